This is an optimization exercise on Yosys and OpenROAD, whose aim is small area, not a production implementation.
RTL that was checked went through simulation tests only; none was proved equivalent to the original.
Runs are listed by start time; runs that overlapped did not see each other's results, and the first one shown may already differ from the original design.
The series may have gaps, and a smaller design here may also do less where the tests do not look.
Only the layout flow was run in runs 2 to 7; the RTL was not checked for function there.

## design.v

```verilog
`timescale 1ns/1ps
module lms_filter #(
    parameter DW = 16,
    parameter M  = 32,
    parameter MU = 16'd32     
)(
    input wire clk,
    input wire rst_n,
    input wire signed [DW-1:0] pcm_in,
    input wire pcm_valid,
    input wire speech,
    output reg signed [DW-1:0] pcm_out,
    output reg pcm_out_valid
);
reg signed [DW-1:0] delay_line [0:M-1];
reg signed [DW-1:0] weights [0:M-1];
integer i;
integer i1;
reg signed [DW-1:0] s1_in;
reg s1_valid, s1_speech;
always @(posedge clk or negedge rst_n) begin
    if (!rst_n) begin
        s1_valid <= 0; s1_speech <= 0; s1_in <= 0;
        for (i1 = 0; i1 < M; i1 = i1 + 1) delay_line[i1] <= 0;
    end else begin
        s1_valid <= pcm_valid;
        s1_speech <= speech;
        s1_in <= pcm_in;
        if (pcm_valid) begin : shift_delay
            integer j;
            for (j = M-1; j > 0; j = j - 1)
                delay_line[j] <= delay_line[j-1];
            delay_line[0] <= pcm_in;
        end
    end
end
reg signed [31:0] y_acc;
reg signed [DW-1:0] s2_in;
reg s2_valid, s2_speech;
always @(posedge clk or negedge rst_n) begin
    if (!rst_n) begin
        y_acc <= 0; s2_valid <= 0; s2_speech <= 0; s2_in <= 0;
    end else begin
        s2_valid <= s1_valid;
        s2_speech <= s1_speech;
        s2_in <= s1_in;
        if (s1_valid) begin : dot_product
            integer k;
            reg signed [31:0] acc;
            acc = 0;
            for (k = 0; k < M; k = k + 1)
                acc = acc + (($signed(weights[k]) * $signed(delay_line[k])) >>> 15);
            y_acc <= acc;
        end
    end
end
wire signed [DW-1:0] y_out = (y_acc > 32767) ? 16'sd32767 :
                                (y_acc < -32768) ? -16'sd32768 : y_acc[15:0];
wire signed [DW-1:0] err_out = s2_in - y_out;
always @(posedge clk or negedge rst_n) begin
    if (!rst_n) begin
        pcm_out <= 0; pcm_out_valid <= 0;
        for (i = 0; i < M; i = i + 1) weights[i] <= 0;
    end else begin
        pcm_out_valid <= s2_valid;
        if (s2_valid) begin
            pcm_out <= err_out;
            if (!s2_speech) begin : weight_update
                integer m;
                reg signed [47:0] upd;
                for (m = 0; m < M; m = m + 1) begin
                    upd = ($signed({32'd0, MU}) * $signed(delay_line[m]) * $signed(err_out)) >>> 30;
                    weights[m] <= weights[m] + upd[DW-1:0];
                end
            end
        end
    end
end
endmodule
```

## run.sh

```bash
#!/bin/bash
# synth_recipe.tcl (not shown) runs the flow's synth.tcl, then flattens the netlist and writes it again
# the make line also repeats each setting of config.mk as NAME=value (left out here)
make -C /OpenROAD-flow-scripts/flow DESIGN_CONFIG=/design/flow/config.mk WORK_HOME=/design/flow/orfs CLKGATE_MAP_FILE= SYNTH_SCRIPT=/design/flow/synth_recipe.tcl finish
```

## config.mk

```make
export PLATFORM = sky130hd
export DESIGN_NAME = lms_filter
export DESIGN_NICKNAME = lms_filter
export VERILOG_FILES = /design/flow/design.v
export SDC_FILE = /design/flow/constraint.sdc
export NUM_CORES = 8
export LEC_CHECK = 0
export CAP_MARGIN = 20
export CORE_MARGIN = 2
export CORE_UTILIZATION = 45
export SLEW_MARGIN = 20
```

## constraint.sdc

```tcl
create_clock -name core_clock -period 14.0 [get_ports {clk}]
set_input_delay 2.8000 -clock core_clock [delete_from_list [all_inputs] [get_ports {clk}]]
set_output_delay 2.8000 -clock core_clock [all_outputs]
set_load 0.01 [all_outputs]
```

==> reports/results.tsv, run 1 <==
metric	value	unit
first-pass GRT wire length	2910	mm
largest net degree at the start of global routing	152	
core area	1470000	sq um
CP arrival	14430	ps
clock-pin slew on the worst setup and hold paths	60	ps
Max-Cap Viols	0	
EDFF count, synth	0	
All-Layer GR Usage	25.2	%
DRT Pass-1 Iters	7	
die height	1.22	mm
hpwl dp	1490	mm
area grow syn2layout	5.63	%
CP most frequent cell	fa_1	
post-synth top area share	52.1	%
TNS Setup	0	ps
synthesized cell area	664000	sq um
Worst Skew	120	ps
Hold WC Path Type	reg -> reg	
Met3 Routed Length	112	mm
WS Path Type	reg -> reg	
Post-Syn Area per Cell	9.39	sq um
Finished Layout Cells	89500	
Fin. Hold Viols	0	
Worst Tran Pin Value	1190	ps
number of buffers created by CTS	188	
Max Freq	0.0739	GHz
vias per std cell	5.08	
Post-Syn Nets	93600	
WL final	1800	mm
ANT nets after route	0	
Synth cell types	87	
CP Max Fanout	17	
startpoint types	flop	
Max stage delay on crit path	910	ps
Period minus WS final	13520	ps
number of setup violations in the final report	0	
number of top-level pins	37	
sequential share of the synthesized area	4.18	%
Final period util	96.6	%
Seq cells post-synth	1109	
most frequent cells in the layout	inv_1 (18400), fa_1 (17300), nand2_1 (9482)	
fin. max-slew vios	0	
RSZ-0062 raised after global routing	false	
drt drc	0	
Slowest-stage cell, CP	dfrtp_1	
port bufs	36	
Max Root-Sink Buffers	5	
status	complete, no violations	
vias in the first global route	500000	
layout cell share with drive strength beyond 1	5.16	%
slew margin rel.	19.7	%
H-tree depth	4	
CTS tree	built	
initial antenna violation count	95	
post-synth top area cell	fa_1	
commonest non-fill, non-tap cell in the layout	inv_1	
Starting DRT DRC Count	26300	
Overflow after GRT	0	
Total Nets Final	92700	
Rows	446	
Die X	1.22	mm
Die ar.	1480000	sq um
initial core utilization	45.1	%
Met1 Wirelength	766	mm
Worst Path Required	14900	ps
Setup crit end kind	flop	
Async S/R FF share, synth	100	%
vias post-DR	455000	
Root Driver	clkbuf_16	
post-synthesis cell count	70700	
clock latency on the worst-skew pair	1150	ps
synth top area cells	fa_1 (52%), ha_1 (11%), inv_1 (10%), and2_1 (5.5%), nand2_1 (5.4%)	
Max Used Layer	met5	
hold buffers post-CTS	0	
placed insts	89100	
wire length per cell	20.2	microns
fillcell total	140000	
CTS Sinks	1109	
Met2 Routed Length	854	mm
YS warnings	3	
Top FF cell, synth	dfrtp_1	
RD Place Congestion	0.936	
-- per-stage QoR --
stage	utilization [%]	hold WS [ps]	worst slack [ps]	area [sq um]
finish	47.6	343	476	701000
global route	47.6	351	0.155	701000
CTS	47.6	343	145	700000
detailed placement	47.1	335	127	694000
global placement	47.1	334	144	694000
floorplan	-	331	1450	664000
-- routing by layer --
layer | up-vias | track usage [%]
met5 | - | 0
met4 | 18 | 8.30
met3 | 2262 | 3.58
met2 | 11800 | 41.7
met1 | 239000 | 34.3
li1 | 202000 | -
-- Yosys cell counts, types with 501 or more instances --
| cell | n |
|---|---|
| inv_1 | 18400 |
| fa_1 | 17300 |
| nand2_1 | 9483 |
| and2_1 | 5882 |
| ha_1 | 5593 |
| clkbuf_1 | 3075 |
| xnor2_1 | 1318 |
| dfrtp_1 | 1109 |
| o21ai_0 | 895 |
| nor2_1 | 849 |
| a21oi_1 | 839 |
| nor2b_1 | 812 |
| nand2b_1 | 765 |
| mux2_2 | 520 |
| or2_2 | 501 |
-- final timing paths --
kind | from | end | slack (ps) | depth (start not counted)
max | delay_line[29][11]$_DFFE_PN0P_ | y_acc[23]$_DFFE_PN0P_ | 480 | 45
min | s1_in[2]$_DFF_PN0_ | s2_in[2]$_DFF_PN0_ | 340 | 0
max reg2reg | delay_line[29][11]$_DFFE_PN0P_ | y_acc[23]$_DFFE_PN0P_ | 480 | 45
min reg2reg | s1_in[2]$_DFF_PN0_ | s2_in[2]$_DFF_PN0_ | 340 | 0
max in group asynchronous | rst_n | weights[13][12]$_DFFE_PN0P_ | 9370 | 4
min in group asynchronous | rst_n | weights[2][3]$_DFFE_PN0P_ | 1690 | 1
-- state kept, by name, summed over array words and instances, names as in the netlist --
signal / cells
delay_line: 512
pcm_out: 16
pcm_out_valid: 1
s1_in: 16
s1_speech: 1
s1_valid: 1
s2_in: 16
s2_speech: 1
s2_valid: 1
weights: 512
y_acc: 32
-- cells by family after synthesis --
family	count (synthesis)	synth area share, %
AND/OR/NAND/NOR	19400	14.4
buffers and inverters	21600	12.2
multiplexers	566	0.952
flip-flops	1109	4.18
XOR/XNOR	1775	2.34
AO/OA/AOI/OAI	3401	3.30
adder cells (fa/ha/maj)	22900	62.6
-- repair_timing --
| item | CTS | global route |
|---|---|---|
| pin swaps | 0 | 4 |
| endpoints found under the setup margin | 1 | 23 |
| buffers inserted | 0 | 3 |
| hold endpoints to repair | 0 | 0 |
| resized for setup | 1 | 136 |
-- worst max-delay path: cells and delay by family (launching register included) --
family | cells | cell delay, ps
adders and majority gates | 16 | 7140
xor gates and xnor gates | 2 | 390
buffers and inverters | 11 | 1190
and+or+nand+nor | 5 | 1000
AOI/OAI and AO/OA | 11 | 2710
DFF | 1 | 910
-- area by class of cell --
class | instances | area, sq um | area share [%]
tap | 19500 | 24400 | 3.48
antenna | 53 | 133 | 0.0189
timing repair buffer | 2086 | 17600 | 2.52
multi-input combinational | 48000 | 555000 | 79.2
inverter | 18400 | 69200 | 9.87
sequential | 1109 | 27800 | 3.97
clock buffer | 230 | 5150 | 0.735
clock inverter | 101 | 1360 | 0.194
Power of run 1 is left out: the tool's default activity adds up to more than one toggle a clock period on the data nets, which glitch-free logic cannot reach.
==> run 2, diff against run 1 <==
==> design.v (replaced) <==
`timescale 1ns/1ps
module lms_filter #(
    parameter DW = 16,
    parameter M  = 32,
    parameter MU = 16'd32     
)(
    input wire clk,
    input wire rst_n,
    input wire signed [DW-1:0] pcm_in,
    input wire pcm_valid,
    input wire speech,
    output reg signed [DW-1:0] pcm_out,
    output reg pcm_out_valid
);
reg [DW-1:0] dr [0:M-1];    
reg [DW-1:0] wr [0:M-1];    
reg [4:0] ph;               
reg clr;                    
reg pend;                   
reg [DW-1:0] xb;            
reg spb, spf;               
reg s0, upd, dot;           
reg [DW-1:0] ex;            
reg [21:0] acc;             
wire [DW-1:0] dh = dr[M-1];
wire [DW-1:0] wh = wr[M-1];
wire [DW-1:0] mb = upd ? pcm_out : (wh & {DW{s0 | dot}});
wire [9:0]  zl = acc[9:0];                         
wire [11:0] zm = acc[21:10] | (wh[11:0] & {12{upd}});
wire [3:0]  zh = wh[15:12];
wire [40:0] r;
wire one0_0 = mb[0] ^ 1'b0;
wire two0_1 = (mb[1] & ~mb[0] & ~1'b0) | (~mb[1] & mb[0] & 1'b0);
wire pp0_0_2 = (one0_0 & ex[0]) ^ mb[1];
wire pp0_1_3 = ((one0_0 & ex[1]) | (two0_1 & ex[0])) ^ mb[1];
wire pp0_2_4 = ((one0_0 & ex[2]) | (two0_1 & ex[1])) ^ mb[1];
wire pp0_3_5 = ((one0_0 & ex[3]) | (two0_1 & ex[2])) ^ mb[1];
wire pp0_4_6 = ((one0_0 & ex[4]) | (two0_1 & ex[3])) ^ mb[1];
wire pp0_5_7 = ((one0_0 & ex[5]) | (two0_1 & ex[4])) ^ mb[1];
wire pp0_6_8 = ((one0_0 & ex[6]) | (two0_1 & ex[5])) ^ mb[1];
wire pp0_7_9 = ((one0_0 & ex[7]) | (two0_1 & ex[6])) ^ mb[1];
wire pp0_8_10 = ((one0_0 & ex[8]) | (two0_1 & ex[7])) ^ mb[1];
wire pp0_9_11 = ((one0_0 & ex[9]) | (two0_1 & ex[8])) ^ mb[1];
wire pp0_10_12 = ((one0_0 & ex[10]) | (two0_1 & ex[9])) ^ mb[1];
wire pp0_11_13 = ((one0_0 & ex[11]) | (two0_1 & ex[10])) ^ mb[1];
wire pp0_12_14 = ((one0_0 & ex[12]) | (two0_1 & ex[11])) ^ mb[1];
wire pp0_13_15 = ((one0_0 & ex[13]) | (two0_1 & ex[12])) ^ mb[1];
wire pp0_14_16 = ((one0_0 & ex[14]) | (two0_1 & ex[13])) ^ mb[1];
wire pp0_15_17 = ((one0_0 & ex[15]) | (two0_1 & ex[14])) ^ mb[1];
wire pp0_16_18 = ((one0_0 & ex[15]) | (two0_1 & ex[15])) ^ mb[1];
wire ppn0_19 = ~pp0_16_18;
wire one1_20 = mb[2] ^ mb[1];
wire two1_21 = (mb[3] & ~mb[2] & ~mb[1]) | (~mb[3] & mb[2] & mb[1]);
wire pp1_0_22 = (one1_20 & ex[0]) ^ mb[3];
wire pp1_1_23 = ((one1_20 & ex[1]) | (two1_21 & ex[0])) ^ mb[3];
wire pp1_2_24 = ((one1_20 & ex[2]) | (two1_21 & ex[1])) ^ mb[3];
wire pp1_3_25 = ((one1_20 & ex[3]) | (two1_21 & ex[2])) ^ mb[3];
wire pp1_4_26 = ((one1_20 & ex[4]) | (two1_21 & ex[3])) ^ mb[3];
wire pp1_5_27 = ((one1_20 & ex[5]) | (two1_21 & ex[4])) ^ mb[3];
wire pp1_6_28 = ((one1_20 & ex[6]) | (two1_21 & ex[5])) ^ mb[3];
wire pp1_7_29 = ((one1_20 & ex[7]) | (two1_21 & ex[6])) ^ mb[3];
wire pp1_8_30 = ((one1_20 & ex[8]) | (two1_21 & ex[7])) ^ mb[3];
wire pp1_9_31 = ((one1_20 & ex[9]) | (two1_21 & ex[8])) ^ mb[3];
wire pp1_10_32 = ((one1_20 & ex[10]) | (two1_21 & ex[9])) ^ mb[3];
wire pp1_11_33 = ((one1_20 & ex[11]) | (two1_21 & ex[10])) ^ mb[3];
wire pp1_12_34 = ((one1_20 & ex[12]) | (two1_21 & ex[11])) ^ mb[3];
wire pp1_13_35 = ((one1_20 & ex[13]) | (two1_21 & ex[12])) ^ mb[3];
wire pp1_14_36 = ((one1_20 & ex[14]) | (two1_21 & ex[13])) ^ mb[3];
wire pp1_15_37 = ((one1_20 & ex[15]) | (two1_21 & ex[14])) ^ mb[3];
wire pp1_16_38 = ((one1_20 & ex[15]) | (two1_21 & ex[15])) ^ mb[3];
wire ppn1_39 = ~pp1_16_38;
wire one2_40 = mb[4] ^ mb[3];
wire two2_41 = (mb[5] & ~mb[4] & ~mb[3]) | (~mb[5] & mb[4] & mb[3]);
wire pp2_0_42 = (one2_40 & ex[0]) ^ mb[5];
wire pp2_1_43 = ((one2_40 & ex[1]) | (two2_41 & ex[0])) ^ mb[5];
wire pp2_2_44 = ((one2_40 & ex[2]) | (two2_41 & ex[1])) ^ mb[5];
wire pp2_3_45 = ((one2_40 & ex[3]) | (two2_41 & ex[2])) ^ mb[5];
wire pp2_4_46 = ((one2_40 & ex[4]) | (two2_41 & ex[3])) ^ mb[5];
wire pp2_5_47 = ((one2_40 & ex[5]) | (two2_41 & ex[4])) ^ mb[5];
wire pp2_6_48 = ((one2_40 & ex[6]) | (two2_41 & ex[5])) ^ mb[5];
wire pp2_7_49 = ((one2_40 & ex[7]) | (two2_41 & ex[6])) ^ mb[5];
wire pp2_8_50 = ((one2_40 & ex[8]) | (two2_41 & ex[7])) ^ mb[5];
wire pp2_9_51 = ((one2_40 & ex[9]) | (two2_41 & ex[8])) ^ mb[5];
wire pp2_10_52 = ((one2_40 & ex[10]) | (two2_41 & ex[9])) ^ mb[5];
wire pp2_11_53 = ((one2_40 & ex[11]) | (two2_41 & ex[10])) ^ mb[5];
wire pp2_12_54 = ((one2_40 & ex[12]) | (two2_41 & ex[11])) ^ mb[5];
wire pp2_13_55 = ((one2_40 & ex[13]) | (two2_41 & ex[12])) ^ mb[5];
wire pp2_14_56 = ((one2_40 & ex[14]) | (two2_41 & ex[13])) ^ mb[5];
wire pp2_15_57 = ((one2_40 & ex[15]) | (two2_41 & ex[14])) ^ mb[5];
wire pp2_16_58 = ((one2_40 & ex[15]) | (two2_41 & ex[15])) ^ mb[5];
wire ppn2_59 = ~pp2_16_58;
wire one3_60 = mb[6] ^ mb[5];
wire two3_61 = (mb[7] & ~mb[6] & ~mb[5]) | (~mb[7] & mb[6] & mb[5]);
wire pp3_0_62 = (one3_60 & ex[0]) ^ mb[7];
wire pp3_1_63 = ((one3_60 & ex[1]) | (two3_61 & ex[0])) ^ mb[7];
wire pp3_2_64 = ((one3_60 & ex[2]) | (two3_61 & ex[1])) ^ mb[7];
wire pp3_3_65 = ((one3_60 & ex[3]) | (two3_61 & ex[2])) ^ mb[7];
wire pp3_4_66 = ((one3_60 & ex[4]) | (two3_61 & ex[3])) ^ mb[7];
wire pp3_5_67 = ((one3_60 & ex[5]) | (two3_61 & ex[4])) ^ mb[7];
wire pp3_6_68 = ((one3_60 & ex[6]) | (two3_61 & ex[5])) ^ mb[7];
wire pp3_7_69 = ((one3_60 & ex[7]) | (two3_61 & ex[6])) ^ mb[7];
wire pp3_8_70 = ((one3_60 & ex[8]) | (two3_61 & ex[7])) ^ mb[7];
wire pp3_9_71 = ((one3_60 & ex[9]) | (two3_61 & ex[8])) ^ mb[7];
wire pp3_10_72 = ((one3_60 & ex[10]) | (two3_61 & ex[9])) ^ mb[7];
wire pp3_11_73 = ((one3_60 & ex[11]) | (two3_61 & ex[10])) ^ mb[7];
wire pp3_12_74 = ((one3_60 & ex[12]) | (two3_61 & ex[11])) ^ mb[7];
wire pp3_13_75 = ((one3_60 & ex[13]) | (two3_61 & ex[12])) ^ mb[7];
wire pp3_14_76 = ((one3_60 & ex[14]) | (two3_61 & ex[13])) ^ mb[7];
wire pp3_15_77 = ((one3_60 & ex[15]) | (two3_61 & ex[14])) ^ mb[7];
wire pp3_16_78 = ((one3_60 & ex[15]) | (two3_61 & ex[15])) ^ mb[7];
wire ppn3_79 = ~pp3_16_78;
wire one4_80 = mb[8] ^ mb[7];
wire two4_81 = (mb[9] & ~mb[8] & ~mb[7]) | (~mb[9] & mb[8] & mb[7]);
wire pp4_0_82 = (one4_80 & ex[0]) ^ mb[9];
wire pp4_1_83 = ((one4_80 & ex[1]) | (two4_81 & ex[0])) ^ mb[9];
wire pp4_2_84 = ((one4_80 & ex[2]) | (two4_81 & ex[1])) ^ mb[9];
wire pp4_3_85 = ((one4_80 & ex[3]) | (two4_81 & ex[2])) ^ mb[9];
wire pp4_4_86 = ((one4_80 & ex[4]) | (two4_81 & ex[3])) ^ mb[9];
wire pp4_5_87 = ((one4_80 & ex[5]) | (two4_81 & ex[4])) ^ mb[9];
wire pp4_6_88 = ((one4_80 & ex[6]) | (two4_81 & ex[5])) ^ mb[9];
wire pp4_7_89 = ((one4_80 & ex[7]) | (two4_81 & ex[6])) ^ mb[9];
wire pp4_8_90 = ((one4_80 & ex[8]) | (two4_81 & ex[7])) ^ mb[9];
wire pp4_9_91 = ((one4_80 & ex[9]) | (two4_81 & ex[8])) ^ mb[9];
wire pp4_10_92 = ((one4_80 & ex[10]) | (two4_81 & ex[9])) ^ mb[9];
wire pp4_11_93 = ((one4_80 & ex[11]) | (two4_81 & ex[10])) ^ mb[9];
wire pp4_12_94 = ((one4_80 & ex[12]) | (two4_81 & ex[11])) ^ mb[9];
wire pp4_13_95 = ((one4_80 & ex[13]) | (two4_81 & ex[12])) ^ mb[9];
wire pp4_14_96 = ((one4_80 & ex[14]) | (two4_81 & ex[13])) ^ mb[9];
wire pp4_15_97 = ((one4_80 & ex[15]) | (two4_81 & ex[14])) ^ mb[9];
wire pp4_16_98 = ((one4_80 & ex[15]) | (two4_81 & ex[15])) ^ mb[9];
wire ppn4_99 = ~pp4_16_98;
wire one5_100 = mb[10] ^ mb[9];
wire two5_101 = (mb[11] & ~mb[10] & ~mb[9]) | (~mb[11] & mb[10] & mb[9]);
wire pp5_0_102 = (one5_100 & ex[0]) ^ mb[11];
wire pp5_1_103 = ((one5_100 & ex[1]) | (two5_101 & ex[0])) ^ mb[11];
wire pp5_2_104 = ((one5_100 & ex[2]) | (two5_101 & ex[1])) ^ mb[11];
wire pp5_3_105 = ((one5_100 & ex[3]) | (two5_101 & ex[2])) ^ mb[11];
wire pp5_4_106 = ((one5_100 & ex[4]) | (two5_101 & ex[3])) ^ mb[11];
wire pp5_5_107 = ((one5_100 & ex[5]) | (two5_101 & ex[4])) ^ mb[11];
wire pp5_6_108 = ((one5_100 & ex[6]) | (two5_101 & ex[5])) ^ mb[11];
wire pp5_7_109 = ((one5_100 & ex[7]) | (two5_101 & ex[6])) ^ mb[11];
wire pp5_8_110 = ((one5_100 & ex[8]) | (two5_101 & ex[7])) ^ mb[11];
wire pp5_9_111 = ((one5_100 & ex[9]) | (two5_101 & ex[8])) ^ mb[11];
wire pp5_10_112 = ((one5_100 & ex[10]) | (two5_101 & ex[9])) ^ mb[11];
wire pp5_11_113 = ((one5_100 & ex[11]) | (two5_101 & ex[10])) ^ mb[11];
wire pp5_12_114 = ((one5_100 & ex[12]) | (two5_101 & ex[11])) ^ mb[11];
wire pp5_13_115 = ((one5_100 & ex[13]) | (two5_101 & ex[12])) ^ mb[11];
wire pp5_14_116 = ((one5_100 & ex[14]) | (two5_101 & ex[13])) ^ mb[11];
wire pp5_15_117 = ((one5_100 & ex[15]) | (two5_101 & ex[14])) ^ mb[11];
wire pp5_16_118 = ((one5_100 & ex[15]) | (two5_101 & ex[15])) ^ mb[11];
wire ppn5_119 = ~pp5_16_118;
wire one6_120 = mb[12] ^ mb[11];
wire two6_121 = (mb[13] & ~mb[12] & ~mb[11]) | (~mb[13] & mb[12] & mb[11]);
wire pp6_0_122 = (one6_120 & ex[0]) ^ mb[13];
wire pp6_1_123 = ((one6_120 & ex[1]) | (two6_121 & ex[0])) ^ mb[13];
wire pp6_2_124 = ((one6_120 & ex[2]) | (two6_121 & ex[1])) ^ mb[13];
wire pp6_3_125 = ((one6_120 & ex[3]) | (two6_121 & ex[2])) ^ mb[13];
wire pp6_4_126 = ((one6_120 & ex[4]) | (two6_121 & ex[3])) ^ mb[13];
wire pp6_5_127 = ((one6_120 & ex[5]) | (two6_121 & ex[4])) ^ mb[13];
wire pp6_6_128 = ((one6_120 & ex[6]) | (two6_121 & ex[5])) ^ mb[13];
wire pp6_7_129 = ((one6_120 & ex[7]) | (two6_121 & ex[6])) ^ mb[13];
wire pp6_8_130 = ((one6_120 & ex[8]) | (two6_121 & ex[7])) ^ mb[13];
wire pp6_9_131 = ((one6_120 & ex[9]) | (two6_121 & ex[8])) ^ mb[13];
wire pp6_10_132 = ((one6_120 & ex[10]) | (two6_121 & ex[9])) ^ mb[13];
wire pp6_11_133 = ((one6_120 & ex[11]) | (two6_121 & ex[10])) ^ mb[13];
wire pp6_12_134 = ((one6_120 & ex[12]) | (two6_121 & ex[11])) ^ mb[13];
wire pp6_13_135 = ((one6_120 & ex[13]) | (two6_121 & ex[12])) ^ mb[13];
wire pp6_14_136 = ((one6_120 & ex[14]) | (two6_121 & ex[13])) ^ mb[13];
wire pp6_15_137 = ((one6_120 & ex[15]) | (two6_121 & ex[14])) ^ mb[13];
wire pp6_16_138 = ((one6_120 & ex[15]) | (two6_121 & ex[15])) ^ mb[13];
wire ppn6_139 = ~pp6_16_138;
wire one7_140 = mb[14] ^ mb[13];
wire two7_141 = (mb[15] & ~mb[14] & ~mb[13]) | (~mb[15] & mb[14] & mb[13]);
wire pp7_0_142 = (one7_140 & ex[0]) ^ mb[15];
wire pp7_1_143 = ((one7_140 & ex[1]) | (two7_141 & ex[0])) ^ mb[15];
wire pp7_2_144 = ((one7_140 & ex[2]) | (two7_141 & ex[1])) ^ mb[15];
wire pp7_3_145 = ((one7_140 & ex[3]) | (two7_141 & ex[2])) ^ mb[15];
wire pp7_4_146 = ((one7_140 & ex[4]) | (two7_141 & ex[3])) ^ mb[15];
wire pp7_5_147 = ((one7_140 & ex[5]) | (two7_141 & ex[4])) ^ mb[15];
wire pp7_6_148 = ((one7_140 & ex[6]) | (two7_141 & ex[5])) ^ mb[15];
wire pp7_7_149 = ((one7_140 & ex[7]) | (two7_141 & ex[6])) ^ mb[15];
wire pp7_8_150 = ((one7_140 & ex[8]) | (two7_141 & ex[7])) ^ mb[15];
wire pp7_9_151 = ((one7_140 & ex[9]) | (two7_141 & ex[8])) ^ mb[15];
wire pp7_10_152 = ((one7_140 & ex[10]) | (two7_141 & ex[9])) ^ mb[15];
wire pp7_11_153 = ((one7_140 & ex[11]) | (two7_141 & ex[10])) ^ mb[15];
wire pp7_12_154 = ((one7_140 & ex[12]) | (two7_141 & ex[11])) ^ mb[15];
wire pp7_13_155 = ((one7_140 & ex[13]) | (two7_141 & ex[12])) ^ mb[15];
wire pp7_14_156 = ((one7_140 & ex[14]) | (two7_141 & ex[13])) ^ mb[15];
wire pp7_15_157 = ((one7_140 & ex[15]) | (two7_141 & ex[14])) ^ mb[15];
wire pp7_16_158 = ((one7_140 & ex[15]) | (two7_141 & ex[15])) ^ mb[15];
wire ppn7_159 = ~pp7_16_158;
wire fs160 = mb[3] ^ pp0_2_4 ^ pp1_0_22;
wire fc161 = (mb[3] & pp0_2_4) | (pp1_0_22 & (mb[3] ^ pp0_2_4));
wire fs162 = pp0_3_5 ^ pp1_1_23 ^ fc161;
wire fc163 = (pp0_3_5 & pp1_1_23) | (fc161 & (pp0_3_5 ^ pp1_1_23));
wire fs164 = mb[5] ^ pp0_4_6 ^ pp1_2_24;
wire fc165 = (mb[5] & pp0_4_6) | (pp1_2_24 & (mb[5] ^ pp0_4_6));
wire fs166 = pp2_0_42 ^ fs164 ^ fc163;
wire fc167 = (pp2_0_42 & fs164) | (fc163 & (pp2_0_42 ^ fs164));
wire fs168 = pp0_5_7 ^ pp1_3_25 ^ pp2_1_43;
wire fc169 = (pp0_5_7 & pp1_3_25) | (pp2_1_43 & (pp0_5_7 ^ pp1_3_25));
wire fs170 = fc165 ^ fs168 ^ fc167;
wire fc171 = (fc165 & fs168) | (fc167 & (fc165 ^ fs168));
wire fs172 = mb[7] ^ pp0_6_8 ^ pp1_4_26;
wire fc173 = (mb[7] & pp0_6_8) | (pp1_4_26 & (mb[7] ^ pp0_6_8));
wire fs174 = pp2_2_44 ^ pp3_0_62 ^ fc169;
wire fc175 = (pp2_2_44 & pp3_0_62) | (fc169 & (pp2_2_44 ^ pp3_0_62));
wire fs176 = fs172 ^ fs174 ^ fc171;
wire fc177 = (fs172 & fs174) | (fc171 & (fs172 ^ fs174));
wire fs178 = pp0_7_9 ^ pp1_5_27 ^ pp2_3_45;
wire fc179 = (pp0_7_9 & pp1_5_27) | (pp2_3_45 & (pp0_7_9 ^ pp1_5_27));
wire fs180 = pp3_1_63 ^ fc173 ^ fs178;
wire fc181 = (pp3_1_63 & fc173) | (fs178 & (pp3_1_63 ^ fc173));
wire fs182 = fc175 ^ fs180 ^ fc177;
wire fc183 = (fc175 & fs180) | (fc177 & (fc175 ^ fs180));
wire fs184 = mb[9] ^ pp0_8_10 ^ pp1_6_28;
wire fc185 = (mb[9] & pp0_8_10) | (pp1_6_28 & (mb[9] ^ pp0_8_10));
wire fs186 = pp2_4_46 ^ pp3_2_64 ^ pp4_0_82;
wire fc187 = (pp2_4_46 & pp3_2_64) | (pp4_0_82 & (pp2_4_46 ^ pp3_2_64));
wire fs188 = fc179 ^ fs184 ^ fs186;
wire fc189 = (fc179 & fs184) | (fs186 & (fc179 ^ fs184));
wire fs190 = fc181 ^ fs188 ^ fc183;
wire fc191 = (fc181 & fs188) | (fc183 & (fc181 ^ fs188));
wire fs192 = pp0_9_11 ^ pp1_7_29 ^ pp2_5_47;
wire fc193 = (pp0_9_11 & pp1_7_29) | (pp2_5_47 & (pp0_9_11 ^ pp1_7_29));
wire fs194 = pp3_3_65 ^ pp4_1_83 ^ fc185;
wire fc195 = (pp3_3_65 & pp4_1_83) | (fc185 & (pp3_3_65 ^ pp4_1_83));
wire fs196 = fc187 ^ fs192 ^ fs194;
wire fc197 = (fc187 & fs192) | (fs194 & (fc187 ^ fs192));
wire fs198 = fc189 ^ fs196 ^ fc191;
wire fc199 = (fc189 & fs196) | (fc191 & (fc189 ^ fs196));
wire fs200 = mb[11] ^ pp0_10_12 ^ pp1_8_30;
wire fc201 = (mb[11] & pp0_10_12) | (pp1_8_30 & (mb[11] ^ pp0_10_12));
wire fs202 = pp2_6_48 ^ pp3_4_66 ^ pp4_2_84;
wire fc203 = (pp2_6_48 & pp3_4_66) | (pp4_2_84 & (pp2_6_48 ^ pp3_4_66));
wire fs204 = pp5_0_102 ^ fc193 ^ fs200;
wire fc205 = (pp5_0_102 & fc193) | (fs200 & (pp5_0_102 ^ fc193));
wire fs206 = fs202 ^ fc195 ^ fs204;
wire fc207 = (fs202 & fc195) | (fs204 & (fs202 ^ fc195));
wire fs208 = fc197 ^ fs206 ^ fc199;
wire fc209 = (fc197 & fs206) | (fc199 & (fc197 ^ fs206));
wire fs210 = pp0_11_13 ^ pp1_9_31 ^ pp2_7_49;
wire fc211 = (pp0_11_13 & pp1_9_31) | (pp2_7_49 & (pp0_11_13 ^ pp1_9_31));
wire fs212 = pp3_5_67 ^ pp4_3_85 ^ pp5_1_103;
wire fc213 = (pp3_5_67 & pp4_3_85) | (pp5_1_103 & (pp3_5_67 ^ pp4_3_85));
wire fs214 = fc201 ^ fc203 ^ fs210;
wire fc215 = (fc201 & fc203) | (fs210 & (fc201 ^ fc203));
wire fs216 = fs212 ^ fc205 ^ fs214;
wire fc217 = (fs212 & fc205) | (fs214 & (fs212 ^ fc205));
wire fs218 = fc207 ^ fs216 ^ fc209;
wire fc219 = (fc207 & fs216) | (fc209 & (fc207 ^ fs216));
wire fs220 = mb[13] ^ pp0_12_14 ^ pp1_10_32;
wire fc221 = (mb[13] & pp0_12_14) | (pp1_10_32 & (mb[13] ^ pp0_12_14));
wire fs222 = pp2_8_50 ^ pp3_6_68 ^ pp4_4_86;
wire fc223 = (pp2_8_50 & pp3_6_68) | (pp4_4_86 & (pp2_8_50 ^ pp3_6_68));
wire fs224 = pp5_2_104 ^ pp6_0_122 ^ fc211;
wire fc225 = (pp5_2_104 & pp6_0_122) | (fc211 & (pp5_2_104 ^ pp6_0_122));
wire fs226 = fc213 ^ fs220 ^ fs222;
wire fc227 = (fc213 & fs220) | (fs222 & (fc213 ^ fs220));
wire fs228 = fs224 ^ fc215 ^ fs226;
wire fc229 = (fs224 & fc215) | (fs226 & (fs224 ^ fc215));
wire fs230 = fc217 ^ fs228 ^ fc219;
wire fc231 = (fc217 & fs228) | (fc219 & (fc217 ^ fs228));
wire fs232 = pp0_13_15 ^ pp1_11_33 ^ pp2_9_51;
wire fc233 = (pp0_13_15 & pp1_11_33) | (pp2_9_51 & (pp0_13_15 ^ pp1_11_33));
wire fs234 = pp3_7_69 ^ pp4_5_87 ^ pp5_3_105;
wire fc235 = (pp3_7_69 & pp4_5_87) | (pp5_3_105 & (pp3_7_69 ^ pp4_5_87));
wire fs236 = pp6_1_123 ^ fc221 ^ fc223;
wire fc237 = (pp6_1_123 & fc221) | (fc223 & (pp6_1_123 ^ fc221));
wire fs238 = fs232 ^ fs234 ^ fc225;
wire fc239 = (fs232 & fs234) | (fc225 & (fs232 ^ fs234));
wire fs240 = fs236 ^ fc227 ^ fs238;
wire fc241 = (fs236 & fc227) | (fs238 & (fs236 ^ fc227));
wire fs242 = fc229 ^ fs240 ^ fc231;
wire fc243 = (fc229 & fs240) | (fc231 & (fc229 ^ fs240));
wire fs244 = mb[15] ^ pp0_14_16 ^ pp1_12_34;
wire fc245 = (mb[15] & pp0_14_16) | (pp1_12_34 & (mb[15] ^ pp0_14_16));
wire fs246 = pp2_10_52 ^ pp3_8_70 ^ pp4_6_88;
wire fc247 = (pp2_10_52 & pp3_8_70) | (pp4_6_88 & (pp2_10_52 ^ pp3_8_70));
wire fs248 = pp5_4_106 ^ pp6_2_124 ^ pp7_0_142;
wire fc249 = (pp5_4_106 & pp6_2_124) | (pp7_0_142 & (pp5_4_106 ^ pp6_2_124));
wire fs250 = fc233 ^ fc235 ^ fs244;
wire fc251 = (fc233 & fc235) | (fs244 & (fc233 ^ fc235));
wire fs252 = fs246 ^ fs248 ^ fc237;
wire fc253 = (fs246 & fs248) | (fc237 & (fs246 ^ fs248));
wire fs254 = fs250 ^ fc239 ^ fs252;
wire fc255 = (fs250 & fc239) | (fs252 & (fs250 ^ fc239));
wire fs256 = fc241 ^ fs254 ^ fc243;
wire fc257 = (fc241 & fs254) | (fc243 & (fc241 ^ fs254));
wire fs258 = zl[0] ^ pp0_15_17 ^ pp1_13_35;
wire fc259 = (zl[0] & pp0_15_17) | (pp1_13_35 & (zl[0] ^ pp0_15_17));
wire fs260 = pp2_11_53 ^ pp3_9_71 ^ pp4_7_89;
wire fc261 = (pp2_11_53 & pp3_9_71) | (pp4_7_89 & (pp2_11_53 ^ pp3_9_71));
wire fs262 = pp5_5_107 ^ pp6_3_125 ^ pp7_1_143;
wire fc263 = (pp5_5_107 & pp6_3_125) | (pp7_1_143 & (pp5_5_107 ^ pp6_3_125));
wire fs264 = fc245 ^ fc247 ^ fc249;
wire fc265 = (fc245 & fc247) | (fc249 & (fc245 ^ fc247));
wire fs266 = fs258 ^ fs260 ^ fs262;
wire fc267 = (fs258 & fs260) | (fs262 & (fs258 ^ fs260));
wire fs268 = fs264 ^ fc251 ^ fs266;
wire fc269 = (fs264 & fc251) | (fs266 & (fs264 ^ fc251));
wire fs270 = fc253 ^ fs268 ^ fc255;
wire fc271 = (fc253 & fs268) | (fc255 & (fc253 ^ fs268));
wire fs272 = 1'b1 ^ zl[1] ^ pp1_14_36;
wire fc273 = (1'b1 & zl[1]) | (pp1_14_36 & (1'b1 ^ zl[1]));
wire fs274 = pp2_12_54 ^ pp3_10_72 ^ pp4_8_90;
wire fc275 = (pp2_12_54 & pp3_10_72) | (pp4_8_90 & (pp2_12_54 ^ pp3_10_72));
wire fs276 = pp5_6_108 ^ pp6_4_126 ^ pp7_2_144;
wire fc277 = (pp5_6_108 & pp6_4_126) | (pp7_2_144 & (pp5_6_108 ^ pp6_4_126));
wire fs278 = ppn0_19 ^ fc259 ^ fc261;
wire fc279 = (ppn0_19 & fc259) | (fc261 & (ppn0_19 ^ fc259));
wire fs280 = fc263 ^ fs272 ^ fs274;
wire fc281 = (fc263 & fs272) | (fs274 & (fc263 ^ fs272));
wire fs282 = fs276 ^ fc265 ^ fs278;
wire fc283 = (fs276 & fc265) | (fs278 & (fs276 ^ fc265));
wire fs284 = fc267 ^ fs280 ^ fc269;
wire fc285 = (fc267 & fs280) | (fc269 & (fc267 ^ fs280));
wire fs286 = fs282 ^ fs284 ^ fc271;
wire fc287 = (fs282 & fs284) | (fc271 & (fs282 ^ fs284));
wire fs288 = 1'b1 ^ zl[2] ^ pp1_15_37;
wire fc289 = (1'b1 & zl[2]) | (pp1_15_37 & (1'b1 ^ zl[2]));
wire fs290 = pp2_13_55 ^ pp3_11_73 ^ pp4_9_91;
wire fc291 = (pp2_13_55 & pp3_11_73) | (pp4_9_91 & (pp2_13_55 ^ pp3_11_73));
wire fs292 = pp5_7_109 ^ pp6_5_127 ^ pp7_3_145;
wire fc293 = (pp5_7_109 & pp6_5_127) | (pp7_3_145 & (pp5_7_109 ^ pp6_5_127));
wire fs294 = fc273 ^ fc275 ^ fc277;
wire fc295 = (fc273 & fc275) | (fc277 & (fc273 ^ fc275));
wire fs296 = fs288 ^ fs290 ^ fs292;
wire fc297 = (fs288 & fs290) | (fs292 & (fs288 ^ fs290));
wire fs298 = fc279 ^ fs294 ^ fc281;
wire fc299 = (fc279 & fs294) | (fc281 & (fc279 ^ fs294));
wire fs300 = fs296 ^ fc283 ^ fs298;
wire fc301 = (fs296 & fc283) | (fs298 & (fs296 ^ fc283));
wire fs302 = fc285 ^ fs300 ^ fc287;
wire fc303 = (fc285 & fs300) | (fc287 & (fc285 ^ fs300));
wire fs304 = zl[3] ^ pp2_14_56 ^ pp3_12_74;
wire fc305 = (zl[3] & pp2_14_56) | (pp3_12_74 & (zl[3] ^ pp2_14_56));
wire fs306 = pp4_10_92 ^ pp5_8_110 ^ pp6_6_128;
wire fc307 = (pp4_10_92 & pp5_8_110) | (pp6_6_128 & (pp4_10_92 ^ pp5_8_110));
wire fs308 = pp7_4_146 ^ ppn1_39 ^ fc289;
wire fc309 = (pp7_4_146 & ppn1_39) | (fc289 & (pp7_4_146 ^ ppn1_39));
wire fs310 = fc291 ^ fc293 ^ fs304;
wire fc311 = (fc291 & fc293) | (fs304 & (fc291 ^ fc293));
wire fs312 = fs306 ^ fc295 ^ fs308;
wire fc313 = (fs306 & fc295) | (fs308 & (fs306 ^ fc295));
wire fs314 = fc297 ^ fs310 ^ fc299;
wire fc315 = (fc297 & fs310) | (fc299 & (fc297 ^ fs310));
wire fs316 = fs312 ^ fc301 ^ fs314;
wire fc317 = (fs312 & fc301) | (fs314 & (fs312 ^ fc301));
wire fs318 = 1'b1 ^ zl[4] ^ pp2_15_57;
wire fc319 = (1'b1 & zl[4]) | (pp2_15_57 & (1'b1 ^ zl[4]));
wire fs320 = pp3_13_75 ^ pp4_11_93 ^ pp5_9_111;
wire fc321 = (pp3_13_75 & pp4_11_93) | (pp5_9_111 & (pp3_13_75 ^ pp4_11_93));
wire fs322 = pp6_7_129 ^ pp7_5_147 ^ fc305;
wire fc323 = (pp6_7_129 & pp7_5_147) | (fc305 & (pp6_7_129 ^ pp7_5_147));
wire fs324 = fc307 ^ fs318 ^ fs320;
wire fc325 = (fc307 & fs318) | (fs320 & (fc307 ^ fs318));
wire fs326 = fc309 ^ fs322 ^ fc311;
wire fc327 = (fc309 & fs322) | (fc311 & (fc309 ^ fs322));
wire fs328 = fs324 ^ fc313 ^ fs326;
wire fc329 = (fs324 & fc313) | (fs326 & (fs324 ^ fc313));
wire fs330 = fc315 ^ fs328 ^ fc317;
wire fc331 = (fc315 & fs328) | (fc317 & (fc315 ^ fs328));
wire fs332 = zl[5] ^ pp3_14_76 ^ pp4_12_94;
wire fc333 = (zl[5] & pp3_14_76) | (pp4_12_94 & (zl[5] ^ pp3_14_76));
wire fs334 = pp5_10_112 ^ pp6_8_130 ^ pp7_6_148;
wire fc335 = (pp5_10_112 & pp6_8_130) | (pp7_6_148 & (pp5_10_112 ^ pp6_8_130));
wire fs336 = ppn2_59 ^ fc319 ^ fc321;
wire fc337 = (ppn2_59 & fc319) | (fc321 & (ppn2_59 ^ fc319));
wire fs338 = fs332 ^ fs334 ^ fc323;
wire fc339 = (fs332 & fs334) | (fc323 & (fs332 ^ fs334));
wire fs340 = fs336 ^ fc325 ^ fs338;
wire fc341 = (fs336 & fc325) | (fs338 & (fs336 ^ fc325));
wire fs342 = fc327 ^ fs340 ^ fc329;
wire fc343 = (fc327 & fs340) | (fc329 & (fc327 ^ fs340));
wire fs344 = 1'b1 ^ zl[6] ^ pp3_15_77;
wire fc345 = (1'b1 & zl[6]) | (pp3_15_77 & (1'b1 ^ zl[6]));
wire fs346 = pp4_13_95 ^ pp5_11_113 ^ pp6_9_131;
wire fc347 = (pp4_13_95 & pp5_11_113) | (pp6_9_131 & (pp4_13_95 ^ pp5_11_113));
wire fs348 = pp7_7_149 ^ fc333 ^ fc335;
wire fc349 = (pp7_7_149 & fc333) | (fc335 & (pp7_7_149 ^ fc333));
wire fs350 = fs344 ^ fs346 ^ fc337;
wire fc351 = (fs344 & fs346) | (fc337 & (fs344 ^ fs346));
wire fs352 = fs348 ^ fc339 ^ fs350;
wire fc353 = (fs348 & fc339) | (fs350 & (fs348 ^ fc339));
wire fs354 = fc341 ^ fs352 ^ fc343;
wire fc355 = (fc341 & fs352) | (fc343 & (fc341 ^ fs352));
wire fs356 = zl[7] ^ pp4_14_96 ^ pp5_12_114;
wire fc357 = (zl[7] & pp4_14_96) | (pp5_12_114 & (zl[7] ^ pp4_14_96));
wire fs358 = pp6_10_132 ^ pp7_8_150 ^ ppn3_79;
wire fc359 = (pp6_10_132 & pp7_8_150) | (ppn3_79 & (pp6_10_132 ^ pp7_8_150));
wire fs360 = fc345 ^ fc347 ^ fs356;
wire fc361 = (fc345 & fc347) | (fs356 & (fc345 ^ fc347));
wire fs362 = fs358 ^ fc349 ^ fs360;
wire fc363 = (fs358 & fc349) | (fs360 & (fs358 ^ fc349));
wire fs364 = fc351 ^ fs362 ^ fc353;
wire fc365 = (fc351 & fs362) | (fc353 & (fc351 ^ fs362));
wire fs366 = 1'b1 ^ zl[8] ^ pp4_15_97;
wire fc367 = (1'b1 & zl[8]) | (pp4_15_97 & (1'b1 ^ zl[8]));
wire fs368 = pp5_13_115 ^ pp6_11_133 ^ pp7_9_151;
wire fc369 = (pp5_13_115 & pp6_11_133) | (pp7_9_151 & (pp5_13_115 ^ pp6_11_133));
wire fs370 = fc357 ^ fs366 ^ fs368;
wire fc371 = (fc357 & fs366) | (fs368 & (fc357 ^ fs366));
wire fs372 = fc359 ^ fc361 ^ fs370;
wire fc373 = (fc359 & fc361) | (fs370 & (fc359 ^ fc361));
wire fs374 = fc363 ^ fs372 ^ fc365;
wire fc375 = (fc363 & fs372) | (fc365 & (fc363 ^ fs372));
wire fs376 = zl[9] ^ pp5_14_116 ^ pp6_12_134;
wire fc377 = (zl[9] & pp5_14_116) | (pp6_12_134 & (zl[9] ^ pp5_14_116));
wire fs378 = pp7_10_152 ^ ppn4_99 ^ fc367;
wire fc379 = (pp7_10_152 & ppn4_99) | (fc367 & (pp7_10_152 ^ ppn4_99));
wire fs380 = fc369 ^ fs376 ^ fs378;
wire fc381 = (fc369 & fs376) | (fs378 & (fc369 ^ fs376));
wire fs382 = fc371 ^ fc373 ^ fs380;
wire fc383 = (fc371 & fc373) | (fs380 & (fc371 ^ fc373));
wire fs384 = 1'b1 ^ zm[0] ^ pp5_15_117;
wire fc385 = (1'b1 & zm[0]) | (pp5_15_117 & (1'b1 ^ zm[0]));
wire fs386 = pp6_13_135 ^ pp7_11_153 ^ fc377;
wire fc387 = (pp6_13_135 & pp7_11_153) | (fc377 & (pp6_13_135 ^ pp7_11_153));
wire fs388 = fs384 ^ fc379 ^ fs386;
wire fc389 = (fs384 & fc379) | (fs386 & (fs384 ^ fc379));
wire fs390 = fc381 ^ fs388 ^ fc383;
wire fc391 = (fc381 & fs388) | (fc383 & (fc381 ^ fs388));
wire fs392 = zm[1] ^ pp6_14_136 ^ pp7_12_154;
wire fc393 = (zm[1] & pp6_14_136) | (pp7_12_154 & (zm[1] ^ pp6_14_136));
wire fs394 = ppn5_119 ^ fc385 ^ fs392;
wire fc395 = (ppn5_119 & fc385) | (fs392 & (ppn5_119 ^ fc385));
wire fs396 = fc387 ^ fs394 ^ fc389;
wire fc397 = (fc387 & fs394) | (fc389 & (fc387 ^ fs394));
wire fs398 = 1'b1 ^ zm[2] ^ pp6_15_137;
wire fc399 = (1'b1 & zm[2]) | (pp6_15_137 & (1'b1 ^ zm[2]));
wire fs400 = pp7_13_155 ^ fc393 ^ fs398;
wire fc401 = (pp7_13_155 & fc393) | (fs398 & (pp7_13_155 ^ fc393));
wire fs402 = fc395 ^ fs400 ^ fc397;
wire fc403 = (fc395 & fs400) | (fc397 & (fc395 ^ fs400));
wire fs404 = zm[3] ^ pp7_14_156 ^ ppn6_139;
wire fc405 = (zm[3] & pp7_14_156) | (ppn6_139 & (zm[3] ^ pp7_14_156));
wire fs406 = fc399 ^ fs404 ^ fc401;
wire fc407 = (fc399 & fs404) | (fc401 & (fc399 ^ fs404));
wire fs408 = 1'b1 ^ zm[4] ^ pp7_15_157;
wire fc409 = (1'b1 & zm[4]) | (pp7_15_157 & (1'b1 ^ zm[4]));
wire fs410 = fs408 ^ fc405 ^ fc407;
wire fc411 = (fs408 & fc405) | (fc407 & (fs408 ^ fc405));
wire fs412 = zm[5] ^ ppn7_159 ^ fc409;
wire fc413 = (zm[5] & ppn7_159) | (fc409 & (zm[5] ^ ppn7_159));
wire fs414 = 1'b1 ^ zm[6] ^ fc413;
wire fc415 = (1'b1 & zm[6]) | (fc413 & (1'b1 ^ zm[6]));
wire fs416 = 1'b1 ^ zm[7] ^ fc415;
wire fc417 = (1'b1 & zm[7]) | (fc415 & (1'b1 ^ zm[7]));
wire fs418 = 1'b1 ^ zm[8] ^ fc417;
wire fc419 = (1'b1 & zm[8]) | (fc417 & (1'b1 ^ zm[8]));
wire fs420 = 1'b1 ^ zm[9] ^ fc419;
wire fc421 = (1'b1 & zm[9]) | (fc419 & (1'b1 ^ zm[9]));
wire fs422 = 1'b1 ^ zm[10] ^ fc421;
wire fc423 = (1'b1 & zm[10]) | (fc421 & (1'b1 ^ zm[10]));
wire fs424 = 1'b1 ^ zm[11] ^ fc423;
wire fc425 = (1'b1 & zm[11]) | (fc423 & (1'b1 ^ zm[11]));
wire fs426 = 1'b1 ^ zh[0] ^ fc425;
wire fc427 = (1'b1 & zh[0]) | (fc425 & (1'b1 ^ zh[0]));
wire fs428 = 1'b1 ^ zh[1] ^ fc427;
wire fc429 = (1'b1 & zh[1]) | (fc427 & (1'b1 ^ zh[1]));
wire fs430 = 1'b1 ^ zh[2] ^ fc429;
wire fc431 = (1'b1 & zh[2]) | (fc429 & (1'b1 ^ zh[2]));
wire fs432 = 1'b1 ^ zh[3] ^ fc431;
wire fc433 = (1'b1 & zh[3]) | (fc431 & (1'b1 ^ zh[3]));
wire rs434 = mb[1] ^ pp0_0_2;
wire rc435 = mb[1] & pp0_0_2;
wire rs436 = pp0_1_3 ^ rc435;
wire rc437 = pp0_1_3 & rc435;
wire rs438 = fs160 ^ rc437;
wire rc439 = fs160 & rc437;
wire rs440 = fs162 ^ rc439;
wire rc441 = fs162 & rc439;
wire rs442 = fs166 ^ rc441;
wire rc443 = fs166 & rc441;
wire rs444 = fs170 ^ rc443;
wire rc445 = fs170 & rc443;
wire rs446 = fs176 ^ rc445;
wire rc447 = fs176 & rc445;
wire rs448 = fs182 ^ rc447;
wire rc449 = fs182 & rc447;
wire rs450 = fs190 ^ rc449;
wire rc451 = fs190 & rc449;
wire rs452 = fs198 ^ rc451;
wire rc453 = fs198 & rc451;
wire rs454 = fs208 ^ rc453;
wire rc455 = fs208 & rc453;
wire rs456 = fs218 ^ rc455;
wire rc457 = fs218 & rc455;
wire rs458 = fs230 ^ rc457;
wire rc459 = fs230 & rc457;
wire rs460 = fs242 ^ rc459;
wire rc461 = fs242 & rc459;
wire rs462 = fs256 ^ rc461;
wire rc463 = fs256 & rc461;
wire rs464 = fs270 ^ fc257 ^ rc463;
wire rc465 = (fs270 & fc257) | (rc463 & (fs270 ^ fc257));
wire rs466 = fs286 ^ rc465;
wire rc467 = fs286 & rc465;
wire rs468 = fs302 ^ rc467;
wire rc469 = fs302 & rc467;
wire rs470 = fs316 ^ fc303 ^ rc469;
wire rc471 = (fs316 & fc303) | (rc469 & (fs316 ^ fc303));
wire rs472 = fs330 ^ rc471;
wire rc473 = fs330 & rc471;
wire rs474 = fs342 ^ fc331 ^ rc473;
wire rc475 = (fs342 & fc331) | (rc473 & (fs342 ^ fc331));
wire rs476 = fs354 ^ rc475;
wire rc477 = fs354 & rc475;
wire rs478 = fs364 ^ fc355 ^ rc477;
wire rc479 = (fs364 & fc355) | (rc477 & (fs364 ^ fc355));
wire rs480 = fs374 ^ rc479;
wire rc481 = fs374 & rc479;
wire rs482 = fs382 ^ fc375 ^ rc481;
wire rc483 = (fs382 & fc375) | (rc481 & (fs382 ^ fc375));
wire rs484 = fs390 ^ rc483;
wire rc485 = fs390 & rc483;
wire rs486 = fs396 ^ fc391 ^ rc485;
wire rc487 = (fs396 & fc391) | (rc485 & (fs396 ^ fc391));
wire rs488 = fs402 ^ rc487;
wire rc489 = fs402 & rc487;
wire rs490 = fs406 ^ fc403 ^ rc489;
wire rc491 = (fs406 & fc403) | (rc489 & (fs406 ^ fc403));
wire rs492 = fs410 ^ rc491;
wire rc493 = fs410 & rc491;
wire rs494 = fs412 ^ fc411 ^ rc493;
wire rc495 = (fs412 & fc411) | (rc493 & (fs412 ^ fc411));
wire rs496 = fs414 ^ rc495;
wire rc497 = fs414 & rc495;
wire rs498 = fs416 ^ rc497;
wire rc499 = fs416 & rc497;
wire rs500 = fs418 ^ rc499;
wire rc501 = fs418 & rc499;
wire rs502 = fs420 ^ rc501;
wire rc503 = fs420 & rc501;
wire rs504 = fs422 ^ rc503;
wire rc505 = fs422 & rc503;
wire rs506 = fs424 ^ rc505;
wire rc507 = fs424 & rc505;
wire rs508 = fs426 ^ rc507;
wire rc509 = fs426 & rc507;
wire rs510 = fs428 ^ rc509;
wire rc511 = fs428 & rc509;
wire rs512 = fs430 ^ rc511;
wire rc513 = fs430 & rc511;
wire rs514 = fs432 ^ rc513;
wire rc515 = fs432 & rc513;
assign r = {rs514, rs512, rs510, rs508, rs506, rs504, rs502, rs500, rs498, rs496, rs494, rs492, rs490, rs488, rs486, rs484, rs482, rs480, rs478, rs476, rs474, rs472, rs470, rs468, rs466, rs464, rs462, rs460, rs458, rs456, rs454, rs452, rs450, rs448, rs446, rs444, rs442, rs440, rs438, rs436, rs434};
wire [21:0] asum = r[36:15];
wire ovp = ~asum[21] & (|asum[20:15]);
wire ovn = asum[21] & ~(&asum[20:15]);
wire [16:0] sc;             
wire [15:0] eraw;
wire [16:0] ic;             
wire [15:0] einc;
assign sc[0] = 1'b1;
assign ic[0] = 1'b1;
genvar g;
generate for (g = 0; g < 16; g = g + 1) begin : esub
    wire nb = ~asum[g];
    assign eraw[g] = ex[g] ^ nb ^ sc[g];
    assign sc[g+1] = (ex[g] & nb) | (sc[g] & (ex[g] ^ nb));
    assign einc[g] = ex[g] ^ ic[g];
    assign ic[g+1] = ex[g] & ic[g];
end endgenerate
wire [15:0] e = ovp ? (einc ^ 16'h8000) : ovn ? (ex ^ 16'h8000) : eraw;
wire [DW-1:0] din = (s0 | upd) ? ex : (dh & {DW{~clr}});
wire [DW-1:0] win = (upd & ~spf) ? r[40:25] : (wh & {DW{~clr}});
wire start = (ph == 5'd31) & pend & ~upd;
integer i;
always @(posedge clk) begin
    for (i = M-1; i > 0; i = i - 1) begin
        dr[i] <= dr[i-1];
        wr[i] <= wr[i-1];
    end
    dr[0] <= din;
    wr[0] <= win;
    ex <= (ph == 5'd31) ? xb : dh;
    if (pcm_valid) begin
        xb <= pcm_in;
        spb <= speech;
    end
    if (start) spf <= spb;
    if (s0) pcm_out <= e;
    acc <= r[36:15] & {22{~(s0 | upd | clr)}};
end
always @(posedge clk or negedge rst_n) begin
    if (!rst_n) begin
        ph <= 0; clr <= 1; pend <= 0;
        s0 <= 0; upd <= 0; dot <= 0;
        pcm_out_valid <= 0;
    end else begin
        ph <= ph + 5'd1;
        if (ph == 5'd31) clr <= 0;
        if (pcm_valid) pend <= 1;
        else if (start) pend <= 0;
        s0 <= start;
        upd <= s0 | (upd & (ph != 5'd0));
        dot <= (upd & (ph == 5'd0)) | (dot & (ph != 5'd31));
        pcm_out_valid <= s0;
    end
end
endmodule
==> run 2 against run 1 <==
  * Still clean on timing, DRC and antenna
  * Sequential share of layout area is 56 points higher
  * Register-to-register slack worse by 110 ps
  * Die area is 95% lower
  * Synthesized cell count is 97% lower
  * Cell area is 95% lower
  * Critical path depth is 2 higher
  * Non-clock buffer count is 1976 lower
  * Utilization is 5.1 points higher
  * Critical path type unchanged
  * Critical endpoint is now pcm_out[9]$_DFFE_PP_
  * Largest cell class is now sequential cells
==> reports/results.tsv, run 2 <==
metric	value	unit
count leader, synth	dfxtp_1	
die height	272	microns
Top FF cell, synth	dfxtp_1	
DRT Pass-1 Iters	6	
Final period util	97.4	%
hpwl dp	41.9	mm
Root Driver	clkbuf_16	
Worst Path Required	14410	ps
WS Path Type	reg -> reg	
post-synthesis cell count	2401	
CP startpoint	s0$_DFF_PN0_	
fin. max-slew vios	0	
Synth top cells by count	dfxtp_1 (1062), fa_1 (140), nand3_1 (136)	
sequential share of the synthesized area	70.0	%
Die ar.	73700	sq um
Max Freq	0.0734	GHz
Antenna Cells	0	
most frequent cells in the layout	dfxtp_1 (1062), nand3_1 (136), fa_1 (130)	
Post-Syn Area per Cell	13.4	sq um
Worst Tran Pin Value	1030	ps
Max-Cap Viols	0	
number of top-level pins	37	
layout cell share with drive strength beyond 1	13.3	%
FF-to-FF Start	s0$_DFF_PN0_	
post-synth top area share	66.0	%
area grow syn2layout	16.4	%
Die X	272	microns
Crit Reg-Reg Endpoint	pcm_out[9]$_DFFE_PP_	
Synth cell types	63	
post-synth top area cell	dfxtp_1	
Met3 Routed Length	3.87	mm
first-pass GRT wire length	101	mm
CP most frequent cell	fa_1	
Fin. Hold Viols	0	
Worst R2R Setup Slack	370	ps
Worst Skew	53.7	ps
CP Max Fanout	14	
Max Used Layer	met4	
number of buffers created by CTS	100	
CTS tree	built	
vias in the first global route	17400	
wire length per cell	18.2	microns
number of setup violations in the final report	0	
synth top area cells	dfxtp_1 (66%), fa_1 (8.7%), edfxtp_1 (3.2%), a22oi_1 (2.2%), nand3_1 (2.1%)	
Max stage delay on crit path	440	ps
largest net degree at the start of global routing	40	
Rows	98	
dpl ws	-238	ps
PnR worst setup slack	371	ps
CP arrival	14040	ps
initial antenna violation count	0	
synthesized cell area	32200	sq um
H-tree depth	3	
Hold WC Path Type	reg -> reg	
commonest non-fill, non-tap cell in the layout	dfxtp_1	
drt drc	0	
Async S/R FF share, synth	0.994	%
vias per std cell	4.91	
YS warnings	3	
ANT nets after route	0	
slew margin rel.	30.8	%
Starting DRT DRC Count	1191	
initial core utilization	45.3	%
clock latency on the worst-skew pair	680	ps
hold buffers post-CTS	0	
EDFF count, synth	34	
Reg2Reg Depth	47	
core area	71100	sq um
Total Nets Final	2687	
Met1 Wirelength	29.9	mm
Setup crit end kind	flop	
WL final	63.9	mm
Post-Syn Nets	2613	
Largest regs	dr: 512 flops, wr: 512 flops, acc: 22 flops	
Period minus WS final	13630	ps
Util after Layout	52.7	%
TNS Setup	0	ps
Seq cells post-synth	1107	
vias post-DR	17300	
RD Place Congestion	0.865	
Met2 Routed Length	28.0	mm
All-Layer GR Usage	17.6	%
startpoint types	flop	
port bufs	36	
clock-pin slew on the worst setup and hold paths	70	ps
Max Root-Sink Buffers	3	
Slowest-stage cell, CP	fa_1	
status	complete, no violations	
Overflow after GRT	0	
CTS Sinks	1107	
Setup crit end	pcm_out[9]$_DFFE_PP_	
## run 2: changes by cell type in the layout (fill, tap and decap cells not counted), sizes merged, moves of 1062 or more
| cell | before | now |
|---|---|---|
| inv | 18441 | 117 |
| ha | 5593 | 52 |
| dfxtp | 0 | 1062 |
| dfrtp | 1109 | 10 |
| xnor2 | 1318 | 16 |
| and2 | 5882 | 12 |
| buf | 2052 | 74 |
| fa | 17272 | 140 |
| nand2 | 9483 | 129 |
## run 2: metrics by stage
step	std cells	hold WS, ps	instance area, sq um
CTS	3509	303	37400
global placement	3320	310	33700
floorplan	2401	310	32200
global route	3512	312	37500
detailed placement	3320	312	33700
finish	3512	306	37500
## run 2: metal layers
metal	up-vias	track usage [%]
met1	8448	25.1
met5	-	0
met4	0	6.69
met2	548	26.8
met3	137	3.41
li1	8126	-
## run 2: layout make-up
type / instances / area (sq um)
Timing Repair Buffer: 110 / 920
Clock inverter: 56 / 802
Tap cell: 950 / 1190
Multi-Input combinational cell: 1045 / 8720
Clock buffer: 133 / 2880
Fill cell: 6003 / 33600
Sequential cell: 1107 / 22600
Inverter: 111 / 417
## run 2: worst min path at each step
stage	from	cells past startpoint	slack, ps	end
6_report	dr[21][9]$_DFF_P_	0	310	dr[22][9]$_DFF_P_
5_1_grt	wr[29][11]$_DFF_P_	0	310	wr[30][11]$_DFF_P_
4_1_cts	dr[21][9]$_DFF_P_	0	300	dr[22][9]$_DFF_P_
3_5_place_dp	dr[11][1]$_DFF_P_	0	310	dr[12][1]$_DFF_P_
3_3_place_gp	dr[1][15]$_DFF_P_	0	310	dr[2][15]$_DFF_P_
2_1_floorplan	dr[9][0]$_DFF_P_	0	310	dr[10][0]$_DFF_P_
## run 2: timing repair
action                                  in CTS  in global routing
gates resized for setup                      3                 30
buffers inserted                             0                  3
pin swaps                                    0                 11
endpoints found under the setup margin      15                 19
## run 2: logic make-up (layout without fill, tap and decap cells)
| kind of cell | Yosys count | after routing | synth area share (%) |
|---|---|---|---|
| AO/OA/AOI/OAI | 282 | 282 | 6.39 |
| adder cells (fa/ha/maj) | 193 | 193 | 10.8 |
| AND/OR/NAND/NOR | 525 | 525 | 8.00 |
| buffers and inverters | 249 | 410 | 3.23 |
| XOR/XNOR | 18 | 18 | 0.688 |
| multiplexers | 27 | 27 | 0.901 |
| flip-flops | 1107 | 1107 | 70.0 |
## run 2: critical path: cells and delay by family, from the launching register on
family          cells  cell delay [ps]
fa+ha+maj          34            10750
compound gates      7             1390
simple gates        4              430
flops               1              430
buf+inv             2              350
Power of run 2 is not shown: the default activity estimate is doubtful for this run.
==> run 3, diff against run 2 <==
--- a/config.mk
+++ b/config.mk
@@ -7,5 +7,7 @@
 export LEC_CHECK = 0
 export CAP_MARGIN = 20
 export CORE_MARGIN = 2
-export CORE_UTILIZATION = 45
+export CORE_UTILIZATION = 70
+export CTS_BUF_LIST = sky130_fd_sc_hd__clkbuf_4
+export PLACE_DENSITY = 0.8
 export SLEW_MARGIN = 20
==> run 3 against run 2 <==
  * Setup slack better by 78 ps
  * Clock skew down 5.5 ps
  * Critical path type unchanged
  * Non-clock buffer count up 7
  * Synthesized area unchanged
  * Still clean
  * Final cell count down 3.5%
  * Via count up 10%
  * Cell area down 2.8%
  * Routed wire length up 17%
  * Utilization up 28 points
  * Global-route usage up 15 points
  * Highest routed layer unchanged
  * Maximum frequency up 0.57%
  * Critical endpoint is now pcm_out[12]$_DFFE_PP_
==> reports/results.tsv, run 3 <==
metric	value	unit
Worst Path Required	14850	ps
Max Freq	0.0738	GHz
Post-Syn Area per Cell	13.4	sq um
Max Root-Sink Buffers	3	
hpwl dp	46.1	mm
Max-Cap Viols	0	
Slowest-stage cell, CP	dfrtp_2	
startpoint types	flop	
Synth top cells by count	dfxtp_1 (1062), fa_1 (140), nand3_1 (136)	
initial antenna violation count	2	
number of top-level pins	37	
CTS Sinks	1107	
layout cell share with drive strength beyond 1	19.1	%
post-synth top area cell	dfxtp_1	
clock latency on the worst-skew pair	1110	ps
EDFF count, synth	34	
WL final	74.6	mm
fin area	36400	sq um
Starting DRT DRC Count	1921	
synthesized cell area	32200	sq um
area grow syn2layout	13.1	%
Max stage delay on crit path	450	ps
number of setup violations in the final report	0	
synth top area cells	dfxtp_1 (66%), fa_1 (8.7%), edfxtp_1 (3.2%), a22oi_1 (2.2%), nand3_1 (2.1%)	
Total Nets Final	2825	
Post-Syn Nets	2613	
slew margin rel.	22.0	%
clock-pin slew on the worst setup and hold paths	70	ps
die height	219	microns
number of buffers created by CTS	231	
ANT nets after route	0	
All-Layer GR Usage	32.8	%
RD Place Congestion	0.956	
status	complete, no violations	
Final period util	96.8	%
vias post-DR	19100	
vias per std cell	5.63	
first-pass GRT wire length	115	mm
Die ar.	47700	sq um
DP Area	33200	sq um
Synth cell types	63	
fin. max-slew vios	0	
drt drc	0	
Largest regs	dr: 512 flops, wr: 512 flops, acc: 22 flops	
CTS tree	built	
vias in the first global route	20300	
Root Driver	clkbuf_4	
hold buffers post-CTS	0	
count leader, synth	dfxtp_1	
Die X	219	microns
CP Max Fanout	11	
most frequent cells in the layout	dfxtp_1 (1062), clkbuf_4 (339), nand3_1 (135)	
post-synthesis cell count	2401	
DRT Pass-1 Iters	9	
post-synth top area share	66.0	%
Overflow after GRT	0	
YS warnings	3	
Hold WC Path Type	reg -> reg	
Period minus WS final	13550	ps
commonest non-fill, non-tap cell in the layout	dfxtp_1	
CP arrival	14400	ps
sequential share of the synthesized area	70.0	%
Async S/R FF share, synth	0.994	%
Top FF cell, synth	dfxtp_1	
Worst Tran Pin Value	1170	ps
H-tree depth	4	
largest net degree at the start of global routing	40	
core area	45400	sq um
Setup crit end kind	flop	
Fin. Hold Viols	0	
wire length per cell	22.0	microns
Rows	78	
port bufs	36	
Seq cells post-synth	1107	
WS Path Type	reg -> reg	
Worst Skew	48.2	ps
CP most frequent cell	ha_1	
initial core utilization	71.0	%
run 3: cell counts after synthesis:
Identical to the previous run, type by type.
run 3: path summary, 6_finish.rpt:
| check | startpoint | end | slack (ps) | cells past startpoint |
|---|---|---|---|---|
| hold reg to reg | dr[9][15]$_DFF_P_ | dr[10][15]$_DFF_P_ | 300 | 0 |
| max in group asynchronous | rst_n | s0$_DFF_PN0_ | 11320 | 1 |
| hold / removal | dr[9][15]$_DFF_P_ | dr[10][15]$_DFF_P_ | 300 | 0 |
| setup / recovery | upd$_DFF_PN0_ | pcm_out[12]$_DFFE_PP_ | 450 | 47 |
| setup reg to reg | upd$_DFF_PN0_ | pcm_out[12]$_DFFE_PP_ | 450 | 47 |
| min in group asynchronous | rst_n | ph[3]$_DFF_PN0_ | 2130 | 1 |
run 3: worst max-delay path, delay by kind of cell, from the launching register on:
family                   cells  cell delay, ps
AO/OA/AOI/OAI                4             810
adder cells (fa/ha/maj)     34           10780
flip-flops                   1             450
XOR/XNOR                     1             200
buffers and inverters        2             400
AND/OR/NAND/NOR              6             670
run 3: logic make-up after synthesis:
kind of cell	count (synthesis)	synth area share, %
AND/OR/NAND/NOR	525	8.00
flip-flops	1107	70.0
AO/OA/AOI/OAI	282	6.39
buffers and inverters	249	3.23
XOR/XNOR	18	0.688
multiplexers	27	0.901
adder cells (fa/ha/maj)	193	10.8
run 3: layout make-up:
| class | instances | area [sq um] |
|---|---|---|
| sequential | 1107 | 22600 |
| fill | 2373 | 8950 |
| multi-input combinational | 1045 | 8720 |
| clock buffer | 339 | 2540 |
| timing repair buffer | 117 | 987 |
| tap | 600 | 751 |
| clock inverter | 61 | 429 |
| inverter | 111 | 417 |
| antenna | 8 | 20.0 |
run 3: repair_timing:
item                                    CTS  global route
pin swaps                                 1            10
setup buffers                             1             8
endpoints found under the setup margin   16            19
resized for setup                         5            32
run 3: routing by layer:
metal	up-vias	global-route usage, %	share of wire [%]
met1	9217	41.6	40
met3	289	9.13	8.3
met4	0	17.4	4.9
li1	8539	-	-
met2	1014	51.6	47
met5	-	0	0
run 3: stage by stage:
stage	utilization, %	setup TNS [ps]	setup slack (ps)	std cells	hold slack (ps)
after global routing	80.3	-0.306	-0.306	3384	291
after floorplan	-	0	39.2	2401	310
after CTS	79.8	0	7.19	3372	295
after global placement	73.2	0	30.4	2971	309
after detailed placement	73.2	-3420	-285	2971	312
final	80.3	0	449	3388	304
Power of run 3 is not shown: the default activity estimate is doubtful for this run.
==> run 4, diff against run 3 <==
--- a/config.mk
+++ b/config.mk
@@ -8,6 +8,7 @@
 export CAP_MARGIN = 20
 export CORE_MARGIN = 2
 export CORE_UTILIZATION = 70
-export CTS_BUF_LIST = sky130_fd_sc_hd__clkbuf_4
+export CTS_BUF_LIST = sky130_fd_sc_hd__clkbuf_2 sky130_fd_sc_hd__clkbuf_4 sky130_fd_sc_hd__clkbuf_8
+export CTS_CLUSTER_SIZE = 20
 export PLACE_DENSITY = 0.8
 export SLEW_MARGIN = 20
==> run 4 against run 3 <==
  * Via count decreased by 2.8%
  * Global-route usage decreased by 0.44 points
  * Clock skew decreased by 3.7 ps
  * Worst hold slack improved by 9.1 ps
==> reports/results.tsv, run 4 <==
metric	value	unit
first-pass GRT wire length	114	mm
hold wc startpoint	dr[29][8]$_DFF_P_	
Hold WC Path Type	reg -> reg	
Worst R2R Setup Slack	340	ps
Starting DRT DRC Count	1820	
TNS Setup	0	ps
Root Driver	clkbuf_8	
Max Freq	0.0732	GHz
vias post-DR	18500	
FF-to-FF Start	s0$_DFF_PN0_	
fin area	36700	sq um
hold path depth	0	
status	complete, no violations	
Hold EP	dr[30][8]$_DFF_P_	
Antenna Cells	0	
Worst Skew	44.4	ps
Top FF cell, synth	dfxtp_1	
Die ar.	47700	sq um
CTS tree	built	
initial core utilization	71.0	%
EDFF count, synth	34	
Async S/R FF share, synth	0.994	%
CP arrival	14210	ps
Synth top cells by count	dfxtp_1 (1062), fa_1 (140), nand3_1 (136)	
core area	45400	sq um
Post-Syn Nets	2613	
most frequent cells in the layout	dfxtp_1 (1062), clkbuf_8 (188), nand3_1 (135)	
clock-pin slew on the worst setup and hold paths	60	ps
CTS Sinks	1107	
Max Root-Sink Buffers	3	
post-synth top area cell	dfxtp_1	
area grow syn2layout	13.9	%
ANT nets after route	0	
Reg2Reg Depth	48	
commonest non-fill, non-tap cell in the layout	dfxtp_1	
hold buffers post-CTS	0	
wire length per cell	22.7	microns
Synth cell types	63	
largest net degree at the start of global routing	40	
Overflow after GRT	0	
Worst Tran Pin Value	1140	ps
synthesized cell area	32200	sq um
number of top-level pins	37	
Final period util	97.5	%
Period minus WS final	13660	ps
post-synth top area share	66.0	%
WS Path Type	reg -> reg	
Max-Cap Viols	0	
number of buffers created by CTS	151	
count leader, synth	dfxtp_1	
layout cell share with drive strength beyond 1	16.5	%
DRT Pass-1 Iters	8	
CP Max Fanout	14	
number of setup violations in the final report	0	
slew margin rel.	23.7	%
H-tree depth	4	
Fin. Hold Viols	0	
drt drc	0	
YS warnings	3	
Largest regs	dr: 512 flops, wr: 512 flops, acc: 22 flops	
fin. max-slew vios	0	
Post-Syn Area per Cell	13.4	sq um
Crit Reg-Reg Endpoint	pcm_out[9]$_DFFE_PP_	
Slowest-stage cell, CP	fa_1	
Worst Path Required	14550	ps
startpoint types	flop	
Setup crit end kind	flop	
hpwl dp	46.1	mm
RD Place Congestion	0.956	
sequential share of the synthesized area	70.0	%
All-Layer GR Usage	32.4	%
WL final	73.8	mm
clock latency on the worst-skew pair	830	ps
Die X	219	microns
vias in the first global route	19400	
Max stage delay on crit path	490	ps
DP Area	33200	sq um
Seq cells post-synth	1107	
post-synthesis cell count	2401	
port bufs	36	
synth top area cells	dfxtp_1 (66%), fa_1 (8.7%), edfxtp_1 (3.2%), a22oi_1 (2.2%), nand3_1 (2.1%)	
Rows	78	
vias per std cell	5.70	
Total Nets Final	2743	
CP most frequent cell	ha_1	
initial antenna violation count	0	
die height	219	microns
run 4: final cells by class:
class	count	area [sq um]
timing repair buffer	115	980
fill	2265	8700
clock inverter	33	289
tap	600	751
inverter	111	417
multi-input combinational	1045	8720
clock buffer	239	2970
sequential	1107	22600
run 4: timing repair:
action	4_1_cts	5_1_grt
buffers inserted	1	6
setup endpoints to repair	16	19
resized for setup	5	30
pin swaps	1	9
run 4: metrics by stage:
stage               hold WS [ps]  util, %  cells  setup WS [ps]
floorplan                    310        -   2401           39.2
global placement             309     73.2   2971           30.4
detailed placement           312     73.2   2971           -285
CTS                          307     80.5   3244           8.47
global route                 313     80.8   3250          -8.77
finish                       313     80.8   3250            344
run 4: cell families (layout without fill, tap and decap cells):
logic type | count (synthesis) | count (layout) | synth area share [%]
AO/OA/AOI/OAI | 282 | 282 | 6.39
flip-flops | 1107 | 1107 | 70.0
multiplexers | 27 | 27 | 0.901
AND/OR/NAND/NOR | 525 | 525 | 8.00
adder cells (fa/ha/maj) | 193 | 193 | 10.8
buffers and inverters | 249 | 498 | 3.23
XOR/XNOR | 18 | 18 | 0.688
run 4: worst max-delay path: cells and delay by family (launching register included):
kind / cells / cell delay, ps
buffers and inverters: 3 / 510
AND/OR/NAND/NOR: 6 / 670
flip-flops: 1 / 460
AO/OA/AOI/OAI: 5 / 940
adder cells (fa/ha/maj): 34 / 10830
run 4: metal layers:
layer	GRT usage, %	part of all wire, %	up-vias
met3	8.07	8.2	254
li1	-	-	8261
met4	15.8	4.5	0
met5	0	0	-
met2	51.0	47	975
met1	42.2	40	9029
run 4: worst max path at each step:
stage | from | end | slack, ps | depth (start not counted)
after floorplan | s0$_DFF_PN0_ | pcm_out[13]$_DFFE_PP_ | 40 | 51
after global placement | upd$_DFF_PN0_ | pcm_out[1]$_DFFE_PP_ | 30 | 46
after detailed placement | upd$_DFF_PN0_ | pcm_out[1]$_DFFE_PP_ | -280 | 46
after CTS | s0$_DFF_PN0_ | wr[0][15]$_DFF_P_ | 8 | 50
after global routing | s0$_DFF_PN0_ | pcm_out[15]$_DFFE_PP_ | -9 | 44
final | s0$_DFF_PN0_ | pcm_out[9]$_DFFE_PP_ | 340 | 48
Power of run 4 is not shown: the default activity estimate is doubtful for this run.
==> run 5, diff against run 4 <==
--- a/config.mk
+++ b/config.mk
@@ -8,7 +8,8 @@
 export CAP_MARGIN = 20
 export CORE_MARGIN = 2
 export CORE_UTILIZATION = 70
-export CTS_BUF_LIST = sky130_fd_sc_hd__clkbuf_2 sky130_fd_sc_hd__clkbuf_4 sky130_fd_sc_hd__clkbuf_8
-export CTS_CLUSTER_SIZE = 20
+export CTS_BUF_LIST = sky130_fd_sc_hd__clkbuf_16
+export CTS_CLUSTER_DIAMETER = 60
+export CTS_CLUSTER_SIZE = 25
 export PLACE_DENSITY = 0.8
 export SLEW_MARGIN = 20
==> run 5 against run 4 <==
  * Non-clock buffer count unchanged
  * First-iteration DRC count increased by 18%
  * Clock skew fell by 1.2 ps
  * Setup slack improved by 120 ps
  * Flip-flop and latch count stayed put
  * Utilization decreased by 3.3 points
  * Register-to-register slack better by 120 ps
  * Die area unchanged
  * Worst hold slack better by 0.71 ps
  * Global-route usage down 0.53 points
  * Critical path type unchanged
  * Highest routed layer is now met5
==> reports/results.tsv, run 5 <==
metric	value	unit
Max Freq	0.0739	GHz
CP arrival	14060	ps
area grow syn2layout	9.24	%
Max stage delay on crit path	510	ps
area of the multi-input gates	8690	sq um
Worst Path Required	14520	ps
YS warnings	3	
sequential share of the synthesized area	70.0	%
clock-pin slew on the worst setup and hold paths	100	ps
WL final	73.4	mm
core area	45400	sq um
FF-to-FF Start	s0$_DFF_PN0_	
hold path depth	0	
Max-Cap Viols	0	
initial antenna violation count	1	
Period minus WS final	13540	ps
CTS Sinks	1107	
vias per std cell	5.86	
post-synth top area cell	dfxtp_1	
Starting DRT DRC Count	2144	
Finished Layout Cells	3066	
Setup crit end	wr[0][15]$_DFF_P_	
fin area	35200	sq um
Total Nets Final	2650	
Post-Syn Area per Cell	13.4	sq um
Seq cells post-synth	1107	
post-synthesis cell count	2401	
RSZ-0062 raised after global routing	false	
RD Place Congestion	0.956	
Largest regs	dr: 512 flops, wr: 512 flops, acc: 22 flops	
count leader, synth	dfxtp_1	
wire length per cell	24.0	microns
vias in the first global route	18700	
hpwl dp	46.1	mm
Worst Skew	43.2	ps
fin. max-slew vios	0	
number of setup violations in the final report	0	
Top FF cell, synth	dfxtp_1	
Rows	78	
Reg2Reg Depth	50	
Overflow after GRT	0	
Synth top cells by count	dfxtp_1 (1062), fa_1 (140), nand3_1 (136)	
dpl ws	-285	ps
commonest non-fill, non-tap cell in the layout	dfxtp_1	
largest net degree at the start of global routing	40	
EDFF count, synth	34	
die height	219	microns
number of top-level pins	37	
Crit Reg-Reg Endpoint	wr[0][15]$_DFF_P_	
H-tree depth	2	
number of buffers created by CTS	58	
Top delay family on crit path	adder cells	
fillcell total	2469	
Fin. Hold Viols	0	
Die ar.	47700	sq um
Worst R2R Setup Slack	460	ps
Root Driver	clkbuf_16	
WS Path Type	reg -> reg	
Slowest-stage cell, CP	fa_1	
synth top area cells	dfxtp_1 (66%), fa_1 (8.7%), edfxtp_1 (3.2%), a22oi_1 (2.2%), nand3_1 (2.1%)	
placed insts	2971	
ANT nets after route	0	
slew margin rel.	26.8	%
Worst Tran Pin Value	1090	ps
DRT Pass-1 Iters	7	
Bufs and invs on worst path	1	
layout cell share with drive strength beyond 1	9.66	%
Util after Layout	77.5	%
port bufs	36	
drt drc	0	
Async S/R FF share, synth	0.994	%
CP Max Fanout	5	
vias post-DR	18000	
clock latency on the worst-skew pair	650	ps
CP startpoint	s0$_DFF_PN0_	
status	complete, no violations	
Hold WC Path Type	reg -> reg	
CTS tree	built	
Reg area	22600	sq um
startpoint types	flop	
first-pass GRT wire length	113	mm
hold buffers post-CTS	0	
Die X	219	microns
Setup crit end kind	flop	
Synth cell types	63	
DP Area	33200	sq um
synthesized cell area	32200	sq um
post-synth top area share	66.0	%
Worst path depth	50	
Final period util	96.7	%
Max Root-Sink Buffers	3	
initial core utilization	71.0	%
Post-Syn Nets	2613	
PnR worst setup slack	459	ps
CP most frequent cell	ha_1	
All-Layer GR Usage	31.8	%
most frequent cells in the layout	dfxtp_1 (1062), nand3_1 (135), nand2_1 (128), fa_1 (128), inv_1 (117)	
-- run 5: timing repair --
action                     CTS  global route
resized for setup            8            18
setup buffers                3             4
setup endpoints to repair   17            18
pin swaps                    5             6
-- run 5: layout make-up --
type                    count  share of cell area, %
inverters                 111                   1.18
well taps                 600                   2.13
diodes                      1                0.00711
repair buffers            115                   2.72
flip-flops and latches   1107                   64.1
clock buffers              59                   4.20
clock inverters            28                  0.957
multi-input cells        1045                   24.7
-- run 5: worst min path at each step --
stage	from	endpoint	slack, ps
finish	wr[15][1]$_DFF_P_	wr[16][1]$_DFF_P_	310
global route	dr[3][0]$_DFF_P_	dr[4][0]$_DFF_P_	320
CTS	wr[15][1]$_DFF_P_	wr[16][1]$_DFF_P_	310
detailed placement	dr[18][10]$_DFF_P_	dr[19][10]$_DFF_P_	310
global placement	wr[11][12]$_DFF_P_	wr[12][12]$_DFF_P_	310
floorplan	dr[9][0]$_DFF_P_	dr[10][0]$_DFF_P_	310
-- run 5: through the flow --
stage	hold slack (ps)	setup TNS (ps)
2_1_floorplan	310	0
5_1_grt	317	0
3_5_place_dp	312	-3420
4_1_cts	310	0
3_3_place_gp	309	0
6_report	313	0
-- run 5: kinds of logic (layout without fill, tap and decap cells) --
group                    count (synthesis)  in the layout  share of synthesized area [%]
adder cells (fa/ha/maj)                193            193                           10.8
AO/OA/AOI/OAI                          282            282                           6.39
multiplexers                            27             27                          0.901
buffers and inverters                  249            313                           3.23
XOR/XNOR                                18             18                          0.688
AND/OR/NAND/NOR                        525            525                           8.00
flip-flops                            1107           1107                           70.0
other                                    0              1                              0
-- run 5: routing by layer --
| layer | global-route usage, % | vias up | part of all wire (%) |
|---|---|---|---|
| li1 | - | 7994 | - |
| met5 | 0 | - | 0.0095 |
| met2 | 51.3 | 966 | 47 |
| met1 | 42.2 | 8735 | 40 |
| met3 | 6.40 | 277 | 8.4 |
| met4 | 13.8 | 2 | 4.8 |
Power of run 5 is not shown: the default activity estimate is doubtful for this run.
==> run 6, diff against run 5 <==
--- a/config.mk
+++ b/config.mk
@@ -8,8 +8,8 @@
 export CAP_MARGIN = 20
 export CORE_MARGIN = 2
 export CORE_UTILIZATION = 70
-export CTS_BUF_LIST = sky130_fd_sc_hd__clkbuf_16
-export CTS_CLUSTER_DIAMETER = 60
-export CTS_CLUSTER_SIZE = 25
+export CTS_BUF_LIST = sky130_fd_sc_hd__clkbuf_8
+export CTS_CLUSTER_DIAMETER = 50
+export CTS_CLUSTER_SIZE = 20
 export PLACE_DENSITY = 0.8
 export SLEW_MARGIN = 20
==> run 6 against run 5 <==
  * Cell area shrank 1.0%
  * Flip-flop and latch count stayed put
  * Synthesized cell count unchanged
  * Setup slack got worse by 56 ps
  * Via count shrank 2.8%
  * Routed wire length down 8.8%
  * Worst hold slack lost 5.8 ps
  * Clock skew barely moved
  * First-iteration DRC count decreased by 19%
  * Critical endpoint is now pcm_out[9]$_DFFE_PP_
==> reports/results.tsv, run 6 <==
metric	value	unit
status	complete, no violations	
TNS Setup	0	ps
drt drc	0	
vias per std cell	5.66	
ANT nets after route	0	
CTS Sinks	1107	
area grow syn2layout	8.13	%
FF-to-FF Start	s0$_DFF_PN0_	
most frequent cells in the layout	dfxtp_1 (1062), nand3_1 (135), fa_1 (130)	
Max-Cap Viols	0	
first-pass GRT wire length	104	mm
initial antenna violation count	0	
hold wc startpoint	wr[0][11]$_DFF_P_	
slew margin rel.	27.3	%
initial core utilization	71.0	%
placed insts	2971	
CP Max Fanout	14	
Setup crit end kind	flop	
number of top-level pins	37	
Hold EP	wr[1][11]$_DFF_P_	
commonest non-fill, non-tap cell in the layout	dfxtp_1	
Reg2Reg Depth	48	
Util after Layout	76.8	%
port bufs	36	
Max Freq	0.0735	GHz
Slowest-stage cell, CP	dfrtp_2	
hpwl dp	46.1	mm
layout cell share with drive strength beyond 1	10.6	%
Top FF cell, synth	dfxtp_1	
startpoint types	flop	
Antenna Cells	0	
clock-pin slew on the worst setup and hold paths	110	ps
die height	219	microns
Starting DRT DRC Count	1733	
Post-Syn Nets	2613	
number of buffers created by CTS	74	
Largest regs	dr: 512 flops, wr: 512 flops, acc: 22 flops	
post-synthesis cell count	2401	
Final period util	97.1	%
vias post-DR	17500	
fin. max-slew vios	0	
vias in the first global route	17900	
Period minus WS final	13600	ps
Die ar.	47700	sq um
post-synth top area cell	dfxtp_1	
synth top area cells	dfxtp_1 (66%), fa_1 (8.7%), edfxtp_1 (3.2%), a22oi_1 (2.2%), nand3_1 (2.1%)	
Crit Reg-Reg Endpoint	pcm_out[9]$_DFFE_PP_	
Hold WC Path Type	reg -> reg	
Max stage delay on crit path	460	ps
hold path depth	0	
RD Place Congestion	0.956	
Seq cells post-synth	1107	
Die X	219	microns
Worst R2R Setup Slack	400	ps
Worst Path Required	14440	ps
WS Path Type	reg -> reg	
synthesized cell area	32200	sq um
Fin. Hold Viols	0	
wire length per cell	21.7	microns
Total Nets Final	2668	
Synth cell types	63	
Worst Skew	43.3	ps
YS warnings	3	
Worst Tran Pin Value	1090	ps
Rows	78	
core area	45400	sq um
Finished Layout Cells	3089	
All-Layer GR Usage	29.3	%
post-synth top area share	66.0	%
Async S/R FF share, synth	0.994	%
Root Driver	clkbuf_8	
CTS tree	built	
CP arrival	14040	ps
DRT Pass-1 Iters	6	
H-tree depth	3	
count leader, synth	dfxtp_1	
EDFF count, synth	34	
Max Root-Sink Buffers	3	
number of setup violations in the final report	0	
sequential share of the synthesized area	70.0	%
Post-Syn Area per Cell	13.4	sq um
fillcell total	2605	
Synth top cells by count	dfxtp_1 (1062), fa_1 (140), nand3_1 (136)	
largest net degree at the start of global routing	40	
Overflow after GRT	0	
CP most frequent cell	ha_1	
WL final	67.0	mm
clock latency on the worst-skew pair	700	ps
## run 6: cell counts after synthesis
No cell type changed its count.
## run 6: through the flow
step | hold slack [ps] | worst slack (ps) | area, sq um
after detailed placement | 312 | -285 | 33200
after CTS | 305 | 31.2 | 34600
after global placement | 309 | 30.4 | 33200
final | 308 | 403 | 34800
after floorplan | 310 | 39.2 | 32200
after global routing | 323 | -9.20 | 34800
## run 6: how the worst max path moves through the flow
stage	start	end	slack [ps]	depth (start not counted)
after floorplan	s0$_DFF_PN0_	pcm_out[13]$_DFFE_PP_	40	51
after global routing	s0$_DFF_PN0_	pcm_out[10]$_DFFE_PP_	-9	48
after CTS	s0$_DFF_PN0_	wr[0][15]$_DFF_P_	30	50
after detailed placement	upd$_DFF_PN0_	pcm_out[1]$_DFFE_PP_	-280	46
final	s0$_DFF_PN0_	pcm_out[9]$_DFFE_PP_	400	48
after global placement	upd$_DFF_PN0_	pcm_out[1]$_DFFE_PP_	30	46
## run 6: repair_timing
item	in CTS	in global routing
resized for setup	3	33
pin swaps	0	10
setup buffers	1	8
hold buffers	0	0
endpoints found under the hold margin	0	0
setup endpoints to repair	16	19
## run 6: cell families (layout without fill, tap and decap cells)
group	count (synthesis)	in the layout	share of synthesized area, %
XOR/XNOR	18	18	0.688
buffers and inverters	249	337	3.23
flip-flops	1107	1107	70.0
multiplexers	27	27	0.901
AO/OA/AOI/OAI	282	282	6.39
AND/OR/NAND/NOR	525	525	8.00
adder cells (fa/ha/maj)	193	193	10.8
## run 6: final cells by class
class                      instances  area, sq um  area share [%]
clock buffer                      76         1050            3.00
inverter                         111          417            1.20
multi-input combinational       1045         8720            25.0
sequential                      1107        22600            64.8
tap                              600          751            2.16
timing repair buffer             117          991            2.85
clock inverter                    33          345           0.991
## run 6: worst max-delay path: cells and delay by family (launching register included)
family	cells	cell delay, ps
buf+inv	3	510
flops	1	460
compound gates	4	740
fa+ha+maj	34	10830
simple gates	6	710
xor+xnor	1	140
## run 6: layer usage
layer	up-vias	track usage, %	part of all wire (%)	wire [microns]
li1	8032	-	-	-
met1	8417	39.7	41	27700
met2	805	45.7	46	30900
met3	215	6.03	7.9	5260
met4	0	13.7	4.6	3110
met5	-	0	0	0
Power of run 6 is not shown: the default activity estimate is doubtful for this run.
==> run 7, diff against run 6 <==
--- a/config.mk
+++ b/config.mk
@@ -5,11 +5,11 @@
 export SDC_FILE = /design/flow/constraint.sdc
 export NUM_CORES = 8
 export LEC_CHECK = 0
-export CAP_MARGIN = 20
+export CAP_MARGIN = 0
 export CORE_MARGIN = 2
 export CORE_UTILIZATION = 70
 export CTS_BUF_LIST = sky130_fd_sc_hd__clkbuf_8
 export CTS_CLUSTER_DIAMETER = 50
 export CTS_CLUSTER_SIZE = 20
 export PLACE_DENSITY = 0.8
-export SLEW_MARGIN = 20
+export SLEW_MARGIN = 0
==> run 7 against run 6 <==
  * Still clean
  * Setup slack improved by 41 ps
  * Synthesized cell count unchanged
  * Die area stayed put
  * Final cell count is essentially flat
  * Critical path type unchanged
  * Largest cell class unchanged
  * Highest routed layer unchanged
==> reports/results.tsv, run 7 <==
metric	value	unit
CP startpoint	s0$_DFF_PN0_	
YS warnings	3	
CTS tree	built	
H-tree depth	3	
Total Nets Final	2668	
CTS Sinks	1107	
Min Hold Slack	308	ps
Synth top cells by count	dfxtp_1 (1062), fa_1 (140), nand3_1 (136)	
drt drc	0	
Overflow after GRT	0	
CP Max Fanout	11	
Setup crit end kind	flop	
FF-to-FF Start	s0$_DFF_PN0_	
initial core utilization	71.0	%
vias per std cell	5.67	
Reg2Reg Depth	47	
Worst path depth	47	
EDFF count, synth	34	
clock-pin slew on the worst setup and hold paths	110	ps
Fin. Hold Viols	0	
Die X	219	microns
RD Place Congestion	0.956	
first-pass GRT wire length	104	mm
CP arrival	14010	ps
Post-Syn Area per Cell	13.4	sq um
vias in the first global route	17900	
commonest non-fill, non-tap cell in the layout	dfxtp_1	
Max stage delay on crit path	480	ps
Util after Layout	76.8	%
post-synthesis cell count	2401	
status	complete, no violations	
post-synth top area cell	dfxtp_1	
Max-Cap Viols	0	
Max Freq	0.0738	GHz
most frequent cells in the layout	dfxtp_1 (1062), nand3_1 (135), fa_1 (130)	
WL final	67.0	mm
ANT nets after route	0	
sequential share of the synthesized area	70.0	%
core area	45400	sq um
initial antenna violation count	0	
hold buffers post-CTS	0	
Worst R2R Setup Slack	440	ps
post-synth top area share	66.0	%
Top delay family on crit path	adder cells	
clock latency on the worst-skew pair	700	ps
Final period util	96.8	%
Worst Skew	42.5	ps
fin. max-slew vios	0	
CP most frequent cell	ha_1	
startpoint types	flop	
Seq cells post-synth	1107	
Post-Syn Nets	2613	
number of buffers created by CTS	74	
DRT Pass-1 Iters	6	
Max Root-Sink Buffers	3	
synth top area cells	dfxtp_1 (66%), fa_1 (8.7%), edfxtp_1 (3.2%), a22oi_1 (2.2%), nand3_1 (2.1%)	
number of setup violations in the final report	0	
layout cell share with drive strength beyond 1	10.6	%
synthesized cell area	32200	sq um
vias post-DR	17500	
Starting DRT DRC Count	1727	
Hold WC Path Type	reg -> reg	
wire length per cell	21.7	microns
die height	219	microns
Period minus WS final	13560	ps
TNS Setup	0	ps
Worst Tran Pin Value	1250	ps
area grow syn2layout	8.15	%
largest net degree at the start of global routing	40	
Top FF cell, synth	dfxtp_1	
Async S/R FF share, synth	0.994	%
port bufs	36	
Bufs and invs on worst path	2	
Worst Path Required	14460	ps
WS Path Type	reg -> reg	
number of top-level pins	37	
Rows	78	
Slowest-stage cell, CP	fa_1	
Root Driver	clkbuf_8	
Crit Reg-Reg Endpoint	pcm_out[12]$_DFFE_PP_	
hpwl dp	46.1	mm
Die ar.	47700	sq um
All-Layer GR Usage	29.3	%
slew margin rel.	16.5	%
Synth cell types	63	
Setup crit end	pcm_out[12]$_DFFE_PP_	
count leader, synth	dfxtp_1	
Largest regs	dr: 512 flops, wr: 512 flops, acc: 22 flops	
run 7: cell counts after synthesis:
Identical to the previous run, type by type.
run 7: cell type report:
cell class	instances	area [sq um]
flip-flops and latches	1107	22600
fillers	2605	10500
multi-input cells	1045	8710
clock buffers	76	1050
repair buffers	117	1000
well taps	600	751
inverters	111	417
clock inverters	33	345
diodes	1	2.50
run 7: metal layers:
metal / global-route usage [%] / up-vias / share of wire (%)
li1: - / 8040 / -
met1: 39.7 / 8430 / 41
met2: 45.7 / 838 / 46
met3: 6.03 / 224 / 8.2
met4: 13.7 / 0 / 4.6
met5: 0 / - / 0
run 7: cells by family (layout without fill, tap and decap cells):
family          Yosys count  in the layout  share of synthesized area (%)
buf+inv                 249            337                           3.23
compound gates          282            282                           6.39
flops                  1107           1107                           70.0
mux                      27             27                          0.901
other cells               0              1                              0
simple gates            525            525                           8.00
xor+xnor                 18             18                          0.688
fa+ha+maj               193            193                           10.8
run 7: timing repair:
action                     in CTS  in global routing
gates resized for setup         3                 36
gates cloned                    0                  0
setup endpoints to repair      16                 19
pin swaps                       0                 10
setup buffers                   1                  8
run 7: worst min-delay path by stage:
stage | start | endpoint | slack [ps] | depth (start not counted)
floorplan | dr[9][0]$_DFF_P_ | dr[10][0]$_DFF_P_ | 310 | 0
global placement | wr[11][12]$_DFF_P_ | wr[12][12]$_DFF_P_ | 310 | 0
detailed placement | dr[18][10]$_DFF_P_ | dr[19][10]$_DFF_P_ | 310 | 0
global route | dr[3][0]$_DFF_P_ | dr[4][0]$_DFF_P_ | 320 | 0
finish | wr[22][7]$_DFF_P_ | wr[23][7]$_DFF_P_ | 310 | 0
CTS | wr[19][10]$_DFF_P_ | wr[20][10]$_DFF_P_ | 300 | 0
run 7: metrics by stage:
stage	cells	worst slack, ps	instance area (sq um)
floorplan	2401	39.2	32200
global placement	2971	30.4	33200
detailed placement	2971	-285	33200
CTS	3081	31.2	34600
global route	3089	-64.0	34800
finish	3090	443	34800
Power of run 7 is not shown: the default activity estimate is doubtful for this run.

-- static timing again, ports no longer ideal --
No port has a modelled driver above. Below, the same layouts with a new extraction and two added sets of constraints. Step 1: set_driving_cell puts a clkbuf_16 on clk and a buf_2 on each other input, an assumption about the parent block. Step 2 also shifts input and output timing later by t, the mid clock arrival at the registers, as if the neighbouring blocks saw the same clock. Three values: no drivers, after step 1, after step 2; two values: the first two.
| run | shift t [ns] | slack for setup (ns) | hold WS [ns] | worst data-port slew with drivers (ns) |
|---|---|---|---|---|
| run 1 | 1.262 | 0.476 / 0.476 / 0.476 | 0.343 / 0.343 / 0.343 | 0.11 |
| run 2 | 0.716 | 0.371 / 0.371 / 0.371 | 0.306 / 0.306 / 0.306 | 0.05 |
| run 3 | 1.143 | 0.449 / 0.449 / 0.449 | 0.304 / 0.304 / 0.304 | 0.06 |
| run 4 | 0.861 | 0.344 / 0.344 / 0.344 | 0.313 / 0.313 / 0.313 | 0.06 |
| run 5 | 0.683 | 0.459 / 0.459 / 0.459 | 0.313 / 0.313 / 0.313 | 0.05 |
| run 6 | 0.728 | 0.403 / 0.403 / 0.403 | 0.308 / 0.308 / 0.308 | 0.05 |
| run 7 | 0.730 | 0.443 / 0.443 / 0.443 | 0.308 / 0.308 / 0.308 | 0.05 |
After both steps setup and hold are still met in every run listed.
